This is an optimization exercise on Yosys and OpenROAD, whose aim is small area, a short achievable clock period and few clock cycles, not a production implementation.
At most, simulation tests tie the RTL to the original design; equivalence was not proved.
Order is by start time. A run may have started before the one above it ended, and the first run may already hold edits.
Not every run is shown, and edits may drop behaviour that the tests do not exercise.
Only the layout flow was run in runs 3 and 4; the RTL was not checked for function there.
Power and IR drop assume default switching activity.

`flow/design.v`:
```
`timescale 1ns / 1ps
module ALU(output_data, zero, sourceA, sourceB, ALUSel);
parameter word_size = 32;
input [word_size-1:0] sourceA, sourceB;
input [2:0] ALUSel; 
output reg [word_size-1:0] output_data;
output zero;
always @(sourceA, sourceB, ALUSel) begin
	case (ALUSel)
		3'b000: output_data = sourceA + sourceB;
		3'b001: output_data = sourceA - sourceB;
		3'b010: output_data = ($signed(sourceA) < $signed(sourceB))? 1 : 0;
		3'b011: output_data = (sourceA >> sourceB);
		3'b100: output_data = (sourceA << sourceB);
		3'b101: output_data = sourceA | sourceB;
		4'b110: output_data = sourceA & sourceB;
		4'b111: output_data = sourceA ^ sourceB;
		default: output_data = 0;
	endcase
end
assign zero = (output_data == 0);
endmodule
`timescale 1ns / 1ps
module RegFile (rna,rnb,d,wn,we,clk,clrn,qa,qb);
	input 	[4:0]	rna,rnb,wn;
	input 	[31:0] 	d;
	input		we,clk,clrn;
	output 	[31:0] 	qa,qb;
	reg 	[31:0] 	register [0:31];  
	assign qa = (rna == 0)? 0 : register[rna];  
	assign qb = (rnb == 0)? 0 : register[rnb];  
	always @(posedge clk) begin
		if ((wn != 0) && (we == 1))  
			register[wn] <= d;
	end
endmodule
`timescale 1ns / 1ps
module holding_reg(output_data, input_data, write, clk, reset, resetData);
parameter word_size = 32;
input [word_size-1:0] input_data;
input [word_size-1:0] resetData;
input	write, clk, reset;
output [word_size-1:0] output_data;
reg [word_size-1:0] content;
assign output_data = content;
always @(posedge clk) begin
	if (reset) begin
		content <= resetData;
	end
	else if (write) begin
		content <= input_data;
	end
end
endmodule
`timescale 1ns / 1ps
module mux_1bit(output_data, input_data0, input_data1, select);
parameter word_size = 32;
input select;
input [word_size-1:0] input_data0, input_data1;
output reg [word_size-1:0] output_data;
always @(select or input_data0 or input_data1) begin
	case (select)
		0: output_data <= input_data0;
		1: output_data <= input_data1;
		default: output_data <= 0;
	endcase
end
endmodule
`timescale 1ns / 1ps
module mux_2bit(output_data, input_data0, input_data1, input_data2, input_data3, select);
parameter word_size = 32;
input [1:0] select;
input [word_size-1:0] input_data0, input_data1, input_data2, input_data3;
output reg [word_size-1:0] output_data;
always @(input_data0 or input_data1 or input_data2 or input_data3 or select) begin
	case (select)
		0: output_data <= input_data0;
		1: output_data <= input_data1;
		2: output_data <= input_data2;
		3: output_data <= input_data3;
		default: output_data <= 0;
	endcase
end
endmodule
`timescale 1ns / 1ps
module read_mux(output_data, input_data0, input_data1, input_data2, select);
parameter word_size = 5;
input [1:0] select;
input [word_size-1:0] input_data0, input_data1, input_data2;
output reg [word_size-1:0] output_data;
always @(select or input_data0 or input_data1 or input_data2) begin
	case (select)
		2'b00: output_data <= input_data0;
		2'b01: output_data <= input_data1;
		2'b10: output_data <= input_data2;
		default: output_data <= 0;
	endcase
end
endmodule
`timescale 1ns / 1ps
module sign_extend(input_data, output_data);
parameter word_size = 32;
parameter imm_size = 16;
input [imm_size-1:0] input_data;
output [word_size-1:0] output_data;
assign output_data = $signed(input_data);
endmodule
`timescale 1ns / 1ps
module zero_extend(input_data, output_data);
parameter word_size = 32;
parameter imm_size = 16;
input [imm_size-1:0] input_data;
output [word_size-1:0] output_data;
assign output_data = $unsigned(input_data);
endmodule
`timescale 1ns / 1ps
module sa_extend(input_data, output_data);
parameter word_size = 32;
parameter sa_size = 5;
input [sa_size-1:0] input_data;
output [word_size-1:0] output_data;
assign output_data = $unsigned(input_data);
endmodule
`timescale 1ns / 1ps
module CU(decode, clk, reset, zero, RegWre, PCWre, IRWre, ALUSrcB, ALUOp, ALUM2Reg, RegOut, DataMemRw,
     PCSrc, ExtSel, InsMemRW, WrRegData, SAExt , state, next_state, halted);
	input clk;
	input reset;
	input [5:0] decode;
	input zero;
	output reg RegWre,PCWre,IRWre,ALUSrcB,ALUM2Reg,DataMemRw,ExtSel, InsMemRW, WrRegData, SAExt;
	output reg [1:0] PCSrc;
	output reg [1:0] RegOut;
	output reg [2:0] ALUOp;
	output reg [2:0] state;
	output reg [2:0] next_state;
	output reg halted;
	parameter [2:0] sif   = 3'b000,
						 sid   = 3'b001,
						 sexe1 = 3'b110,
						 sexe2 = 3'b101,
						 sexe3 = 3'b010,
						 smem  = 3'b011,
						 swb1  = 3'b111,
						 swb2  = 3'b100;
	parameter [5:0] op_add  = 6'b000000,
						 op_sub  = 6'b000001,
						 op_addi = 6'b000010,
						 op_or   = 6'b010000,
						 op_and  = 6'b010001,
						 op_ori  = 6'b010010,
						 op_sll  = 6'b011000,
						 op_move = 6'b100000,
						 op_slt  = 6'b100111,
						 op_sw   = 6'b110000,
						 op_lw   = 6'b110001,
						 op_beq  = 6'b110100,
						 op_j    = 6'b111000,
						 op_jr   = 6'b111001,
						 op_jal  = 6'b111010,
						 op_halt = 6'b111111;
	always @(posedge clk) begin
		if (reset) begin
			state <= sif;
			halted <= 0;
		end else begin
			state <= next_state;
			if (state == sid && decode == op_halt)
				halted <= 1;
		end
	end
	always @(*) begin
		PCWre = 0;       
		IRWre = 0;       
		PCSrc = 2'b00;   
		ExtSel = 0;      
		SAExt = 0;       
		ALUSrcB = 0;     
		ALUOp = 3'b000;  
		DataMemRw = 0;   
		ALUM2Reg = 0;    
		RegOut = 2'b10;  
		RegWre = 0;      
		WrRegData = 0;   
		InsMemRW = 0;    
		next_state = state;
		if (reset) begin
			IRWre = 1;
			next_state = sif;
		end else begin
			case (state)
				sif: begin
					next_state = sid;
					IRWre = 1;
				end
				sid: begin
					case (decode)
						op_add : begin next_state = sexe1; end
						op_sub : begin next_state = sexe1; end
						op_addi: begin next_state = sexe1; ExtSel = 1; end
						op_or  : begin next_state = sexe1; end
						op_and : begin next_state = sexe1; end
						op_ori : begin next_state = sexe1; ExtSel = 1; end
						op_move: begin next_state = sexe1; end
						op_slt : begin next_state = sexe1; end
						op_sll : begin next_state = sexe1; end
						op_beq : begin next_state = sexe2; ExtSel = 1; end
						op_sw  : begin next_state = sexe3; ExtSel = 1; end
						op_lw  : begin next_state = sexe3; ExtSel = 1; end
						op_j   : begin next_state = sif; PCWre = 1; PCSrc = 2'b11; end
						op_jal : begin next_state = sif; PCWre = 1; PCSrc = 2'b11; RegOut = 2'b00; RegWre = 1; end
						op_jr  : begin next_state = sif; PCWre = 1; PCSrc = 2'b10; end
						op_halt: begin next_state = sif; end
						default: ;
					endcase
				end
				sexe1: begin
					next_state = swb1;
					WrRegData = 1;
					case (decode)
						op_add :begin ALUOp = 3'b000; end
						op_sub :begin ALUOp = 3'b001; end
						op_addi:begin ALUOp = 3'b000; ALUSrcB = 1; end
						op_or  :begin ALUOp = 3'b101; end
						op_and :begin ALUOp = 3'b110; end
						op_ori :begin ALUOp = 3'b101; ALUSrcB = 1; end
						op_move:begin ALUOp = 3'b000; end
						op_slt :begin ALUOp = 3'b010; end
						op_sll :begin ALUOp = 3'b100; ALUSrcB = 1; SAExt = 1; end
						default: ;
					endcase
				end
				sexe2: begin
					next_state = sif;
					ALUOp = 3'b001;
					PCWre = 1;
					PCSrc = zero ? 2'b01 : 2'b00;
				end
				sexe3: begin
					case (decode)
						op_sw  : begin next_state = smem; ALUOp = 3'b000; ALUSrcB = 1; end
						op_lw  : begin next_state = smem; ALUOp = 3'b000; ALUSrcB = 1; end
						default: ;
					endcase
				end
				smem: begin
					case (decode)
						op_sw  : begin next_state = sif; DataMemRw = 1; PCWre = 1; end
						op_lw  : begin next_state = swb2; ALUM2Reg = 1; end
						default: ;
					endcase
				end
				swb1: begin
					next_state = sif;
					PCWre = 1;
					WrRegData = 1;
					RegWre = 1;
					case (decode)
						op_add : begin RegOut = 2'b10; end
						op_sub : begin RegOut = 2'b10; end
						op_addi: begin RegOut = 2'b01; end
						op_or  : begin RegOut = 2'b10; end
						op_and : begin RegOut = 2'b10; end
						op_ori : begin RegOut = 2'b01; end
						op_move: begin RegOut = 2'b10; end
						op_slt : begin RegOut = 2'b10; end
						op_sll : begin RegOut = 2'b10; end
						default: ;
					endcase
				end
				swb2: begin
					next_state = sif;
					PCWre = 1;
					WrRegData = 1;
					RegWre = 1;
					RegOut = 2'b01;
				end
			endcase
		end
	end
endmodule
`timescale 1ns / 1ps
module DataPath(decode, clk, reset, zero, RegWre, PCWre, IRWre, ALUSrcB, ALUOp, ALUM2Reg, RegOut, DataMemRw,
     PCSrc, ExtSel, InsMemRW, WrRegData, SAExt, initPC, PCout,
     IMout, DMout, DAddr, DWData, DWe);
	input clk;
	input reset;
	output [5:0] decode;
	output zero;
	input RegWre,PCWre,ALUSrcB,ALUM2Reg,DataMemRw,ExtSel, InsMemRW, IRWre, WrRegData, SAExt;
	input [1:0] PCSrc;
	input [1:0] RegOut;
	input [2:0] ALUOp;
	input [31:0] initPC;
	input [31:0] IMout;       
	input [31:0] DMout;       
	output [31:0] DAddr;
	output [31:0] DWData;
	output DWe;
	parameter word_size = 32;
	parameter zero32 = 32'h0000;
	wire [word_size-1:0] PCin; 
	output [word_size-1:0] PCout;
	wire [word_size-1:0] IRout;
	wire [word_size-1:0] MDRout;
	wire [word_size-1:0] MDRin;
	wire [word_size-1:0] immZE, immSE, saSAE;
	wire [4:0] write_address;
	wire [word_size-1:0] write_data;
	wire [word_size-1:0] read_data_1, read_data_2;
	wire [word_size-1:0] Aout, Bout;
	wire [word_size-1:0] top_extend_wire;
	wire [word_size-1:0] origin_extend_wire;
	wire [word_size-1:0]	sourceB;
	wire [word_size-1:0] ALU_wire;
	wire [word_size-1:0] ALUOut_wire;
	wire [15:0] immediate;
	wire [4:0] rs, rt, rd, sa;
	wire [25:0] j_address;
	assign decode = IRout[31:26];
	assign immediate = IRout[15:0];
	assign rs = IRout[25:21];
	assign rt = IRout[20:16];
	assign rd = IRout[15:11];
	assign sa = IRout[10:6];
	assign j_address[25:0] = IRout[25:0];
	assign DAddr = ALUOut_wire;
	assign DWData = Bout;
	assign DWe = DataMemRw;
	RegFile		RF(rs, rt, write_data, write_address, RegWre,
						clk, 1'b1, read_data_1, read_data_2);
	holding_reg IR(IRout, IMout, IRWre, clk, reset, zero32);
	holding_reg	A(Aout, read_data_1, 1'b1, clk, reset, zero32);
	holding_reg B(Bout, read_data_2, 1'b1, clk, reset, zero32);
	holding_reg	ALUOut(ALUOut_wire, ALU_wire, 1'b1, clk, reset, zero32);
	holding_reg MDR(MDRout, MDRin, 1'b1, clk, reset, zero32);
	zero_extend	ZE(immediate, immZE);
	sign_extend SE(immediate, immSE);
	sa_extend   SAE(sa, saSAE);
	mux_1bit extend_mux(origin_extend_wire, immZE, immSE, ExtSel);
	mux_1bit sa_extend_mux(top_extend_wire, origin_extend_wire, saSAE,  SAExt);
	read_mux	read_sel_mux(write_address, 5'b11111, rt, rd, RegOut); 
	mux_1bit write_data_mux(write_data,PCout+4, MDRout,  WrRegData);
	mux_1bit ALUSrcB_mux(sourceB, Bout, top_extend_wire, ALUSrcB);
	mux_1bit ALUM2Reg_mux(MDRin, ALU_wire, DMout, ALUM2Reg);
	wire [31:0] jump_address;
	assign jump_address[31:28] = PCout[31:28];
	assign jump_address[27:2] = j_address[25:0];
	assign jump_address[1:0] = 2'b00;
	mux_2bit	PC_mux(PCin,
						 PCout+4,        
						 PCout+4+(immSE<<2),  
						 read_data_1,    
						 jump_address,  
						 PCSrc);
	holding_reg	PC(PCout, PCin, PCWre, clk, reset, initPC);
	ALU	mainALU(ALU_wire, zero, Aout, sourceB, ALUOp);
endmodule
`timescale 1ns / 1ps
module CPU(clk, reset, initPC,
			  imem_addr, imem_rdata,
			  dmem_addr, dmem_wdata, dmem_we, dmem_rdata,
			  halted);
	input clk, reset;
	input [31:0] initPC;
	output [31:0] imem_addr;
	input  [31:0] imem_rdata;
	output [31:0] dmem_addr;
	output [31:0] dmem_wdata;
	output dmem_we;
	input  [31:0] dmem_rdata;
	output halted;
	wire [5:0] decode;
	wire zero, RegWre,PCWre,ALUSrcB,ALUM2Reg,DataMemRw,ExtSel, InsMemRW, IRWre, WrRegData, SAExt;
	wire [1:0] PCSrc;
	wire [1:0] RegOut;
	wire [2:0] ALUOp;
	wire [2:0] state, next_state;
	wire [31:0] PCout;
	assign imem_addr = PCout;
	CU _CU(decode, clk, reset, zero, RegWre, PCWre, IRWre, ALUSrcB, ALUOp, ALUM2Reg, RegOut, DataMemRw,
     PCSrc, ExtSel, InsMemRW, WrRegData, SAExt, state, next_state, halted);
	DataPath _DataPath(decode, clk, reset, zero, RegWre, PCWre, IRWre, ALUSrcB, ALUOp, ALUM2Reg, RegOut, DataMemRw,
     PCSrc, ExtSel, InsMemRW, WrRegData, SAExt, initPC, PCout,
     imem_rdata, dmem_rdata, dmem_addr, dmem_wdata, dmem_we);
endmodule
```
`flow/run.sh`:
```
#!/bin/bash
# synth_recipe.tcl (not shown) runs the flow's synth.tcl, then flattens the netlist and writes it again
# the make line also repeats each setting of config.mk as NAME=value (left out here)
make -C /OpenROAD-flow-scripts/flow DESIGN_CONFIG=/design/flow/config.mk WORK_HOME=/design/flow/orfs CLKGATE_MAP_FILE= SYNTH_SCRIPT=/design/flow/synth_recipe.tcl finish
```
`flow/config.mk`:
```
export PLATFORM = sky130hd
export DESIGN_NAME = CPU
export DESIGN_NICKNAME = CPU
export VERILOG_FILES = /design/flow/design.v
export SDC_FILE = /design/flow/constraint.sdc
export NUM_CORES = 4
export LEC_CHECK = 0
export CAP_MARGIN = 20
export CORE_MARGIN = 2
export CORE_UTILIZATION = 40
export SLEW_MARGIN = 20
```
`flow/constraint.sdc`:
```
create_clock -name core_clock -period 10.0 [get_ports {clk}]
set_input_delay 2.0000 -clock core_clock [delete_from_list [all_inputs] [get_ports {clk}]]
set_output_delay 2.0000 -clock core_clock [all_outputs]
set_load 0.01 [all_outputs]
```
==> results.txt, run 1 <==
- The maximum clock rate is ~0.10 GHz.
- After synthesis the cells add up to around 65000 µm².
- The most instantiated library cell after synthesis is edfxtp_1.
- The clock tree from TritonCTS is yes.
- The number of antenna violations at the first check in global routing came to 10.
- The beginning of the worst register-to-register path is _DataPath.IR.content[27].
- The maximum number of buffers from clock root to sink is 3.
- In this run the critical register-to-register path is captured at _DataPath.PC.content[11].
- The number of setup violations in the final report is 0.
- The run finished with no timing, DRC or antenna violations.
- Walking the worst path, the cells encountered are buf_6 -> and4bb_2 -> o211ai_1 -> nand2_1 -> a31o_2 -> ha_1 -> a221oi_1 -> buf_4 -> o311ai_0 -> o211a_1 -> o21ai_0 -> a221o_1 -> a221oi_1 -> o21ai_0 -> buf_4 -> nand3b_1 -> or4_1 -> nor4_2 -> nand4_2 -> nor2_1 -> o21ai_0 -> a32o_1.
- Once the clock tree was built, the resizer swapped 0 gates to a different size.
- The min-delay analysis places its worst path in the category reg2reg.
- The first detailed-routing pass ran for 8 iterations.
- Synthesis produced roughly 4600 cells.
- For this run, the total global-route usage over all layers was measured as 0.300.
- The register bit count reported by yosys is around 1200.
- The detail route stage leaves a number of antenna-violating nets equal to 0.
- In this run the tightest slew margin relative to its limit is 0.281.
- The sequential element share of the synthesized area is 0.541.
- The number of design rule violations left after detail routing is 0.
- Entering global routing, the biggest net connects between 100 and 150 pins.
- The worst hold path stage count is 2.
- Relative to the synthesized area, the layout overhead comes to 15.5%.
- The critical path contains buffers and inverters numbering 3 combined.
- Max-cap violations in this run came to 0.
- In this run the number of H-tree levels came out at 4.
- The endpoint class of the critical path is a register.
- On the critical path, the stage with the largest delay is an instance of o311ai_0.
- Tracing the worst setup path back leads to its startpoint at reset.
- After synthesis, the share of flip-flops with an asynchronous set or reset is 0.
- In this run the mean area of a mapped cell was ~14 µm².
- The site row count is 147.
- The post-CTS setup buffer count is 0.
- Dividing the final minimum period by the clock period gives 0.960.
- The total overflow left after global routing is 0.
- The setup slack on the worst flop-to-flop path is slightly below 0.8 ns.
- The startpoint identified for the worst hold timing path is _DataPath.IR.content[21].
- Of the cells placed in the final design, the portion with a size suffix greater than 1 is 0.238.
- Once layout is done, the placed cells without fillers occupy between 70000 and 80000 µm².
- The core footprint is about 160000 µm².
- Measured on the finished design, the core utilization comes to 0.466.
- The post-layout net count is roughly 5000.
- The half-perimeter wire length after placement is around 170000 µm.
- The die is slightly above 400 µm tall.
- The slew of the pin with the lowest slew margin is approximately 1.1 ns.
- The area enclosed by the die boundary is between 150000 and 200000 µm².
- The global-route wire length before repair is about 350000 µm.
- The nature of the critical path startpoint is an input port.
- In this design, the stage delay of the slowest critical-path cell is roughly 0.86 ns.
- The final number of hold-violating endpoints was 0.
- During synthesis, Yosys emitted a total of 7 warnings.
- The leading area contributor after synthesis is edfxtp_1.
- The sink count of the clock tree is ~1200.
- The overall die width is 407 µm.
- The number of global-route vias before repair is 44000.
- For this design the ratio of total power to cell area is between 200 and 300 nW/µm².
- Sorting the synthesized cells by area gives the leading types as edfxtp_1, mux4_2, dfxtp_1.
- The clock transition at the registers of the reported paths is roughly 0.070 ns.
- The final worst clock skew is just under 0.07 ns.
- At the worst endpoint, the required time is between 10 and 15 ns.
- After layout, the minimum clock period comes to approximately 9.6 ns.
- The worst hold-check slack is 0.518 ns.
- The signal arrival time at the worst endpoint is a little over 10 ns.
- The critical path in this run is classified as in2reg.
- The number of buffers added by the clock tree synthesis step is 135.
- After detailed placement, the total cell area comes to 70300 µm².
- The met3 track utilization from global routing is 0.0633.
- The most crowded layer after global routing is met2.
- In the final routed layout, each cell accounts on average for between 30 and 40 µm.
- The initial detailed-routing violation count is 6122.
- The largest voltage drop on the vdd net is 0.171 mV.
- Setup repair after global routing left no endpoint under its margin.
- The top cell type's share of synthesized area is 0.489.
- The vias after detailed routing is between 40000 and 50000.
- The most frequently used flop master after synthesis is edfxtp_1.
- The number of different library cells used by synthesis comes to 107.
- The number of vias per cell after detailed routing is between 6 and 7.
- The number of synthesized flops with an enable pin is between 1000 and 1500.
- Summed over all failing endpoints, the final setup total negative slack is 0 ns.
- Counting cells, the worst reg-to-reg path comes to 22.
- The cell at the root of the clock tree is clkbuf_16.
- The number of I/O port buffers is 195.
- Buffers inserted to repair hold after CTS numbered 0.
- For this block, the routed nets add up to between 200000 and 250000 µm of wire.
- For this run, global-route usage on met1 was measured as 0.404.
- For this design the static power due to leakage is approximately 24 nW.
- The cell type with the highest occurrence count on the critical path is o21ai_0.
- The total I/O pin count is between 150 and 200.
- The count of pins over their slew limit is 0.
- The commonest cells after synthesis are edfxtp_1, mux4_2, nand2_1.
- Routability-driven placement finished with a final weighted congestion of 1.05.
- Along the worst path, the maximum fanout reaches 23.
- In this design, the largest share of critical-path delay is due to compound AO/OA/AOI/OAI gates.
- The effective utilization at floorplan is 0.403.
- The clock latency on the worst-skew pair is around 0.8 ns.
- In the global route stage, met2 resource usage came out at 0.463.
-- registers in the layout (all words and copies together) (netlist names), 3 cells and up, named ones only --
register                  cells
_DataPath.A.content          32
_DataPath.PC.content         32
_DataPath.B.content          32
_DataPath.MDR.content        32
_DataPath.ALUOut.content     32
_DataPath.IR.content         32
_DataPath.RF.register      1024
_CU.state                     3
-- worst reg2reg max path, cell delays in order (launching register included) --
cell and delay [ns]:
dfxtp_1 0.57, buf_4 0.30, and3b_1 0.23, o211ai_1 0.69
nand2_1 0.51, a31o_2 0.43, ha_1 0.48, a221oi_1 0.10
buf_4 0.18, o311ai_0 0.86, o211a_1 0.28, o21ai_0 0.12
a221o_1 0.38, a221oi_1 0.56, o21ai_0 0.27, buf_4 0.23
nand3b_1 0.14, or4_1 0.64, nor4_2 0.50, nand4_2 0.33
nor2_1 0.64, o21ai_0 0.26, a32o_1 0.31
-- per-stage QoR --
| step | total power, W | instances | worst slack, ns |
|---|---|---|---|
| finish | 0.0210 | 7052 | 0.395 |
| global route | 0.0216 | 7052 | 0.0390 |
| CTS | 0.0208 | 7048 | 0.813 |
| detailed placement | 0.0157 | 6802 | -0.0297 |
| global placement | 0.0157 | 6801 | -0.0208 |
| floorplan | 0.0120 | 4590 | 1.24 |
-- placed cells by master, fill, tap and decap left out, drive strengths merged, types with 151 or more instances in the layout --
cell type         n
a21oi           206
nand2           339
mux4            555
edfxtp         1056
buf             181
inv             151
dfxtp           169
o21ai           156
clkdlybuf4s50   194
clkbuf          170
nor2            322
-- metal layers --
metal,share of wire,vias up
li1,-,18700
met1,0.40,23600
met2,0.45,2607
met3,0.095,539
met4,0.055,4
met5,0.00011,-
-- power by group --
part           switching (W)  leakage [nW]  total, W  internal, W
logic                0.00551          10.9   0.00903      0.00352
registers           0.000728          11.0   0.00680      0.00608
clock network        0.00225          2.21   0.00515      0.00289
total                0.00849          24.1    0.0210       0.0125
-- worst max path at each step --
stage,endpoint,slack (ns),cells past startpoint
3_3_place_gp,_DataPath.PC.content[4],-0.02,24
5_1_grt,_DataPath.PC.content[11],0.04,24
6_report,_DataPath.PC.content[11],0.40,22
3_5_place_dp,_DataPath.PC.content[11],-0.03,24
2_1_floorplan,_DataPath.PC.content[12],1.24,27
4_1_cts,_DataPath.PC.content[11],0.81,24
-- area by class of cell --
| type | instances | area, µm² |
|---|---|---|
| Fill cell | 14000 | 85800 |
| Sequential cell | 1225 | 35100 |
| Multi-Input combinational cell | 2903 | 28600 |
| Clock buffer | 170 | 3630 |
| Timing Repair Buffer | 375 | 3410 |
| Tap cell | 2160 | 2700 |
| Clock inverter | 76 | 942 |
| Inverter | 141 | 532 |
| Antenna cell | 2 | 5.00 |
-- logic make-up (layout without fill, tap and decap cells) --
logic type,after synthesis,count (layout),synth area share
flops,1225,1225,0.541
simple gates,1033,1033,0.0745
compound gates,844,844,0.0899
mux,772,772,0.228
buf+inv,462,762,0.0278
fa+ha+maj,140,140,0.0273
xor+xnor,82,82,0.0111
other cells,1,34,0.0000578
Testbench counts, summed over its fixed seeds: cycles 71,624.
==> run 2: changes to the inputs <==
==> flow/design.v (replaced) <==
`timescale 1ns / 1ps
module ALU (a, b, sa, sub, sel_or, sel_and, sel_slt, sel_sll, y);
	input [31:0] a, b;
	input [4:0] sa;
	input sub, sel_or, sel_and, sel_slt, sel_sll;
	output reg [31:0] y;
	wire [31:0] sum = a + (sub ? ~b : b) + {31'd0, sub};
	wire lt = (a[31] ^ b[31]) ? a[31] : sum[31];
	always @(*) begin
		if (sel_or) y = a | b;
		else if (sel_and) y = a & b;
		else if (sel_slt) y = {31'd0, lt};
		else if (sel_sll) y = a << sa;
		else y = sum;
	end
endmodule
`timescale 1ns / 1ps
module RegFile (clk, we, wa, wd, ra1, ra2, rd1, rd2);
	input clk, we;
	input [4:0] wa, ra1, ra2;
	input [31:0] wd;
	output [31:0] rd1, rd2;
	reg [31:0] register [1:31];
	assign rd1 = (ra1 == 5'd0) ? 32'd0 : register[ra1];
	assign rd2 = (ra2 == 5'd0) ? 32'd0 : register[ra2];
	always @(posedge clk)
		if (we && wa != 5'd0)
			register[wa] <= wd;
endmodule
`timescale 1ns / 1ps
module CPU(clk, reset, initPC,
			  imem_addr, imem_rdata,
			  dmem_addr, dmem_wdata, dmem_we, dmem_rdata,
			  halted);
	input clk, reset;
	input [31:0] initPC;
	output [31:0] imem_addr;
	input  [31:0] imem_rdata;
	output [31:0] dmem_addr;
	output [31:0] dmem_wdata;
	output dmem_we;
	input  [31:0] dmem_rdata;
	output reg halted;
	localparam [5:0] op_add  = 6'b000000, op_sub  = 6'b000001, op_addi = 6'b000010,
	                 op_or   = 6'b010000, op_and  = 6'b010001, op_ori  = 6'b010010,
	                 op_sll  = 6'b011000, op_move = 6'b100000, op_slt  = 6'b100111,
	                 op_sw   = 6'b110000, op_lw   = 6'b110001, op_beq  = 6'b110100,
	                 op_j    = 6'b111000, op_jr   = 6'b111001, op_jal  = 6'b111010,
	                 op_halt = 6'b111111;
	reg [31:0] PC;
	assign imem_addr = PC;
	reg [31:0] e_a, e_b;
	reg [15:0] e_imm;
	reg [4:0]  e_rd;
	reg e_we, e_lw, e_sw, e_beq, e_jr, e_halt;
	reg e_useimm, e_sub, e_or, e_and, e_slt, e_sll;
	wire [31:0] srcb = e_useimm ? {16'd0, e_imm} : e_b;
	wire [31:0] alu_y;
	ALU alu(.a(e_a), .b(srcb), .sa(e_imm[10:6]), .sub(e_sub), .sel_or(e_or),
	        .sel_and(e_and), .sel_slt(e_slt), .sel_sll(e_sll), .y(alu_y));
	wire [31:0] wb = e_lw ? dmem_rdata : alu_y;
	assign dmem_addr  = e_a + {16'd0, e_imm};
	assign dmem_wdata = e_b;
	assign dmem_we    = e_sw & ~reset;
	wire taken = e_beq & (e_a == e_b);
	wire redirect = taken | e_jr;
	wire [31:0] btarget = PC + {{14{e_imm[15]}}, e_imm, 2'b00};
	wire [31:0] ins = imem_rdata;
	wire [5:0] op = ins[31:26];
	wire [4:0] rs = ins[25:21], rt = ins[20:16], rd = ins[15:11];
	wire d_add  = op == op_add,  d_sub  = op == op_sub,  d_addi = op == op_addi;
	wire d_or   = op == op_or,   d_and  = op == op_and,  d_ori  = op == op_ori;
	wire d_sll  = op == op_sll,  d_move = op == op_move, d_slt  = op == op_slt;
	wire d_sw   = op == op_sw,   d_lw   = op == op_lw,   d_beq  = op == op_beq;
	wire d_j    = op == op_j,    d_jr   = op == op_jr,   d_jal  = op == op_jal;
	wire d_halt = op == op_halt;
	wire wr_rd = d_add | d_sub | d_or | d_and | d_sll | d_move | d_slt;
	wire wr_rt = d_addi | d_ori | d_lw;
	wire [4:0] dest = d_jal ? 5'd31 : (wr_rt ? rt : rd);
	wire [31:0] rf_a, rf_b;
	RegFile RF(.clk(clk), .we(e_we), .wa(e_rd), .wd(wb),
	           .ra1(rs), .ra2(rt), .rd1(rf_a), .rd2(rf_b));
	wire [31:0] pc4 = PC + 32'd4;
	wire fwd_a = e_we & (e_rd == rs);
	wire fwd_b = e_we & (e_rd == rt);
	wire [31:0] a_val = d_jal ? pc4 : (fwd_a ? wb : rf_a);
	wire [31:0] b_val = fwd_b ? wb : rf_b;
	wire kill = reset | redirect;
	always @(posedge clk) begin
		e_a <= a_val;
		e_b <= b_val;
		e_imm <= d_jal ? 16'd0 : ins[15:0];
		e_rd <= dest;
		e_useimm <= d_addi | d_ori | d_sw | d_lw | d_jal;
		e_sub <= d_sub | d_slt;
		e_or  <= d_or | d_ori;
		e_and <= d_and;
		e_slt <= d_slt;
		e_sll <= d_sll;
		if (kill) begin
			e_we <= 1'b0; e_lw <= 1'b0; e_sw <= 1'b0;
			e_beq <= 1'b0; e_jr <= 1'b0; e_halt <= 1'b0;
		end else begin
			e_we <= (wr_rd | wr_rt | d_jal) & (dest != 5'd0);
			e_lw <= d_lw; e_sw <= d_sw;
			e_beq <= d_beq; e_jr <= d_jr; e_halt <= d_halt;
		end
	end
	always @(posedge clk) begin
		if (reset) PC <= initPC;
		else if (redirect) PC <= e_jr ? e_a : btarget;
		else if (d_halt) PC <= PC;
		else if (d_j | d_jal) PC <= {PC[31:28], ins[25:0], 2'b00};
		else PC <= pc4;
	end
	always @(posedge clk) begin
		if (reset) halted <= 1'b0;
		else if (e_halt) halted <= 1'b1;
	end
endmodule
==> results.txt, run 2 <==
- The synthesized netlist cell count is 3988.
- The net switching power is about 0.0042 W.
- At the end of routability-driven placement, the weighted congestion stood at approximately 1.0.
- The run finished with no timing, DRC or antenna violations.
- Counting every sink on the clock net gives 1122.
- In this run the remaining antenna-violating nets after routing total 0.
- Clock skew on the completed layout was measured at 0.0605 ns.
- Data on the critical path is required at its endpoint by 8.00 ns.
- Each instance of the synthesized netlist takes up on average 15.1 µm².
- The overall die width is 392 µm.
- Sorting the synthesized cells by area gives the leading types as edfxtp_1, mux4_2, mux2i_1.
- The commonest cells after synthesis are edfxtp_1, mux4_2, nor2_1.
- The number of vias per cell after detailed routing is between 6 and 7.
- The first routing iteration left between 4000 and 5000 violations.
- On the worst path, the slowest cell contributes a delay of between 0.6 and 0.7 ns.
- The overall fraction of global-route tracks in use is 0.287.
- The number of setup violations in the final report is 0.
- Entering global routing, the biggest net connects 143 pins.
- The cell at the root of the clock tree is clkbuf_16.
- The share of the Yosys chip area taken by registers is 0.543.
- The number of design rule violations left after detail routing is 0.
- The iteration count of the initial detailed-routing pass is 6.
- The H-tree generated during clock tree synthesis spans 3 levels.
- The number of antenna violations at the first check in global routing is 12.
- The maximum clock rate is ~0.15 GHz.
- At the worst endpoint, the arrival time is around 4.7 ns.
- The final number of hold-violating endpoints is 0.
- The top register by number of flip-flops is RF.register.
- The share of power burned in the clock network is 0.323.
- The placed cell count is 6038.
- The most instantiated library cell after synthesis is edfxtp_1.
- Max-cap violations in this run came to 0.
- The sequential group share of total power is 0.443.
- Setup repair after global routing left no endpoint under its margin.
- The core footprint is 150000 µm².
- In the finished design, the share of the clock period the worst path needs comes to 0.667.
- The number of global-route vias before repair was around 40000.
- The clock tree from TritonCTS is yes.
- After clock tree synthesis, the clock-pin slew on the worst setup and hold paths is 0.06 ns.
- Yosys printed 3 warnings.
- The synthesized cell area is approximately 60000 µm².
- The global route total overflow is 0.
- In this run the tool buffered the top-level ports with 195 buffer cells.
- The post-layout net count is around 4300.
- The register with the most flip-flops in the layout has 992 of them.
- Measured along the y axis, the die boundary spans 392 µm.
- The worst setup slack after layout is 3.33 ns.
- After routing the design area is roughly 69000 µm².
- The register bit count reported by yosys is ~1100.
- In this run the deepest clock path goes through 3 buffers.
- The critical path goes through ha_1 -> inv_1 -> fa_1 -> nor2b_1 -> o21ai_0 -> a21boi_0 -> o21a_1 -> o211ai_1 -> a31oi_1 -> a21oi_1 -> nor4_1 -> xor2_1 -> clkdlybuf4s50_1.
- The signed area change from the synthesized netlist to the final layout is 14.2%.
- The highest fanout seen on the critical path is 10.
- The final setup TNS is 0 ns.
- The final layout contains routed wiring with a total length of approximately 220000 µm.
- The worst slew slack as a fraction of its limit is 0.199.
- Once the clock tree was built, the setup fixing pass inserted 0 buffers.
- The HPWL after detailed placement is approximately 140000 µm.
- In this run the core area contains approximately 140 standard-cell rows.
- In the final routed layout, each cell accounts on average for about 35 µm.
- The internal portion of the total power is approximately 0.0094 W.
- Once the clock tree was built, the resizer swapped 0 gates to a different size.
- The final critical delay including setup and external delays is between 6 and 7 ns.
- The largest voltage drop on the vdd net is 0.134 mV.
- The fraction of final layout cells sized beyond drive strength 1 is 0.242.
- Pin placement for this block handled slightly below 200 I/O pins.
- The most frequently used flop master after synthesis is edfxtp_1.
- For this design the ratio of total power to cell area is a little under 200 nW/µm².
- The switching power share of the total is 0.310.
- Counting flops with an async set or reset pin after synthesis yields a share of 0.
- The commonest non-fill, non-tap cell in the layout is edfxtp_1.
- In the layout the commonest cells are edfxtp_1, mux4_2, nor2_1.
- For this configuration, the core starts out at a cell density of 0.402.
- The clock latency on the worst-skew pair is roughly 0.78 ns.
- Before CTS, the worst setup slack after placement is between 4 and 5 ns.
- The share of synthesized area in the top cell type comes to 0.510.
- The slew of the pin with the lowest slew margin is 1.19 ns.
- The leading area contributor after synthesis is edfxtp_1.
- Across all layers, the routed design uses ~41000 vias.
- The first global-routing pass estimated ~310000 µm of wire.
- After synthesis, the netlist uses 86 different library cells.
- The kind of critical path is reg2out.
- STA classifies the critical path endpoint as an output port.
- The worst hold-check slack is about 0.46 ns.
- Of the total power, combinational logic draws 0.233.
- Summed over all cells, the static leakage comes to roughly 23 nW.
- The number of buffers added by the clock tree synthesis step is between 100 and 150.
- For this design, the CTS-stage hold fixing added 0 buffers.
- STA classifies the critical path startpoint as a register.
- The min-delay analysis places its worst path in the category reg2reg.
- The total placed instance area is 64900 µm².
- The count of placed standard cells in the final layout, fillers left out is about 6300.
- The master of the slowest instance on the critical path is dfxtp_1.
- The number of synthesized flops with an enable pin is 1024.
- The die covers about 150000 µm².
- The count of pins over their slew limit is 0.
[run 2: changes by cell type after synthesis, sizes merged, moves of 63 or more]
cell	previous run	this run
nand2	339	188
dfxtp	169	98
inv	140	68
mux2i	135	202
nor2	322	255
clkbuf	237	174
[run 2: final timing paths]
check / depth (start not counted) / slack, ns / start / to
worst min-delay path: 2 / 0.46 / e_halt / halted
worst max-delay path: 13 / 3.33 / e_a[0] / dmem_addr[30]
worst min register to register: 2 / 0.46 / e_halt / halted
worst max register to register: 14 / 4.31 / e_useimm / RF.register[21][30]
[run 2: area by class of cell]
| class | instances | area (µm²) |
|---|---|---|
| repair buffers | 328 | 3020 |
| clock buffers | 132 | 2980 |
| diodes | 2 | 5.00 |
| clock inverters | 88 | 877 |
| multi-input cells | 2501 | 26400 |
| fillers | 13000 | 81000 |
| well taps | 2016 | 2520 |
| flip-flops and latches | 1122 | 32700 |
| inverters | 71 | 267 |
[run 2: kinds of logic after synthesis]
kind of cell / count (synthesis) / synth area share
and+or+nand+nor: 733 / 0.0573
muxes: 825 / 0.260
adders and majority gates: 88 / 0.0186
DFF: 1122 / 0.543
AOI/OAI and AO/OA: 686 / 0.0726
xor gates and xnor gates: 169 / 0.0246
buffers and inverters: 365 / 0.0243
[run 2: routing by layer]
metal | global-route usage | share of wire | vias up
met5 | 0 | 0.00033 | -
met4 | 0.135 | 0.053 | 12
met3 | 0.0608 | 0.10 | 489
met2 | 0.459 | 0.47 | 2406
met1 | 0.373 | 0.38 | 21300
li1 | - | - | 16500
[run 2: through the flow]
| step | total power, W | util |
|---|---|---|
| 2_1_floorplan | 0.00782 | - |
| 3_3_place_gp | 0.00927 | 0.433 |
| 3_5_place_dp | 0.00927 | 0.434 |
| 4_1_cts | 0.0137 | 0.459 |
| 5_1_grt | 0.0141 | 0.459 |
| 6_report | 0.0137 | 0.459 |
[run 2: power groups by stage]
| stage | Combinational [W] | Sequential [W] | Clock (W) |
|---|---|---|---|
| final | 0.00319 | 0.00606 | 0.00442 |
| after global routing | 0.00338 | 0.00606 | 0.00465 |
| after CTS | 0.00313 | 0.00605 | 0.00447 |
| after detailed placement | 0.00312 | 0.00615 | 0 |
| after global placement | 0.00312 | 0.00615 | 0 |
| after floorplan | 0.00173 | 0.00609 | 0 |
[run 2: worst max-delay path: cells and delay by family (launching register included)]
kind / cells / cell delay [ns]
AO/OA/AOI/OAI: 6 / 1.37
buffers and inverters: 2 / 0.62
adder cells (fa/ha/maj): 2 / 0.65
flip-flops: 1 / 0.62
XOR/XNOR: 1 / 0.19
AND/OR/NAND/NOR: 2 / 0.43
Testbench counts for the RTL of run 2, summed over its fixed seeds: cycles 18,835.
==> run 3: changes to the inputs <==
--- a/flow/design.v
+++ b/flow/design.v
@@ -19,10 +19,17 @@
 	input clk, we;
 	input [4:0] wa, ra1, ra2;
 	input [31:0] wd;
-	output [31:0] rd1, rd2;
+	output reg [31:0] rd1, rd2;
 	reg [31:0] register [1:31];
-	assign rd1 = (ra1 == 5'd0) ? 32'd0 : register[ra1];
-	assign rd2 = (ra2 == 5'd0) ? 32'd0 : register[ra2];
+	integer i;
+	always @(*) begin
+		rd1 = 32'd0;
+		rd2 = 32'd0;
+		for (i = 1; i < 32; i = i + 1) begin
+			rd1 = rd1 | (register[i] & {32{ra1 == i}});
+			rd2 = rd2 | (register[i] & {32{ra2 == i}});
+		end
+	end
 	always @(posedge clk)
 		if (we && wa != 5'd0)
 			register[wa] <= wd;
@@ -52,14 +59,16 @@
 	reg [31:0] e_a, e_b;
 	reg [15:0] e_imm;
 	reg [4:0]  e_rd;
-	reg e_we, e_lw, e_sw, e_beq, e_jr, e_halt;
+	reg e_we, e_lw, e_sw, e_beq, e_jr;
 	reg e_useimm, e_sub, e_or, e_and, e_slt, e_sll;
 	wire [31:0] srcb = e_useimm ? {16'd0, e_imm} : e_b;
 	wire [31:0] alu_y;
 	ALU alu(.a(e_a), .b(srcb), .sa(e_imm[10:6]), .sub(e_sub), .sel_or(e_or),
 	        .sel_and(e_and), .sel_slt(e_slt), .sel_sll(e_sll), .y(alu_y));
 	wire [31:0] wb = e_lw ? dmem_rdata : alu_y;
-	assign dmem_addr  = e_a + {16'd0, e_imm};
+	wire [16:0] addr_lo = {1'b0, e_a[15:0]} + {1'b0, e_imm};
+	wire [15:0] addr_hi1 = e_a[31:16] + 16'd1;
+	assign dmem_addr  = {addr_lo[16] ? addr_hi1 : e_a[31:16], addr_lo[15:0]};
 	assign dmem_wdata = e_b;
 	assign dmem_we    = e_sw & ~reset;
 	wire taken = e_beq & (e_a == e_b);
@@ -99,11 +108,11 @@
 		e_sll <= d_sll;
 		if (kill) begin
 			e_we <= 1'b0; e_lw <= 1'b0; e_sw <= 1'b0;
-			e_beq <= 1'b0; e_jr <= 1'b0; e_halt <= 1'b0;
+			e_beq <= 1'b0; e_jr <= 1'b0;
 		end else begin
 			e_we <= (wr_rd | wr_rt | d_jal) & (dest != 5'd0);
 			e_lw <= d_lw; e_sw <= d_sw;
-			e_beq <= d_beq; e_jr <= d_jr; e_halt <= d_halt;
+			e_beq <= d_beq; e_jr <= d_jr;
 		end
 	end
 	always @(posedge clk) begin
@@ -115,6 +124,6 @@
 	end
 	always @(posedge clk) begin
 		if (reset) halted <= 1'b0;
-		else if (e_halt) halted <= 1'b1;
+		else if (d_halt & ~redirect) halted <= 1'b1;
 	end
 endmodule
--- a/flow/config.mk
+++ b/flow/config.mk
@@ -7,5 +7,7 @@
 export LEC_CHECK = 0
 export CAP_MARGIN = 20
 export CORE_MARGIN = 2
-export CORE_UTILIZATION = 40
+export CORE_UTILIZATION = 45
+export CTS_BUF_LIST = sky130_fd_sc_hd__clkbuf_4 sky130_fd_sc_hd__clkbuf_8
+export SETUP_SLACK_MARGIN = 5
 export SLEW_MARGIN = 20
==> results.txt, run 3 <==
- At the pin with the least slew margin, the transition time is 1.24 ns.
- The floorplan has roughly 130 rows.
- The total placed instance area is between 60000 and 70000 µm².
- The number of fillers in the final layout is 10500.
- The most frequently used flop master after synthesis is edfxtp_1.
- Input and output buffers added on the ports amount to ~200.
- The share of synthesized area in the top cell type comes to 0.553.
- The area enclosed by the die boundary is approximately 130000 µm².
- The part of the total power dissipated in combinational logic is 0.227.
- The share of total power dissipated in sequential elements is 0.456.
- By count the netlist is led by edfxtp_1, a22oi_1, nand2_1.
- The final standard cell area without fillers is 65000 µm².
- In this run the power density over the cells is 205 nW/µm².
- The sink count of the clock tree is 1121.
- The compound-gate portion of the synthesized area is 0.207.
- The commonest non-fill, non-tap cell in the layout is edfxtp_1.
- The count of nets left with antenna violations after detail routing is 0.
- After clock tree synthesis, the clock-pin slew on the worst setup and hold paths is roughly 0.06 ns.
- The global route total overflow is 0.
- The cell that appears most often on the critical path is buf_4.
- On the critical path, the stage with the largest delay is an instance of dfxtp_4.
- The signal on the critical path passes through ha_4 -> inv_2 -> fa_2 -> nor2b_4 -> o31a_1 -> o22ai_2 -> o211ai_1 -> o311a_1 -> o31ai_1 -> buf_4 -> buf_4 -> nor3b_2 -> xor2_1 -> buf_2.
- The final worst clock skew is between 0.04 and 0.05 ns.
- The final weighted congestion in routability-driven placement is roughly 1.
- edfxtp_1 takes more of the synthesized area than any other cell.
- The worst hold-check slack is 0.563 ns.
- The cell-internal power is between 0.009 and 0.01 W.
- The share of the core filled with cells is 0.528.
- The share of power burned in the clock network is 0.317.
- The share of the Yosys chip area taken by registers is 0.588.
- The register with the most flip-flops in the final layout is RF.register.
- The analysis attributes to net switching a power of ~0.0043 W.
- For this run, the number of Yosys warnings is 3.
- The global-route wire length before repair is roughly 390000 µm.
- The share of synthesized cell area in and, or, nand and nor gates is 0.107.
- Counting flops with a built-in enable in the synthesized netlist gives 1024.
- TritonCTS built the clock tree.
- The xor/xnor share of the synthesized area is 0.0242.
- After layout, the design draws a total of 0.0133 W.
- The number of levels the H-tree was split into is 4.
- The initial detailed-routing violation count is between 9000 and 10000.
- The cell class contributing the biggest share of worst-path delay is compound AO/OA/AOI/OAI gates.
- The adder and majority cell fraction of the synthesized area is 0.0188.
- The clock passes through at most 3 buffers.
- The synthesized cell area is between 50000 and 60000 µm².
- The combinational family with the most area after synthesis is compound AO/OA/AOI/OAI gates.
- The core footprint is 123000 µm².
- The switching power share of the total is 0.320.
- The run finished with no timing, DRC or antenna violations.
- The register bit count reported by yosys is around 1100.
- Together, buffers and inverters on the worst path number 4.
- The largest single stage delay on the critical path is between 0.4 and 0.5 ns.
- The critical path is of the reg2out type.
- Data on the critical path is required at its endpoint by about 8.0 ns.
- Setup repair after global routing could not meet its margin everywhere.
- The routed wire length per instance is about 43 µm.
- The final setup TNS is 0 ns.
- The most instantiated library cell after synthesis is edfxtp_1.
- The cell at the root of the clock tree is clkbuf_8.
- The number of global-route vias before repair is 47300.
- Sorting the synthesized cells by area gives the leading types as edfxtp_1, a22oi_1, dfxtp_1.
- Counting flops with an async set or reset pin after synthesis yields a share of 0.
- Summed over all layers, the routed wires come to approximately 290000 µm.
- After synthesis, the share of cell area in mux cells is 0.0284.
- The worst slew slack as a fraction of its limit is 0.166.
- The endpoint class of the critical path is an output port.
- After the last flow step, the layout net total stands at about 5000.
- The fraction of final layout cells sized beyond drive strength 1 is 0.162.
- During I/O placement, the number of pins put on the boundary was approximately 200.
- The setup slack on the worst flop-to-flop path is between 5 and 6 ns.
- The number of setup violations in the final report is 0.
- The final number of hold-violating endpoints is 0.
- The vias after detailed routing is around 51000.
- In the synthesized netlist, the number of instances is 4627.
- The tightest min-delay check is of the reg2reg type.
- The number of unique standard cell types used by synthesis is between 80 and 90.
- The number of antenna violations at the first check in global routing is 18.
- In this run the vertical extent of the chip is ~360 µm.
- The largest voltage drop on the vdd net is 0.154 mV.
- In the routed layout, each cell is associated on average with a via count of 7.68.
- The highest fanout seen on the critical path is 5.
- The signed area change from the synthesized netlist to the final layout is 16.8%.
- The count of pins over their slew limit was 0.
- The analysis attributes to cell leakage a power of 22.5 nW.
- The initial utilization of the core area, before any placement, comes to 0.452.
- The number of buffers added by the clock tree synthesis step is 177.
- The floorplan step set the die width to around 360 µm.
- The max-cap violation count is 0.
- The clock latency on the worst-skew pair is about 0.91 ns.
- The final critical delay including setup and external delays is between 5 and 6 ns.
- Once detailed placement completed, the half-perimeter wirelength came to 165000 µm.
- The worst setup path is launched from a register.
- The register with the most flip-flops in the layout has 992 of them.
- The number of hold buffers added after cts is 0.
- The overall fraction of global-route tracks in use is 0.443.
- Dividing the final minimum period by the clock period gives 0.578.
- The number of design rule violations left after detail routing is 0.
- The maximum clock rate is around 0.17 GHz.
- The signal arrival time at the worst endpoint is roughly 3.8 ns.
- Leaving out fill and tap cells, the most frequent cells in the layout are edfxtp_1, a22oi_1, nand2_1.
- The first TritonRoute pass finished after 12 iterations.
- The pin count of the biggest net entering global routing is 70.
- The average cell area after synthesis is between 10 and 15 µm².
==> run 3: changes by cell type after synthesis, moves of 36 or more <==
| cell | before | now |
|---|---|---|
| nand2_1 | 188 | 399 |
| a21oi_1 | 213 | 144 |
| a222oi_1 | 2 | 68 |
| clkbuf_1 | 173 | 294 |
| buf_1 | 67 | 31 |
| a22o_1 | 1 | 151 |
| mux2i_1 | 201 | 55 |
| nand4_1 | 20 | 99 |
| a221oi_1 | 10 | 162 |
| nor3_1 | 35 | 85 |
| mux4_2 | 587 | 32 |
| nand3_1 | 45 | 106 |
| a22oi_1 | 11 | 602 |
==> run 3: worst reg2reg max path, cell delays in order (launching register included) <==
cell and delay, ns:
dfxtp_1 0.30, buf_4 0.43, mux2_2 0.47, xor2_1 0.15
ha_1 0.47, o2111a_1 0.33, o211ai_1 0.29, a21boi_0 0.41
a21oi_1 0.17, or4b_2 0.62, nand3_1 0.11, a221o_2 0.73
o21a_1 0.42
==> run 3: power groups by stage <==
stage / Combinational [W] / Sequential, W / Clock [W]
after floorplan: 0.00149 / 0.00608 / 0
after global placement: 0.00278 / 0.00614 / 0
after detailed placement: 0.00280 / 0.00614 / 0
after CTS: 0.00284 / 0.00604 / 0.00421
after global routing: 0.00311 / 0.00605 / 0.00442
final: 0.00302 / 0.00606 / 0.00422
==> run 3: cell families after synthesis <==
logic type                 after synthesis
DFF                                   1121
buffers and inverters                  386
adders and majority gates               82
AOI/OAI and AO/OA                     1541
and+or+nand+nor                       1229
xor gates and xnor gates               154
muxes                                  114
==> run 3: area by class of cell <==
cell class	instances	area (µm²)	area share
tap	1637	2050	0.0315
sequential	1121	32700	0.504
multi-input combinational	3120	22600	0.348
clock inverter	96	841	0.0129
timing repair buffer	419	3620	0.0558
antenna	16	40.0	0.000616
inverter	46	176	0.00271
clock buffer	231	2900	0.0447
==> run 3: what timing repair did <==
item	CTS	global route
buffers inserted	23	14
pin swaps	21	24
endpoints found under the hold margin	0	0
setup endpoints to repair	192	165
resized for setup	174	38
cloned	2	0
==> run 3: per-stage QoR <==
stage / setup WS, ns / instances
6_report: 4.22 / 6686
3_3_place_gp: 4.09 / 6303
4_1_cts: 4.22 / 6655
2_1_floorplan: 5.04 / 4627
3_5_place_dp: 4.08 / 6303
5_1_grt: 4.14 / 6671
==> run 3: metal layers <==
layer	global-route usage	wire, µm
met1	0.526	93400
met2	0.636	117000
met3	0.192	48400
met4	0.329	28700
met5	0.00679	264
==> run 3: worst paths after layout <==
| check | from | cells after the start | to |
|---|---|---|---|
| hold reg to reg | halted | 2 | halted |
| setup / recovery | e_a[0] | 14 | dmem_addr[28] |
| hold / removal | halted | 2 | halted |
| setup reg to reg | e_useimm | 12 | e_b[11] |
==> run 4: changes to the inputs <==
--- a/flow/config.mk
+++ b/flow/config.mk
@@ -8,6 +8,5 @@
 export CAP_MARGIN = 20
 export CORE_MARGIN = 2
 export CORE_UTILIZATION = 45
-export CTS_BUF_LIST = sky130_fd_sc_hd__clkbuf_4 sky130_fd_sc_hd__clkbuf_8
 export SETUP_SLACK_MARGIN = 5
 export SLEW_MARGIN = 20
==> results.txt, run 4 <==
- The flow ran to the end and the layout has no timing, DRC or antenna violations.
- The start point of the critical path is e_a[0].
- For the worst flop-to-flop path, the logic depth is 14.
- The final worst clock skew is between 0.03 and 0.04 ns.
- The die is 356 µm wide.
- The cell class contributing the biggest share of worst-path delay is compound AO/OA/AOI/OAI gates.
- The top register by number of flip-flops is RF.register.
- The number of levels the H-tree was split into is 3.
- Of all nets on the critical path, the largest fanout is 5.
- The final setup TNS is 0 ns.
- By area the synthesized netlist is led by edfxtp_1, a22oi_1, dfxtp_1.
- In this run the power density over the cells is ~210 nW/µm².
- Dividing the detail-routed via count by the number of cells gives 7.77.
- The leading area contributor after synthesis is edfxtp_1.
- The fraction of final layout cells sized beyond drive strength 1 is 0.151.
- Pin placement for this block handled 196 I/O pins.
- After synthesis, the netlist uses slightly below 90 different library cells.
- The worst register-to-register path begins at e_useimm.
- Measured along the y axis, the die boundary spans 356 µm.
- The number of I/O port buffers is between 150 and 200.
- For this run, the number of Yosys warnings is 3.
- The largest voltage drop on the vdd net is approximately 0.17 mV.
- Clock-pin slew was measured on the worst setup and hold paths at ~0.07 ns.
- The area growth from synthesis to layout is 18.0%.
- For this run, asynchronously set or reset flops after synthesis account for 0.
- The slew of the pin with the lowest slew margin is ~1.2 ns.
- Final hold analysis gives a worst-case slack of about 0.55 ns.
- Dividing the synthesized area by the synthesized cell count gives 12.0 µm².
- The synthesized cell area is around 56000 µm².
- The cell at the root of the clock tree is clkbuf_16.
- Across all layers, the routed design uses a little over 50000 vias.
- The initial utilization of the core area, before any placement, comes to 0.452.
- The setup check on the worst reg-to-reg path leaves a slack of a little over 5 ns.
- Max-cap violations in this run came to 0.
- The kind of critical path is reg2out.
- The final critical delay including setup and external delays is roughly 5.6 ns.
- The number of antenna violations at the first check in global routing is 17.
- In this run the standard cell core region covers about 120000 µm².
- In this run the number of cells on the critical path is 14.
- The number of setup violations in the final report is 0.
- The share of synthesized area in the top cell type comes to 0.553.
- Prior to clock tree synthesis, the placed netlist has a worst setup slack of 4.08 ns.
- The signal arrival time at the worst endpoint is about 3.6 ns.
- The final standard cell area without fillers is between 60000 and 70000 µm².
- The total leakage power is between 20 and 25 nW.
- In this run the remaining antenna-violating nets after routing total 0.
- The final number of hold-violating endpoints came to 0.
- The number of design rule violations left after detail routing is 0.
- The multi-input combinational cells in the finished layout cover a total of 22700 µm².
- The endpoint identified for the worst register-to-register timing path is e_a[26].
- The total placed instance area is 60600 µm².
- After synthesis the netlist holds a flip-flop and latch count of ~1100.
- The number of buffers added by the clock tree synthesis step is 112.
- Leaving out fill and tap cells, the most frequent cell in the layout is edfxtp_1.
- The HPWL after detailed placement is approximately 160000 µm.
- The share of the core filled with cells is 0.533.
- The routed design has between 200000 and 300000 µm of wire.
- By count the netlist is led by edfxtp_1, a22oi_1, nand2_1.
- The cell type with the highest occurrence count on the critical path is buf_4.
- The worst setup path is captured at an output port.
- The number of fillers in the final layout is just over 10000.
- The initialized floorplan defines approximately 130 standard-cell rows.
- The routed wire length per instance is approximately 44 µm.
- The number of buffer and inverter instances along the worst setup path is 4.
- The maximum number of buffers from clock root to sink is 3.
- The global route total overflow is 0.
- The worst slew slack as a fraction of its limit is 0.188.
- The number of synthesized flops with an enable pin is 1024.
- The congestion estimate from routability-driven global placement came to 0.977.
- The number of flip-flops in the largest register is approximately 990.
- Setup repair after global routing could not meet its margin everywhere.
- For the worst-skew pair, the clock arrives at the later sink with an insertion delay of ~0.74 ns.
- For this run, the leading register cell type out of synthesis is edfxtp_1.
- The critical path's largest stage delay is ~0.44 ns.
- Summing all flip-flop and latch instances after layout gives around 33000 µm².
- The die covers between 100000 and 150000 µm².
- The post-route clock period utilization is 0.561.
- The first global-routing pass estimated between 300000 and 400000 µm of wire.
- Entering global routing, the biggest net connects 70 pins.
- Leaving out fill and tap cells, the most frequent cells in the layout are edfxtp_1, a22oi_1, nand2_1.
- The net count of the finished layout is about 5000.
- The most instantiated library cell after synthesis is edfxtp_1.
- On the critical path, the stage with the largest delay is an instance of dfxtp_4.
- The capturing instance or port of the critical path is dmem_addr[26].
- STA classifies the critical path startpoint as a register.
- The count of pins over their slew limit is 0.
- Across every metal layer, demand over resource in global routing totals 0.439.
- Counting every instance in the synthesized netlist gives approximately 4600.
- The sink count of the clock tree is roughly 1100.
- The path category of the worst min-delay check is reg2reg.
- For this run, the top clock speed supported by timing is approximately 0.18 GHz.
- The clock tree from TritonCTS is yes.
- The worst hold path begins at halted.
- The number of global-route vias before repair was 46800.
- The endpoint required time on the critical path is approximately 8 ns.
- Traced cell by cell, the critical path runs through ha_4 -> inv_2 -> fa_2 -> nor2b_4 -> o31a_1 -> o22ai_2 -> o211ai_1 -> o311a_1 -> o31ai_2 -> buf_4 -> buf_4 -> nor3b_2 -> xor2_1 -> buf_2.
- Setup slack on the critical path of the routed design comes to 4.39 ns.
- The initial detailed-routing violation count is between 9000 and 10000.
- The iteration count of the initial detailed-routing pass is 14.
- For this run, the register share of the synthesized area comes to 0.588.
run 4: cell counts after synthesis:
Identical to the previous run, type by type.
run 4: metrics by stage:
step | std cells | power [W]
after floorplan | 4627 | 0.00757
after detailed placement | 6303 | 0.00894
after CTS | 6540 | 0.0135
after global placement | 6303 | 0.00892
after global routing | 6582 | 0.0140
final | 6593 | 0.0137
run 4: power breakdown:
group	internal [W]	switching (W)	total [W]
Sequential	0.00587	0.000186	0.00605
Combinational	0.000930	0.00211	0.00304
Clock	0.00273	0.00192	0.00465
Total	0.00953	0.00422	0.0137
run 4: timing repair:
action | 4_1_cts | 5_1_grt
pin swaps | 23 | 32
buffers inserted | 24 | 40
gates cloned | 2 | 1
resized for setup | 161 | 60
endpoints found under the setup margin | 193 | 179
hold buffers | 0 | 0
run 4: worst min path at each step:
stage                         to  slack, ns  cells past startpoint
after global placement    halted       0.53                      2
final                     halted       0.55                      2
after global routing      halted       0.57                      2
after detailed placement  halted       0.54                      2
after floorplan           halted       0.50                      2
after CTS                 halted       0.56                      2
run 4: layout make-up:
cell class,count,share of cell area
flip-flops and latches,1121,0.499
repair buffers,445,0.0595
inverters,46,0.00269
diodes,12,0.000457
clock inverters,70,0.0142
clock buffers,141,0.0474
well taps,1637,0.0312
multi-input cells,3121,0.346
run 4: routing by layer:
| metal | part of all wire | GRT usage | vias to the layer above |
|---|---|---|---|
| li1 | - | - | 19200 |
| met1 | 0.32 | 0.526 | 24600 |
| met2 | 0.41 | 0.637 | 5609 |
| met3 | 0.17 | 0.181 | 1835 |
| met4 | 0.10 | 0.316 | 18 |
| met5 | 0.00067 | 0.00679 | - |
run 4: cell families (layout without fill, tap and decap cells):
kind of cell / count (synthesis) / after routing / share of synthesized area
AND/OR/NAND/NOR: 1229 / 1230 / 0.107
adder cells (fa/ha/maj): 82 / 82 / 0.0188
XOR/XNOR: 154 / 154 / 0.0242
multiplexers: 114 / 114 / 0.0284
flip-flops: 1121 / 1121 / 0.588
buffers and inverters: 386 / 702 / 0.0266
AO/OA/AOI/OAI: 1541 / 1541 / 0.207
other: 0 / 12 / 0
run 4: worst register-to-register path: stages (launching register included):
cell,delay (ns)
dfxtp_1,0.30
buf_4,0.44
mux2i_2,0.66
a21oi_1,0.19
fa_1,0.48
nor2b_1,0.17
o31a_1,0.32
o31ai_2,0.18
a211oi_2,0.41
o31a_1,0.29
mux2i_1,0.24
a21oi_2,0.09
buf_4,0.26
o211ai_1,0.53
o21ai_0,0.18
==> run 5: changes to the inputs <==
--- a/flow/design.v
+++ b/flow/design.v
@@ -15,24 +15,13 @@
 	end
 endmodule
 `timescale 1ns / 1ps
-module RegFile (clk, we, wa, wd, ra1, ra2, rd1, rd2);
-	input clk, we;
-	input [4:0] wa, ra1, ra2;
-	input [31:0] wd;
-	output reg [31:0] rd1, rd2;
-	reg [31:0] register [1:31];
-	integer i;
-	always @(*) begin
-		rd1 = 32'd0;
-		rd2 = 32'd0;
-		for (i = 1; i < 32; i = i + 1) begin
-			rd1 = rd1 | (register[i] & {32{ra1 == i}});
-			rd2 = rd2 | (register[i] & {32{ra2 == i}});
-		end
-	end
-	always @(posedge clk)
-		if (we && wa != 5'd0)
-			register[wa] <= wd;
+module AddrGen (a, imm, y);
+	input [31:0] a;
+	input [15:0] imm;
+	output [31:0] y;
+	wire [16:0] lo = {1'b0, a[15:0]} + {1'b0, imm};
+	wire [15:0] hi1 = a[31:16] + 16'd1;
+	assign y = {lo[16] ? hi1 : a[31:16], lo[15:0]};
 endmodule
 `timescale 1ns / 1ps
 module CPU(clk, reset, initPC,
@@ -60,15 +49,12 @@
 	reg [15:0] e_imm;
 	reg [4:0]  e_rd;
 	reg e_we, e_lw, e_sw, e_beq, e_jr;
-	reg e_useimm, e_sub, e_or, e_and, e_slt, e_sll;
-	wire [31:0] srcb = e_useimm ? {16'd0, e_imm} : e_b;
+	reg e_sub, e_or, e_and, e_slt, e_sll;
 	wire [31:0] alu_y;
-	ALU alu(.a(e_a), .b(srcb), .sa(e_imm[10:6]), .sub(e_sub), .sel_or(e_or),
+	ALU alu(.a(e_a), .b(e_b), .sa(e_imm[10:6]), .sub(e_sub), .sel_or(e_or),
 	        .sel_and(e_and), .sel_slt(e_slt), .sel_sll(e_sll), .y(alu_y));
 	wire [31:0] wb = e_lw ? dmem_rdata : alu_y;
-	wire [16:0] addr_lo = {1'b0, e_a[15:0]} + {1'b0, e_imm};
-	wire [15:0] addr_hi1 = e_a[31:16] + 16'd1;
-	assign dmem_addr  = {addr_lo[16] ? addr_hi1 : e_a[31:16], addr_lo[15:0]};
+	AddrGen ag(.a(e_a), .imm(e_imm), .y(dmem_addr));
 	assign dmem_wdata = e_b;
 	assign dmem_we    = e_sw & ~reset;
 	wire taken = e_beq & (e_a == e_b);
@@ -86,21 +72,32 @@
 	wire wr_rd = d_add | d_sub | d_or | d_and | d_sll | d_move | d_slt;
 	wire wr_rt = d_addi | d_ori | d_lw;
 	wire [4:0] dest = d_jal ? 5'd31 : (wr_rt ? rt : rd);
-	wire [31:0] rf_a, rf_b;
-	RegFile RF(.clk(clk), .we(e_we), .wa(e_rd), .wd(wb),
-	           .ra1(rs), .ra2(rt), .rd1(rf_a), .rd2(rf_b));
+	reg [31:0] register [1:31];
+	reg [31:0] rf_a, rf_b;
+	integer i;
+	always @(*) begin
+		rf_a = 32'd0;
+		rf_b = 32'd0;
+		for (i = 1; i < 32; i = i + 1) begin
+			rf_a = rf_a | (register[i] & {32{rs == i}});
+			rf_b = rf_b | (register[i] & {32{rt == i}});
+		end
+	end
+	always @(posedge clk)
+		if (e_we && e_rd != 5'd0)
+			register[e_rd] <= wb;
 	wire [31:0] pc4 = PC + 32'd4;
 	wire fwd_a = e_we & (e_rd == rs);
 	wire fwd_b = e_we & (e_rd == rt);
 	wire [31:0] a_val = d_jal ? pc4 : (fwd_a ? wb : rf_a);
-	wire [31:0] b_val = fwd_b ? wb : rf_b;
+	wire alu_imm = d_addi | d_ori | d_jal;
+	wire [31:0] b_val = alu_imm ? {16'd0, d_jal ? 16'd0 : ins[15:0]} : (fwd_b ? wb : rf_b);
 	wire kill = reset | redirect;
 	always @(posedge clk) begin
 		e_a <= a_val;
 		e_b <= b_val;
 		e_imm <= d_jal ? 16'd0 : ins[15:0];
 		e_rd <= dest;
-		e_useimm <= d_addi | d_ori | d_sw | d_lw | d_jal;
 		e_sub <= d_sub | d_slt;
 		e_or  <= d_or | d_ori;
 		e_and <= d_and;
--- a/flow/config.mk
+++ b/flow/config.mk
@@ -7,6 +7,7 @@
 export LEC_CHECK = 0
 export CAP_MARGIN = 20
 export CORE_MARGIN = 2
-export CORE_UTILIZATION = 45
+export CORE_UTILIZATION = 40
 export SETUP_SLACK_MARGIN = 5
 export SLEW_MARGIN = 20
+export SYNTH_HIERARCHICAL = 1
==> results.txt, run 5 <==
- At the worst endpoint, the required time is ~8 ns.
- The signed area change from the synthesized netlist to the final layout is 17.4%.
- At the pin with the least slew margin, the transition time is between 1 and 1.5 ns.
- The final worst clock skew is 0.0426 ns.
- STA classifies the critical path endpoint as an output port.
- The initial detailed-routing violation count is 12500.
- Data arrives at the worst endpoint at 3.20 ns.
- The number of antenna violations at the first check in global routing is 24.
- The overall fraction of global-route tracks in use is 0.404.
- The path class of the tightest hold or removal check is reg2reg.
- The final critical delay including setup and external delays is between 5 and 6 ns.
- The signal on the critical path passes through buf_6 -> ha_4 -> o211ai_4 -> a21oi_4 -> nand4bb_4 -> buf_4 -> buf_6 -> buf_6 -> buf_6 -> a211oi_4 -> xnor2_2 -> buf_2.
- The share of total power dissipated in combinational logic is 0.230.
- The analysis attributes to cell leakage a power of around 23 nW.
- The net switching power is roughly 0.0044 W.
- The flow ran to the end and the layout has no timing, DRC or antenna violations.
- The startpoint identified for the worst hold timing path is halted.
- In this run, placement finished with an instance count of 6729.
- The floorplan step defined a core boundary enclosing 139000 µm².
- The worst setup path is of the reg2out kind.
- The number of global-route vias before repair came to ~47000.
- The most instantiated library cell after synthesis is edfxtp_1.
- The critical path starts at e_a[6].
- The fraction of final layout cells sized beyond drive strength 1 is 0.135.
- The clock tree from TritonCTS is yes.
- The total I/O pin count is roughly 200.
- The final weighted congestion in routability-driven placement is around 0.97.
- The iteration count of the initial detailed-routing pass is 11.
- The sink count of the clock tree is roughly 1100.
- Clock latency on the worst-skew pair, taken at its later pin, is 0.78 ns.
- After detailed routing, the number of remaining DRC violations is 0.
- After technology mapping, the gate count stands at just under 5000.
- The clock passes through at most 3 buffers.
- The largest voltage drop on the vdd net is 0.151 mV.
- By count the netlist is led by edfxtp_1, a22oi_1, nand2_1.
- In the routed layout, each cell is associated on average with a via count of roughly 7.4.
- The library cells used most frequently in the layout, excluding fill and tap cells, are edfxtp_1, a22oi_1, nand2_1.
- The number of I/O port buffers is around 200.
- The max-cap violation count is 0.
- The share of async-settable or async-resettable flops after synthesis is 0.
- The cell type with the highest occurrence count on the critical path is buf_6.
- The number of setup violations in the final report is 0.
- The site row count is about 140.
- The sequential group share of total power is 0.450.
- The number of warnings printed during yosys synthesis is 8.
- The mapped netlist covers between 50000 and 60000 µm².
- In this run the number of H-tree levels came out at 3.
- The register with the most flip-flops in the layout has between 900 and 1000 of them.
- STA classifies the critical path startpoint as a register.
- The pin count of the biggest net entering global routing is 80.
- Ranked by total cell area, the synthesized netlist is headed by edfxtp_1, a22oi_1, nand2_1.
- The effective utilization at floorplan is 0.402.
- The overall die width is between 300 and 400 µm.
- Setup repair after global routing could not meet its margin everywhere.
- The number of buffers added by the clock tree synthesis step is around 110.
- The average cell area after synthesis is roughly 12 µm².
- The top register by number of flip-flops is register.
- The master of the slowest instance on the critical path is dfxtp_1.
- The final number of hold-violating endpoints came to 0.
- The half-perimeter wire length after placement is between 150000 and 200000 µm.
- The critical path's largest stage delay is approximately 0.34 ns.
- Leaving out fill and tap cells, the most frequent cell in the layout is edfxtp_1.
- With fillers left out, the area of the finished cells amounts to about 66000 µm².
- For this run, the post-layout net count is 5214.
- Counting flops and latches in the post-synthesis netlist gives 1120.
- The cell at the root of the clock tree is clkbuf_16.
- The total routed wirelength is 300000 µm.
- Along the worst path, the maximum fanout reaches 8.
- The clock transition at the registers of the reported paths is approximately 0.070 ns.
- The vias after detailed routing is roughly 52000.
- The number of fillers in the final layout is about 12000.
- The worst slew slack as a fraction of its limit is 0.0639.
- The count of nets left with antenna violations after detail routing is 0.
- The count of pins over their slew limit was 0.
- The biggest area contributor in the post-synthesis netlist is edfxtp_1.
- The die boundary height is 378 µm.
- The share of synthesized area in the top cell type comes to 0.549.
- The count of cells in the finished layout, fillers not included, comes to 7016.
- Cell internal power was estimated by the tool at 0.00930 W.
- The total placed instance area is around 61000 µm².
- The number of hold buffers added after CTS was 0.
- For this run, the leading register cell type out of synthesis is edfxtp_1.
- The beginning of the worst register-to-register path is e_b[5].
- The total overflow left after global routing is 0.
- Of the synthesized area, sequential elements account for 0.583.
- Of the total power, the clock network draws 0.320.
- Derived from the worst setup path, the maximum achievable clock frequency is 0.192 GHz.
- Dividing the final minimum period by the clock period gives 0.520.
- The number of synthesized flops with an enable pin is 1024.
- After detailed routing, the average wire length per cell comes to 42.7 µm.
- The die covers roughly 140000 µm².
- The global-route wire length before repair is about 390000 µm.
- The synthesized netlist contains 103 unique library cells.
- The power density normalized to cell area is 208 nW/µm².
- The switching power share of the total is 0.322.
- The final setup TNS is 0 ns.
==> run 5: cell types whose count changed in the layout (fill, tap and decap cells not counted), moves of 39 or more <==
cell,delta
nand2_1,+167
a221oi_1,-153
a22oi_1,+258
a22o_1,-142
xor2_1,+39
nand4_1,-48
a21oi_1,+44
nor2_4,-39
==> run 5: per-stage QoR <==
step | total power, W | hold WS [ns] | setup slack, ns | util
floorplan | 0.00769 | 0.489 | 5.35 | -
global placement | 0.00902 | 0.460 | 3.84 | 0.437
detailed placement | 0.00904 | 0.465 | 3.93 | 0.437
CTS | 0.0134 | 0.479 | 4.81 | 0.469
global route | 0.0139 | 0.501 | 4.77 | 0.472
finish | 0.0137 | 0.470 | 4.80 | 0.472
==> run 5: modules after synthesis, one instance, submodules excluded <==
module / cell area [µm²] / times used / cells / flops+latches
CPU: 50200 / 1 / 3999 / 1120
AddrGen: 1240 / 1 / 164 / 0
ALU: 4580 / 1 / 664 / 0
==> run 5: power groups by stage <==
stage                     sequential [W]  combinational (W)  clock (W)
after floorplan                  0.00616            0.00152          0
after detailed placement         0.00626            0.00279          0
after CTS                        0.00615            0.00288    0.00436
final                            0.00617            0.00316    0.00439
after global routing             0.00616            0.00323    0.00454
after global placement           0.00625            0.00276          0
==> run 5: logic make-up (layout without fill, tap and decap cells) <==
kind of cell / Yosys count / after routing / share of synthesized area
xor+xnor: 171 / 171 / 0.0267
compound gates: 1563 / 1563 / 0.203
mux: 102 / 102 / 0.0225
other cells: 0 / 14 / 0
buf+inv: 399 / 696 / 0.0280
simple gates: 1383 / 1385 / 0.117
fa+ha+maj: 89 / 89 / 0.0203
flops: 1120 / 1120 / 0.583
==> run 5: routing by layer <==
metal / track usage / routed length [µm] / vias to the layer above
li1: - / - / 19600
met1: 0.486 / 97500 / 24900
met2: 0.560 / 119000 / 5919
met3: 0.191 / 54000 / 1723
met4: 0.302 / 29100 / 42
met5: 0 / 413 / -
==> run 5: cell type report <==
class | count | area, µm² | area share
antenna | 14 | 35.0 | 0.000532
clock buffer | 145 | 3050 | 0.0464
clock inverter | 68 | 702 | 0.0107
inverter | 63 | 256 | 0.00390
multi-input combinational | 3310 | 22900 | 0.349
sequential | 1120 | 32700 | 0.497
tap | 1876 | 2350 | 0.0357
timing repair buffer | 415 | 3720 | 0.0565
timing repair inverter | 5 | 32.5 | 0.000494
==> run 5: final timing paths <==
path / endpoint / slack, ns / cells after the start
worst max-delay path: dmem_addr[30] / 4.80 / 12
worst min-delay path: halted / 0.47 / 2
worst max register to register: e_a[30] / 5.06 / 15
worst min register to register: halted / 0.47 / 2
==> run 5: what timing repair did <==
action / 4_1_cts / 5_1_grt
gates cloned: 4 / 5
pin swaps: 20 / 16
gates resized for setup: 142 / 70
setup buffers: 29 / 22
endpoints found under the setup margin: 98 / 149
hold endpoints to repair: 0 / 0
==> run 5: worst max-delay path: cells and delay by family, from the launching register on <==
family / cells / cell delay [ns]
XOR/XNOR: 1 / 0.15
buffers and inverters: 6 / 0.87
flip-flops: 1 / 0.34
AO/OA/AOI/OAI: 3 / 0.54
AND/OR/NAND/NOR: 1 / 0.20
adder cells (fa/ha/maj): 1 / 0.31
Testbench counts for the RTL of run 5, summed over its fixed seeds: cycles 18,739.
==> run 6: changes to the inputs <==
==> flow/flow/run.sh (new file) <==
#!/bin/bash
# Own layout flow: the standard flow (standard.sh, every step, its
# synthesis unchanged) with two changes to how the layout is optimised:
#  - the port buffers that global placement inserts are sky130_fd_sc_hd__buf_1
#    rather than the delay buffer buffer_ports picks by default (every input
#    and output port still gets its own buffer, which repair may resize);
#  - repair_timing aims for 5.3 ns of setup slack at the design's 10 ns clock.
# make's full output goes to standard_flow.log in this folder; ORFS's own
# per-step logs stay under orfs/logs.
set -euo pipefail
export BUFFER_PORTS_ARGS="-buffer_cell sky130_fd_sc_hd__buf_1"
export SETUP_SLACK_MARGIN=5.3
bash standard.sh > standard_flow.log 2>&1
==> flow/standard.sh (new file) <==
#!/bin/bash
# synth_recipe.tcl (not shown) runs the flow's synth.tcl, then flattens the netlist and writes it again
# the make line also repeats each setting of config.mk as NAME=value (left out here)
make -C /OpenROAD-flow-scripts/flow DESIGN_CONFIG=/design/flow/config.mk WORK_HOME=/design/flow/orfs CLKGATE_MAP_FILE= SYNTH_SCRIPT=/design/flow/synth_recipe.tcl "${@:-finish}"
--- a/flow/config.mk
+++ b/flow/config.mk
@@ -8,6 +8,7 @@
 export CAP_MARGIN = 20
 export CORE_MARGIN = 2
 export CORE_UTILIZATION = 40
-export SETUP_SLACK_MARGIN = 5
+export CTS_CLUSTER_DIAMETER = 80
+export CTS_CLUSTER_SIZE = 16
 export SLEW_MARGIN = 20
 export SYNTH_HIERARCHICAL = 1
removed: flow/run.sh
==> results.txt, run 6 <==
- For this run, asynchronously set or reset flops after synthesis account for 0.
- The half-perimeter wire length after placement is between 150000 and 200000 µm.
- The die is around 380 µm wide.
- Counting instances in the post-synthesis netlist gives the leading cell types as edfxtp_1, a22oi_1, nand2_1.
- The cell at the root of the clock tree is clkbuf_16.
- The number of flip-flops in the largest register is 992.
- The number of buffers added by the clock tree synthesis step is approximately 80.
- The setup path with the least slack is of type in2reg.
- The final worst clock skew is 0.0341 ns.
- The signed area change from the synthesized netlist to the final layout is 14.1%.
- The number of antenna violations at the first check in global routing is 22.
- The area enclosed by the die boundary is roughly 140000 µm².
- The endpoint required time on the critical path is roughly 11 ns.
- Yosys attributes the largest share of cell area to edfxtp_1, a22oi_1, nand2_1.
- The endpoint identified for the worst register-to-register timing path is e_b[15].
- The number of setup violations in the final report is 0.
- The clock transition at the registers of the reported paths is approximately 0.070 ns.
- Data on the critical path arrives at its endpoint at between 5 and 6 ns.
- Dividing the synthesized area by the synthesized cell count gives 11.6 µm².
- The leading area contributor after synthesis is edfxtp_1.
- Summing over every cut layer, the via total after detailed routing is about 52000.
- IR analysis of the VDD net gives a maximum drop of 0.130 mV.
- In the routed layout, each cell is associated on average with a via count of 7.48.
- After routing, the total negative slack on setup checks comes to 0 ns.
- The post-route clock period utilization is 0.497.
- The power density normalized to cell area is slightly below 200 nW/µm².
- The share of the Yosys chip area taken by registers is 0.583.
- The run finished with no timing, DRC or antenna violations.
- The global-route wire length before repair is 392000 µm.
- Counting flops and latches in the post-synthesis netlist gives about 1100.
- The synthesized design contains 1024 enable-type register cells.
- The synthesized netlist cell count is 4827.
- The clock tree from TritonCTS is yes.
- The maximum number of buffers from clock root to sink is 3.
- The count of buffers added on input and output ports is approximately 200.
- The iteration count of the initial detailed-routing pass is 15.
- The number of global-route vias before repair was roughly 48000.
- Across every metal layer, demand over resource in global routing totals 0.397.
- For this configuration, the core starts out at a cell density of 0.402.
- The total power is ~0.013 W.
- For this block, the initial DRC count from the detailed router was about 13000.
- The detail route stage leaves a number of antenna-violating nets equal to 0.
- The sink count of the clock tree is approximately 1100.
- The count of pins over their slew limit is 0.
- The share of synthesized area in the top cell type comes to 0.549.
- The nature of the critical path startpoint is an input port.
- Measured in cells, the most critical reg-to-reg path has a length of 15.
- The final number of hold-violating endpoints is 0.
- The total routed wirelength is ~300000 µm.
- The global route total overflow is 0.
- In the final routed layout, each cell accounts on average for between 40 and 50 µm.
- Ranked by flip-flop count, first place goes to register.
- The final weighted congestion in routability-driven placement is 1.00.
- The pin count of the biggest net entering global routing is 80.
- The layout has roughly 13000 filler cells.
- Setup repair after global routing could not meet its margin everywhere.
- In this run the count of I/O pins placed on the die edge is a little under 200.
- The total area inside the core boundary comes to approximately 140000 µm².
- Counting instances, the worst hold path has a depth of 2.
- For hold timing, the worst endpoint is halted.
- The launch point of the worst hold path is halted.
- The maximum clock rate is between 0.2 and 0.25 GHz.
- Leaving out fill and tap cells, the most frequent cell in the layout is edfxtp_1.
- In this run the static leakage power is between 20 and 25 nW.
- Yosys mapped the design onto 103 distinct sky130hd cell types.
- Yosys printed 8 warnings.
- The highest fanout seen on the critical path is 29.
- edfxtp_1 is the most common cell in the netlist.
- The post-layout net count is approximately 5200.
- In this run the tightest slew margin relative to its limit is 0.131.
- The most frequently used flop master after synthesis is edfxtp_1.
- The min-delay analysis places its worst path in the category reg2reg.
- The endpoint class of the critical path is a register.
- The beginning of the worst register-to-register path is e_sub.
- The number of levels the H-tree was split into is 3.
- The clock period could shrink to about 5 ns.
- The setup slack on the worst flop-to-flop path is 5.17 ns.
- Max-cap violations in this run came to 0.
- The number of design rule violations left after detail routing is 0.
- The clock latency on the worst-skew pair is between 0.7 and 0.8 ns.
- The fraction of final layout cells sized beyond drive strength 1 is 0.131.
- In the layout the commonest cells are edfxtp_1, a22oi_1, nand2_1.
- The initialized floorplan defines 137 standard-cell rows.
- The slew of the pin with the lowest slew margin is 1.30 ns.
- The synthesized cell area is 56000 µm².
- The die boundary height is between 300 and 400 µm.
## run 6: cell types whose count changed in the layout (fill, tap and decap cells not counted), sizes merged, moves of 5 or more
cell           before  now
clkinvlp           19   14
dlymetal6s2s        6    0
clkdlybuf4s50     164    0
clkbuf            148  136
dlygate4sd2         8    0
bufinv             11    1
clkinv             46    5
buf               232  429
## run 6: cell families after synthesis
| logic type | after synthesis | synth area share |
|---|---|---|
| xor+xnor | 171 | 0.0267 |
| mux | 102 | 0.0225 |
| fa+ha+maj | 89 | 0.0203 |
| compound gates | 1563 | 0.203 |
| simple gates | 1383 | 0.117 |
| buf+inv | 399 | 0.0280 |
| flops | 1120 | 0.583 |
## run 6: stage by stage
| step | hold WS [ns] | cells | setup slack, ns | instance area, µm² | utilization |
|---|---|---|---|---|---|
| after floorplan | 0.489 | 4827 | 5.35 | 56000 | - |
| after detailed placement | 0.470 | 6732 | 4.00 | 59600 | 0.428 |
| after CTS | 0.480 | 6903 | 5.09 | 63200 | 0.453 |
| after global placement | 0.469 | 6732 | 4.00 | 59600 | 0.428 |
| final | 0.472 | 6969 | 5.03 | 63900 | 0.459 |
| after global routing | 0.507 | 6955 | 4.98 | 63900 | 0.458 |
## run 6: worst max path at each step
stage	startpoint	end	slack, ns
after floorplan	reset	dmem_we	5.35
after global placement	imem_rdata[20]	e_b[11]	4.00
after detailed placement	imem_rdata[20]	e_b[11]	4.00
after CTS	e_a[0]	dmem_addr[31]	5.09
after global routing	e_a[0]	dmem_addr[26]	4.98
final	imem_rdata[16]	e_b[15]	5.03
## run 6: final cells by class
type	count	area [µm²]	share of cell area
repair inverters	6	42.5	0.000665
diodes	14	35.0	0.000548
clock inverters	11	194	0.00303
multi-input cells	3312	23100	0.362
well taps	1876	2350	0.0367
flip-flops and latches	1120	32700	0.512
inverters	63	264	0.00413
repair buffers	438	2890	0.0452
clock buffers	129	2300	0.0360
## run 6: per-module statistics from Yosys, one instance, submodules excluded
module,times used,flip-flops and latches,cells inside,cell area [µm²]
ALU,1,0,664,4580
AddrGen,1,0,164,1240
CPU,1,1120,3999,50200
## run 6: layer usage
metal,global-route usage,routed length (µm),vias to the layer above
met5,0.0134,350,-
met4,0.282,29100,20
met3,0.202,55300,1808
met2,0.546,114000,6114
met1,0.476,96000,24700
li1,-,-,19500
## run 6: worst max-delay path, stage by stage
cell and delay (ns):
buf_1 0.07, buf_4 0.23, xnor2_2 0.76, nand3_4 0.60, buf_6 0.43, o211ai_1 0.97, a21oi_2 0.30
## run 6: timing repair
action | in CTS | in global routing
setup endpoints to repair | 438 | 227
setup buffers | 21 | 49
gates resized for setup | 153 | 76
hold buffers | 0 | 0
cloned | 10 | 3
pin swaps | 22 | 33
## run 6: power by group
| part | total, W | internal [W] | switching [W] |
|---|---|---|---|
| logic | 0.00320 | 0.000863 | 0.00234 |
| clock network | 0.00339 | 0.00163 | 0.00175 |
| registers | 0.00613 | 0.00596 | 0.000178 |
==> run 7: changes to the inputs <==
==> flow/run.sh (new file) <==
#!/bin/bash
# synth_recipe.tcl (not shown) runs the flow's synth.tcl, then flattens the netlist and writes it again
# the make line also repeats each setting of config.mk as NAME=value (left out here)
make -C /OpenROAD-flow-scripts/flow DESIGN_CONFIG=/design/flow/config.mk WORK_HOME=/design/flow/orfs CLKGATE_MAP_FILE= SYNTH_SCRIPT=/design/flow/synth_recipe.tcl finish
--- a/flow/config.mk
+++ b/flow/config.mk
@@ -8,7 +8,8 @@
 export CAP_MARGIN = 20
 export CORE_MARGIN = 2
 export CORE_UTILIZATION = 40
-export CTS_CLUSTER_DIAMETER = 80
-export CTS_CLUSTER_SIZE = 16
+export CTS_CLUSTER_DIAMETER = 100
+export CTS_CLUSTER_SIZE = 20
+export SETUP_SLACK_MARGIN = 5
 export SLEW_MARGIN = 20
 export SYNTH_HIERARCHICAL = 1
removed: flow/flow/run.sh
removed: flow/standard.sh
==> results.txt, run 7 <==
- The flow ran to the end and the layout has no timing, DRC or antenna violations.
- The worst slew slack as a fraction of its limit is 0.148.
- For this run, the total global-route usage over all layers was measured as 0.404.
- Once layout is complete, the cells apart from fillers number slightly below 7000.
- The final number of hold-violating endpoints is 0.
- After floorplanning, the core was sized to cover around 140000 µm².
- The final worst clock skew is around 0.044 ns.
- In this run the clock root is driven by a clkbuf_16.
- The clock tree from TritonCTS is yes.
- Setup violations remaining at the end of the flow were counted as 0.
- The filler cells instantiated in the layout total around 13000.
- The number of antenna violations at the first check in global routing is 20.
- The vias after detailed routing is 51500.
- The register with the most flip-flops in the layout has approximately 1000 of them.
- The share of async-settable or async-resettable flops after synthesis is 0.
- The count of pins over their slew limit is 0.
- The number of vias per cell after detailed routing is around 7.4.
- Clock-pin slew was measured on the worst setup and hold paths at approximately 0.090 ns.
- Input and output buffers added on the ports amount to about 200.
- For this run, the detailed router's first-pass iteration total came to 14.
- Counting every sink on the clock net gives 1120.
- Buffers inserted during clock tree synthesis total about 70.
- The maximum number of buffers from clock root to sink is 3.
- Across all hold checks on the routed design, the worst slack comes to around 0.47 ns.
- The total leakage power is 22.4 nW.
- The top cell type's share of synthesized area is 0.549.
- In this run the remaining antenna-violating nets after routing total 0.
- The synthesized cell area is around 56000 µm².
- After the last flow step, the layout net total stands at roughly 5200.
- Global routing finished with a remaining overflow of 0.
- Of the total power, combinational logic draws 0.253.
- The nature of the critical path startpoint is an input port.
- Dividing the final minimum period by the clock period gives 0.514.
- Of all nets on the critical path, the largest fanout is 22.
- Of the total power, the clock network draws 0.247.
- The average cell area after synthesis is ~12 µm².
- The effective utilization at floorplan is 0.402.
- The total routed wirelength is 298000 µm.
- The leading area contributor after synthesis is edfxtp_1.
- The fraction of final layout cells sized beyond drive strength 1 is 0.117.
- Of the total power, the share spent switching nets is 0.335.
- The synthesized design contains between 1000 and 1500 enable-type register cells.
- The die covers 143000 µm².
- After synthesis, the most frequently instantiated cells are edfxtp_1, a22oi_1, nand2_1.
- Detailed placement ended at an HPWL of roughly 170000 µm.
- Compared with the post-synthesis result, the final layout area differs by 14.1%.
- The commonest non-fill, non-tap cell in the layout is edfxtp_1.
- The power density normalized to cell area is just under 200 nW/µm².
- Sorting the synthesized cells by area gives the leading types as edfxtp_1, a22oi_1, nand2_1.
- The synthesized netlist cell count is around 4800.
- The worst-case IR drop observed on VDD is approximately 0.13 mV.
- Summing all placed instances gives a cell area of 60800 µm².
- Data on the critical path is required at its endpoint by between 10 and 15 ns.
- In this run, post-CTS hold repair placed 0 buffers.
- The signal arrival time at the worst endpoint is 5.75 ns.
- Synthesis inferred between 1000 and 1500 register bits.
- Of the total power, registers draw 0.500.
- The worst hold path belongs to the class reg2reg.
- From left edge to right edge, the die measures approximately 380 µm.
- The worst setup path is captured at a register.
- The kind of critical path is in2reg.
- Across the run, the number of max-cap violations was 0.
- The library cells used most frequently in the layout, excluding fill and tap cells, are edfxtp_1, a22oi_1, nand2_1.
- The initialized floorplan defines between 100 and 150 standard-cell rows.
- Entering global routing, the biggest net connects 80 pins.
- The number of design rule violations left after detail routing is 0.
- The number of levels the H-tree was split into is 3.
- After routing, the total negative slack on setup checks comes to 0 ns.
- The number of unique standard cell types used by synthesis is between 100 and 150.
- On the critical path, the stage with the largest delay is an instance of clkdlybuf4s50_1.
- The final weighted congestion in routability-driven placement is between 0.9 and 1.
- Setup repair after global routing could not meet its margin everywhere.
- After the first detailed-routing iteration, the DRC count stood at roughly 12000.
- Yosys printed 8 warnings.
- The die is around 380 µm tall.
- The final critical delay including setup and external delays is ~5.1 ns.
- Summed over all nets, the switching power comes to 0.00413 W.
- edfxtp_1 is the most common cell in the netlist.
- register holds more flip-flops than any other register.
- The total I/O pin count is ~200.
- Summing all non-filler instances in the final layout gives an area of about 64000 µm².
- Counting tap cells, the placed design contains a total of between 6000 and 7000 instances.
- Walking the worst path, the cells encountered are clkdlybuf4s50_1 -> nand3b_1 -> nor2_4 -> buf_4 -> a22oi_1 -> nand2_1 -> nor2_1 -> nand4_1 -> o211ai_1 -> o21ai_0.
- For the pin with the worst max-slew slack, the measured transition is 1.28 ns.
- The maximum clock rate is 0.195 GHz.
- Dividing the detail-routed wire length by the instance count gives between 40 and 50 µm.
- The number of global-route vias before repair is between 40000 and 50000.
- The most frequently used flop master after synthesis is edfxtp_1.
- In this design, the stage delay of the slowest critical-path cell is between 0.7 and 0.8 ns.
- The cell-internal power is ~0.0082 W.
- The global-route wire length before repair is 394000 µm.
- For the worst-skew pair, the clock arrives at the later sink with an insertion delay of around 0.70 ns.
- Of the synthesized area, sequential elements account for 0.583.
==> run 7: cell counts after synthesis <==
Identical to the previous run, type by type.
==> run 7: final timing paths <==
check	startpoint	to	slack, ns	depth (start not counted)
min	halted	halted	0.47	2
max reg2reg	e_b[6]	register[25][25]	5.04	13
max	imem_rdata[22]	e_a[24]	4.86	10
min reg2reg	halted	halted	0.47	2
==> run 7: final cells by class <==
class | instances | area (µm²) | area share
clock inverter | 9 | 120 | 0.00188
inverter | 63 | 256 | 0.00401
antenna | 17 | 42.5 | 0.000665
tap | 1876 | 2350 | 0.0367
clock buffer | 114 | 1950 | 0.0305
sequential | 1120 | 32700 | 0.512
timing repair buffer | 405 | 3610 | 0.0564
multi-input combinational | 3309 | 22900 | 0.358
timing repair inverter | 5 | 32.5 | 0.000509
==> run 7: per-stage QoR <==
stage	power [W]	util	setup slack (ns)
after floorplan	0.00769	-	5.35
final	0.0123	0.459	4.86
after global routing	0.0125	0.459	4.92
after detailed placement	0.00904	0.437	3.93
after CTS	0.0120	0.456	4.82
after global placement	0.00902	0.437	3.84
==> run 7: cell families after synthesis <==
logic type,count (synthesis),synth area share
XOR/XNOR,171,0.0267
AO/OA/AOI/OAI,1563,0.203
buffers and inverters,399,0.0280
AND/OR/NAND/NOR,1383,0.117
flip-flops,1120,0.583
adder cells (fa/ha/maj),89,0.0203
multiplexers,102,0.0225
==> run 7: layer usage <==
metal  global-route usage  vias up  routed length, µm
met5               0.0151        -                391
met1                0.485    24600              97800
li1                     -    19400                  -
met4                0.298       26              28700
met2                0.560     5794             118000
met3                0.188     1631              53300
==> run 7: timing repair <==
item,4_1_cts,5_1_grt
pin swaps,17,15
buffers inserted,33,9
cloned,4,3
resized for setup,122,68
setup endpoints to repair,124,138
==> run 7: worst max-delay path, delay by kind of cell <==
kind | cells | cell delay (ns)
buf+inv | 2 | 1.47
simple gates | 5 | 1.52
compound gates | 3 | 0.71
==> run 7: power groups by stage <==
| stage | registers, W | clock network, W | logic, W |
|---|---|---|---|
| detailed placement | 0.00626 | 0 | 0.00279 |
| floorplan | 0.00616 | 0 | 0.00152 |
| global placement | 0.00625 | 0 | 0.00276 |
| finish | 0.00616 | 0.00304 | 0.00312 |
| global route | 0.00616 | 0.00315 | 0.00320 |
| CTS | 0.00615 | 0.00300 | 0.00287 |
==> run 7: modules after synthesis (local to each module, per instance) <==
module	times used	area [µm²]	flops+latches
AddrGen	1	1240	0
ALU	1	4580	0
CPU	1	50200	1120
==> run 8: changes to the inputs <==
==> flow/flow/run.sh (new file) <==
#!/bin/bash
# Own layout flow: the standard flow (standard.sh, every step, its
# synthesis unchanged) with two changes to how the layout is optimised:
#  - the port buffers that global placement inserts are sky130_fd_sc_hd__buf_1
#    rather than the delay buffer buffer_ports picks by default (every input
#    and output port still gets its own buffer, which repair may resize);
#  - repair_timing aims for 5.6 ns of setup slack at the design's 10 ns clock.
# make's full output goes to standard_flow.log in this folder; ORFS's own
# per-step logs stay under orfs/logs.
set -euo pipefail
export BUFFER_PORTS_ARGS="-buffer_cell sky130_fd_sc_hd__buf_1"
export SETUP_SLACK_MARGIN=5.6
bash standard.sh > standard_flow.log 2>&1
==> flow/standard.sh (new file) <==
#!/bin/bash
# synth_recipe.tcl (not shown) runs the flow's synth.tcl, then flattens the netlist and writes it again
# the make line also repeats each setting of config.mk as NAME=value (left out here)
make -C /OpenROAD-flow-scripts/flow DESIGN_CONFIG=/design/flow/config.mk WORK_HOME=/design/flow/orfs CLKGATE_MAP_FILE= SYNTH_SCRIPT=/design/flow/synth_recipe.tcl "${@:-finish}"
--- a/flow/config.mk
+++ b/flow/config.mk
@@ -10,6 +10,5 @@
 export CORE_UTILIZATION = 40
 export CTS_CLUSTER_DIAMETER = 100
 export CTS_CLUSTER_SIZE = 20
-export SETUP_SLACK_MARGIN = 5
 export SLEW_MARGIN = 20
 export SYNTH_HIERARCHICAL = 1
removed: flow/run.sh
==> results.txt, run 8 <==
- The flow ran to the end and the layout has no timing, DRC or antenna violations.
- The post-layout net count is between 5000 and 6000.
- The multi-input logic area is around 23000 µm².
- The count of pins over their slew limit is 0.
- For this configuration, the core starts out at a cell density of 0.402.
- Leaving out fill and tap cells, the most frequent cells in the layout are edfxtp_1, a22oi_1, nand2_1.
- At the later pin of the worst-skew pair, clock insertion delay measures roughly 0.7 ns.
- Of the cells placed in the final design, the portion with a size suffix greater than 1 is 0.144.
- The cell class contributing the biggest share of worst-path delay is adder cells.
- The top cell type's share of synthesized area is 0.549.
- The critical path contains buffers and inverters numbering 3 combined.
- Sorting the synthesized cells by how often they occur yields edfxtp_1, a22oi_1, nand2_1.
- The number of setup violations in the final report is 0.
- The number of cells on the worst reg-to-reg path is 16.
- The cell at the root of the clock tree is clkbuf_16.
- Clock tree synthesis inserted a total of 68 buffers.
- The tool flagged a number of max-cap violations equal to 0.
- Data on the critical path arrives at its endpoint at 2.85 ns.
- The kind of critical path is reg2out.
- The finished layout holds between 6000 and 7000 standard cells, fillers aside.
- For the pin with the worst max-slew slack, the measured transition is 1.33 ns.
- The sequential cell area is ~33000 µm².
- The overall fraction of global-route tracks in use is 0.410.
- Once detailed placement completed, the half-perimeter wirelength came to 171000 µm.
- Each instance of the synthesized netlist takes up on average roughly 12 µm².
- The final weighted congestion in routability-driven placement is approximately 1.0.
- The clock transition at the registers of the reported paths is ~0.080 ns.
- Summing every instance area after synthesis gives 56000 µm².
- The path with the worst hold slack has its endpoint at halted.
- The analysis attributes to cell leakage a power of about 22 nW.
- The overall die width is 378 µm.
- In the post-synthesis netlist, the biggest area contributors are edfxtp_1, a22oi_1, nand2_1.
- The setup slack on the worst flop-to-flop path is between 5 and 6 ns.
- For this run, the slowest stage of the critical path takes 0.39 ns.
- Across the VDD grid, the largest voltage drop is 0.133 mV.
- The number of global-route vias before repair is approximately 48000.
- The die boundary height is about 380 µm.
- The number of antenna violations at the first check in global routing came to 18.
- The number of levels the H-tree was split into is 3.
- The most frequently used flop master after synthesis is edfxtp_1.
- Final hold analysis gives a worst-case slack of approximately 0.47 ns.
- The synthesized netlist cell count is approximately 4800.
- The worst hold path belongs to the class reg2reg.
- The startpoint identified for the worst hold timing path is halted.
- The die covers 143000 µm².
- The final number of hold-violating endpoints was 0.
- The worst register-to-register path begins at e_sub.
- Walking the worst path, the cells encountered are buf_6 -> ha_4 -> fa_2 -> a211oi_4 -> o21ai_4 -> nand4bb_4 -> buf_4 -> a21oi_1 -> xor2_1 -> buf_2.
- The synthesized design spends more area on one cell type than any other, namely edfxtp_1.
- The number of warnings printed during yosys synthesis is 8.
- The most instantiated library cell after synthesis is edfxtp_1.
- The final worst clock skew is between 0.04 and 0.05 ns.
- The share of async-settable or async-resettable flops after synthesis is 0.
- The worst register-to-register path ends at e_b[15].
- The count of nets left with antenna violations once routing finished came out at 0.
- The commonest non-fill, non-tap cell in the layout is edfxtp_1.
- The pin count of the biggest net entering global routing is between 60 and 70.
- The number of fillers in the final layout is approximately 13000.
- The signed area change from the synthesized netlist to the final layout is 14.8%.
- Dividing the final minimum period by the clock period gives 0.485.
- The worst hold path stage count is 2.
- The first routing iteration left approximately 13000 violations.
- The register bit count reported by yosys is ~1100.
- The first global-routing pass estimated roughly 400000 µm of wire.
- In this run the power density over the cells is between 150 and 200 nW/µm².
- The final setup TNS is 0 ns.
- Timing would allow up to between 0.2 and 0.25 GHz.
- Before antenna repair, the detailed router went through 21 iterations.
- The worst pin sits at a relative slew slack of 0.108.
- The sequential element share of the synthesized area is 0.583.
- The master of the slowest instance on the critical path is fa_2.
- The clock tree from TritonCTS is yes.
- Counting flops with a built-in enable in the synthesized netlist gives a little over 1000.
- Counting flops per register, the top entry is register.
- STA puts the critical path data required time at approximately 8.0 ns.
- During I/O placement, the number of pins put on the boundary was between 150 and 200.
- The total routed wirelength is a little over 300000 µm.
- Setup repair after global routing could not meet its margin everywhere.
- The number of unique standard cell types used by synthesis is 103.
- The share of the core filled with cells is 0.461.
- The vias after detailed routing is 52600.
- The number of I/O port buffers is around 200.
- After detailed routing, the average wire length per cell comes to approximately 43 µm.
- The number of vias per cell after detailed routing is between 7 and 8.
- The maximum number of buffers from clock root to sink is 3.
- In the routed design, unresolved DRC markers number 0.
- The number of flip-flops in the largest register is 992.
- The worst setup path is captured at an output port.
- The worst path in the final design needs a cycle of ~4.9 ns, including I/O delays and setup.
- The nature of the critical path startpoint is a register.
- The sink count of the clock tree is around 1100.
- In this run the worst path has a maximum fanout of 5.
- The total area inside the core boundary comes to between 100000 and 150000 µm².
- The site row count is roughly 140.
- After clock tree synthesis, the flow added hold-fix buffers numbering 0.
- The global route total overflow is 0.
- The placed cell count is roughly 6700.
run 8: cell counts after synthesis:
No cell type changed its count.
run 8: cells by family after synthesis:
logic type               after synthesis  synth area share
buffers and inverters                399            0.0280
AO/OA/AOI/OAI                       1563             0.203
flip-flops                          1120             0.583
multiplexers                         102            0.0225
XOR/XNOR                             171            0.0267
AND/OR/NAND/NOR                     1383             0.117
adder cells (fa/ha/maj)               89            0.0203
run 8: worst reg2reg max path, cell delays in order (launching register included):
cell,delay (ns)
dfxtp_4,0.38
buf_6,0.13
xor2_1,0.15
ha_1,0.38
a21oi_2,0.22
o22ai_4,0.12
a2111oi_4,0.29
buf_4,0.20
o31ai_4,0.08
buf_12,0.16
a21o_1,0.16
a21oi_2,0.16
xor2_2,0.22
o21ai_4,0.09
mux2_4,0.39
o211ai_1,0.98
a21oi_4,0.24
run 8: how the worst max path moves through the flow:
stage                    from            end  slack, ns  depth (start not counted)
2_1_floorplan           reset        dmem_we       5.60                          3
3_3_place_gp   imem_rdata[17]        e_b[11]       3.50                         10
3_5_place_dp   imem_rdata[17]        e_b[11]       3.54                         10
4_1_cts                e_a[0]  dmem_addr[31]       5.16                          9
5_1_grt               e_a[13]  dmem_addr[31]       5.11                         10
6_report               e_a[0]  dmem_addr[18]       5.15                         10
run 8: layout make-up:
| cell class | count | share of cell area |
|---|---|---|
| Sequential cell | 1120 | 0.509 |
| Multi-Input combinational cell | 3316 | 0.365 |
| Timing Repair Buffer | 463 | 0.0514 |
| Tap cell | 1876 | 0.0365 |
| Clock buffer | 107 | 0.0294 |
| Inverter | 63 | 0.00428 |
| Clock inverter | 12 | 0.00198 |
| Timing Repair inverter | 9 | 0.00105 |
| Antenna cell | 21 | 0.000817 |
run 8: per-module statistics from Yosys, one instance, submodules excluded:
module   times used  flip-flops and latches
AddrGen           1                       0
ALU               1                       0
CPU               1                    1120
run 8: metal layers:
layer | GRT usage | up-vias | share of wire
met5 | 0.0151 | - | 0.0018
met3 | 0.212 | 1784 | 0.19
met1 | 0.484 | 25200 | 0.32
met4 | 0.309 | 18 | 0.097
li1 | - | 19600 | -
met2 | 0.562 | 6037 | 0.39
run 8: where the power goes:
group	internal [W]	switching (W)
Sequential	0.00595	0.000164
Clock	0.00133	0.00170
Combinational	0.000984	0.00249
run 8: stage by stage:
stage               area [µm²]  setup slack (ns)  total power [W]
global placement         59600              3.50          0.00891
finish                   64300              5.15           0.0126
detailed placement       59600              3.54          0.00893
global route             64300              5.11           0.0128
CTS                      63400              5.16           0.0121
floorplan                56100              5.60          0.00769
run 8: timing repair:
item	in CTS	in global routing
cloned	16	4
buffers inserted	67	31
setup endpoints to repair	681	392
pin swaps	41	51
resized for setup	268	116
==> run 9: changes to the inputs <==
==> flow/flow/run.sh (replaced) <==
#!/bin/bash
# Own layout flow: the standard flow (standard.sh, every step, its
# synthesis unchanged) with two changes to how the layout is optimised:
#  - the port buffers that global placement inserts are sky130_fd_sc_hd__buf_1
#    rather than the delay buffer buffer_ports picks by default (every input
#    and output port still gets its own buffer, which repair may resize);
#  - repair_timing aims for 5.3 ns of setup slack at the design's 10 ns clock.
# make's full output goes to standard_flow.log in this folder; ORFS's own
# per-step logs stay under orfs/logs.
set -euo pipefail
export BUFFER_PORTS_ARGS="-buffer_cell sky130_fd_sc_hd__buf_1"
export SETUP_SLACK_MARGIN=5.3
bash standard.sh > standard_flow.log 2>&1
--- a/flow/config.mk
+++ b/flow/config.mk
@@ -8,7 +8,8 @@
 export CAP_MARGIN = 20
 export CORE_MARGIN = 2
 export CORE_UTILIZATION = 40
-export CTS_CLUSTER_DIAMETER = 100
-export CTS_CLUSTER_SIZE = 20
+export CTS_BUF_LIST = sky130_fd_sc_hd__clkbuf_8
+export CTS_CLUSTER_DIAMETER = 70
+export CTS_CLUSTER_SIZE = 12
 export SLEW_MARGIN = 20
 export SYNTH_HIERARCHICAL = 1
==> results.txt, run 9 <==
- STA puts the critical path data required time at 8.00 ns.
- In this run the mean area of a mapped cell was about 12 µm².
- The effective utilization at floorplan is 0.402.
- The post-route clock period utilization is 0.514.
- The commonest non-fill, non-tap cell in the layout is edfxtp_1.
- The design draws 0.0121 W.
- The maximum clock rate is 0.195 GHz.
- The path with the worst hold slack has its endpoint at halted.
- The clock latency on the worst-skew pair is 0.94 ns.
- Setup repair after global routing could not meet its margin everywhere.
- In this run, synthesis inferred roughly 1000 flip-flops with an integrated enable.
- IR analysis of the VDD net gives a maximum drop of between 0.1 and 0.15 mV.
- The number of unique standard cell types used by synthesis is between 100 and 150.
- The total overflow left after global routing is 0.
- The flow ran to the end and the layout has no timing, DRC or antenna violations.
- Using the TritonRoute via totals, the vias-per-cell ratio works out to about 7.5.
- The count of pins over their slew limit is 0.
- The filler cells instantiated in the layout total 12700.
- The register bit count reported by yosys is around 1100.
- edfxtp_1 takes more of the synthesized area than any other cell.
- The routed wire length per instance is ~42 µm.
- Of the cells placed in the final design, the portion with a size suffix greater than 1 is 0.133.
- The overall die width is between 300 and 400 µm.
- After layout, the worst setup slack is just under 5 ns.
- The clock transition at the registers of the reported paths is about 0.090 ns.
- In the post-synthesis netlist, the biggest area contributors are edfxtp_1, a22oi_1, nand2_1.
- The worst hold path stage count is 2.
- The critical path is of the reg2out type.
- In this run the most critical hold path is launched from halted.
- The final number of hold-violating endpoints is 0.
- The top register by number of flip-flops is register.
- The max-cap violation count is 0.
- The capture point of the worst reg-to-reg path is e_b[15].
- Clock skew on the completed layout was measured at 0.0780 ns.
- The cell at the root of the clock tree is clkbuf_8.
- The setup slack on the worst flop-to-flop path is about 5.4 ns.
- The number of buffers added by the clock tree synthesis step is approximately 110.
- From synthesis to final layout, the design area changed by 12.9%.
- The number of antenna violations at the first check in global routing came to 29.
- The final weighted congestion in routability-driven placement is approximately 1.0.
- The startpoint identified for the worst register-to-register timing path is e_sub.
- The floorplan step defined a die boundary enclosing around 140000 µm².
- Counting flops with an async set or reset pin after synthesis yields a share of 0.
- The sequential element share of the synthesized area is 0.583.
- The post-layout net count is 5225.
- Traced cell by cell, the critical path runs through buf_6 -> ha_4 -> fa_2 -> a211oi_4 -> o21ai_4 -> nand4bb_4 -> buf_4 -> a21oi_2 -> xor2_2 -> buf_2.
- During synthesis, Yosys emitted a total of 8 warnings.
- The number of hold buffers added after CTS was 0.
- The switching power share of the total is 0.351.
- After routing, the total negative slack on setup checks comes to 0 ns.
- For this block, the via count after detailed routing is 52400.
- The pin count of the biggest net entering global routing is 80.
- The endpoint class of the critical path is an output port.
- The number of I/O port buffers is ~200.
- In the layout the commonest cells are edfxtp_1, a22oi_1, nand2_1.
- The core footprint is 139000 µm².
- The signal arrival time at the worst endpoint is 3.14 ns.
- The min-delay analysis places its worst path in the category reg2reg.
- TritonCTS built the clock tree.
- Synthesis produced just under 5000 cells.
- The number of levels the H-tree was split into is 3.
- The total leakage power is between 20 and 25 nW.
- The most instantiated library cell after synthesis is edfxtp_1.
- The HPWL after detailed placement is 168000 µm.
- At the pin with the least slew margin, the transition time is 1.37 ns.
- Setup violations remaining at the end of the flow were counted as 0.
- Of the post-synthesis cell area, the dominant cell type holds 0.549.
- The sequential group share of total power is 0.505.
- In this design, the stage delay of the slowest critical-path cell is approximately 0.42 ns.
- Ranked by instance count, the synthesized netlist is headed by edfxtp_1, a22oi_1, nand2_1.
- The part of the total power dissipated in combinational logic is 0.263.
- The sink count of the clock tree is around 1100.
- The iteration count of the initial detailed-routing pass is 14.
- The maximum number of buffers from clock root to sink is 3.
- The initial detailed-routing violation count is around 13000.
- The worst setup path is launched from a register.
- The worst slew slack as a fraction of its limit is 0.0804.
- The register with the most flip-flops in the layout has 992 of them.
- The floorplan has roughly 140 rows.
- The detail route stage leaves a number of antenna-violating nets equal to 0.
- Counting cells, the worst reg-to-reg path comes to 14.
- The number of global-route vias before repair is 47700.
- The number of design rule violations left after detail routing is 0.
- Among all stages on the critical path, the largest delay is contributed by fa_2.
- Wires add up to 296000 µm.
- The overall fraction of global-route tracks in use is 0.399.
- The net switching power is roughly 0.0043 W.
- The global-route wire length before repair is roughly 390000 µm.
- The die boundary height is between 300 and 400 µm.
- The most frequently used flop master after synthesis is edfxtp_1.
- Of all nets on the critical path, the largest fanout is 8.
- The mapped netlist covers about 56000 µm².
- During I/O placement, the number of pins put on the boundary was roughly 200.
- The share of total power dissipated in the clock network is 0.232.
- The final critical delay including setup and external delays is about 5.1 ns.
- OpenSTA, run right after detailed placement, puts the worst setup slack at 4.00 ns.
- The cell-internal power is ~0.008 W.
- Dividing total power by cell area gives a power density of between 150 and 200 nW/µm².
==> run 9: cell counts after synthesis <==
No cell type changed its count.
==> run 9: area by class of cell <==
class	count	area, µm²	area share
sequential	1120	32700	0.517
multi-input combinational	3311	23100	0.365
timing repair buffer	424	2790	0.0441
tap	1876	2350	0.0371
clock buffer	113	1560	0.0246
clock inverter	84	417	0.00659
inverter	63	268	0.00423
timing repair inverter	7	50.0	0.000791
antenna	17	42.5	0.000672
==> run 9: how the worst max path moves through the flow <==
stage | start | to | slack, ns | cells past startpoint
after floorplan | reset | dmem_we | 5.35 | 3
after CTS | e_a[0] | dmem_addr[31] | 4.92 | 9
final | e_a[0] | dmem_addr[29] | 4.86 | 10
after global routing | e_a[0] | dmem_addr[18] | 4.83 | 10
after global placement | imem_rdata[20] | e_b[11] | 4.00 | 10
after detailed placement | imem_rdata[20] | e_b[11] | 4.00 | 10
==> run 9: cell families (layout without fill, tap and decap cells) <==
| logic type | Yosys count | after routing | synth area share |
|---|---|---|---|
| XOR/XNOR | 171 | 171 | 0.0267 |
| adder cells (fa/ha/maj) | 89 | 89 | 0.0203 |
| multiplexers | 102 | 102 | 0.0225 |
| AND/OR/NAND/NOR | 1383 | 1386 | 0.117 |
| AO/OA/AOI/OAI | 1563 | 1563 | 0.203 |
| other | 0 | 17 | 0 |
| buffers and inverters | 399 | 691 | 0.0280 |
| flip-flops | 1120 | 1120 | 0.583 |
==> run 9: power by group through the flow <==
stage | Sequential, W | Combinational (W) | Clock [W]
after floorplan | 0.00616 | 0.00152 | 0
after global placement | 0.00623 | 0.00267 | 0
after detailed placement | 0.00623 | 0.00269 | 0
after CTS | 0.00612 | 0.00286 | 0.00279
after global routing | 0.00613 | 0.00327 | 0.00295
final | 0.00613 | 0.00319 | 0.00282
==> run 9: through the flow <==
stage	utilization	hold WS [ns]	instance area [µm²]	instances
CTS	0.449	0.481	62600	6962
global placement	0.428	0.469	59600	6732
floorplan	-	0.489	56000	4827
detailed placement	0.428	0.470	59600	6732
global route	0.454	0.509	63200	6999
finish	0.454	0.473	63300	7015
==> run 9: what timing repair did <==
item / 4_1_cts / 5_1_grt
pin swaps: 21 / 24
gates cloned: 8 / 5
endpoints found under the setup margin: 432 / 209
buffers inserted: 25 / 30
gates resized for setup: 145 / 64
==> run 9: critical path: cells and delay by family, from the launching register on <==
family                   cells  cell delay [ns]
AO/OA/AOI/OAI                3             0.44
AND/OR/NAND/NOR              1             0.25
flip-flops                   1             0.34
buffers and inverters        3             0.46
adder cells (fa/ha/maj)      2             0.58
XOR/XNOR                     1             0.17
==> run 9: per-layer routing <==
layer / track usage / wire (µm) / part of all wire
met5: 0.00240 / 274 / 0.00092
met4: 0.289 / 29200 / 0.099
met3: 0.216 / 55900 / 0.19
met2: 0.542 / 114000 / 0.39
met1: 0.474 / 96800 / 0.33
==> run 9: per-module statistics from Yosys (local to each module, per instance) <==
module	copies in the design	flip-flops and latches
CPU	1	1120
ALU	1	0
AddrGen	1	0
==> run 10: changes to the inputs <==
==> flow/flow/run.sh (replaced) <==
#!/bin/bash
# Own layout flow: the standard flow (standard.sh, every step, its
# synthesis unchanged) with two changes to how the layout is optimised:
#  - the port buffers that global placement inserts are sky130_fd_sc_hd__buf_1
#    rather than the delay buffer buffer_ports picks by default (every input
#    and output port still gets its own buffer, which repair may resize);
#  - repair_timing aims for 6.0 ns of setup slack at the design's 10 ns clock.
# make's full output goes to standard_flow.log in this folder; ORFS's own
# per-step logs stay under orfs/logs.
set -euo pipefail
export BUFFER_PORTS_ARGS="-buffer_cell sky130_fd_sc_hd__buf_1"
export SETUP_SLACK_MARGIN=6.0
bash standard.sh > standard_flow.log 2>&1
--- a/flow/config.mk
+++ b/flow/config.mk
@@ -8,8 +8,7 @@
 export CAP_MARGIN = 20
 export CORE_MARGIN = 2
 export CORE_UTILIZATION = 40
-export CTS_BUF_LIST = sky130_fd_sc_hd__clkbuf_8
-export CTS_CLUSTER_DIAMETER = 70
-export CTS_CLUSTER_SIZE = 12
+export CTS_CLUSTER_DIAMETER = 100
+export CTS_CLUSTER_SIZE = 20
 export SLEW_MARGIN = 20
 export SYNTH_HIERARCHICAL = 1
==> results.txt, run 10 <==
- The run finished with no timing, DRC or antenna violations.
- The initial utilization of the core area, before any placement, comes to 0.402.
- Summing over every cut layer, the via total after detailed routing is around 54000.
- In the layout the commonest cells are edfxtp_1, a22oi_1, nand2_1.
- Input and output buffers added on the ports amount to between 150 and 200.
- The placed instances occupy a cell area of 59700 µm².
- In the final routed layout, each cell accounts on average for ~44 µm.
- The number of levels the H-tree was split into is 3.
- After layout, the worst setup slack is between 5 and 6 ns.
- The average cell area after synthesis is about 12 µm².
- Setup violations remaining at the end of the flow were counted as 0.
- For this run, the leading register cell type out of synthesis is edfxtp_1.
- The number of unique standard cell types used by synthesis is ~100.
- The site row count is between 100 and 150.
- The final worst clock skew is just over 0.04 ns.
- The first detailed-routing pass took 15 iterations.
- The first global-routing pass estimated a little over 400000 µm of wire.
- The total leakage power is ~23 nW.
- For this run, design rule violations remaining after detail routing come to 0.
- STA classifies the critical path endpoint as an output port.
- In this run the worst hold path is classified as reg2reg.
- Yosys mapped a number of flops with a built-in enable equal to 1024.
- The register bit count reported by yosys is ~1100.
- The half-perimeter wire length after placement is 169000 µm.
- At the worst endpoint, the required time is roughly 8.0 ns.
- The clock tree from TritonCTS is yes.
- The total routed wirelength is roughly 310000 µm.
- The finished cells cover 66300 µm².
- After routing, the total negative slack on setup checks comes to 0 ns.
- The count of nets left with antenna violations once routing finished came out at 0.
- The worst pin sits at a relative slew slack of 0.109.
- The area enclosed by the die boundary is between 100000 and 150000 µm².
- The global route total overflow is 0.
- For the pin with the worst max-slew slack, the measured transition is ~1.3 ns.
- During I/O placement, the number of pins put on the boundary was just under 200.
- Summed over all instances, the cell type with the most area after synthesis is edfxtp_1.
- The cell class contributing the biggest share of worst-path delay is compound AO/OA/AOI/OAI gates.
- In the routed layout, each cell is associated on average with a via count of around 7.6.
- The largest voltage drop on the vdd net is approximately 0.14 mV.
- The power density normalized to cell area is around 200 nW/µm².
- The clock transition at the registers of the reported paths is roughly 0.090 ns.
- Setup repair after global routing could not meet its margin everywhere.
- The fraction of final layout cells sized beyond drive strength 1 is 0.176.
- Leaving out fill and tap cells, the most frequent cell in the layout is edfxtp_1.
- The number of hold buffers added after cts is 0.
- Dividing the final minimum period by the clock period gives 0.483.
- The core footprint is roughly 140000 µm².
- The highest fanout seen on the critical path is 3.
- The share of synthesized area in the top cell type comes to 0.549.
- The number of antenna violations at the first check in global routing is 19.
- In the synthesized netlist, the cells that appear most often are edfxtp_1, a22oi_1, nand2_1.
- The pin count of the biggest net entering global routing is 60.
- The synthesized netlist cell count is 4827.
- After synthesis the cells add up to 56000 µm².
- In this run the vertical extent of the chip is approximately 380 µm.
- The filler cells instantiated in the layout total ~12000.
- The signed area change from the synthesized netlist to the final layout is 18.3%.
- Max-cap violations in this run came to 0.
- The maximum clock rate is approximately 0.21 GHz.
- The smallest clock period supported by the final layout is computed as ~4.8 ns.
- The kind of critical path is reg2out.
- Across every metal layer, demand over resource in global routing totals 0.410.
- The share of the Yosys chip area taken by registers is 0.583.
- The Yosys step of the flow raised 8 warnings.
- The count of pins over their slew limit is 0.
- The final number of hold-violating endpoints is 0.
- The initial detailed-routing violation count is ~13000.
- Together, buffers and inverters on the worst path number 1.
- The post-layout net count is about 5300.
- The overall die width is between 300 and 400 µm.
- Sorting the synthesized cells by area gives the leading types as edfxtp_1, a22oi_1, nand2_1.
- The maximum number of buffers from clock root to sink is 3.
- The clock drives 1120 sinks.
- STA classifies the critical path startpoint as a register.
- The clock latency on the worst-skew pair is around 0.71 ns.
- The number of flip-flops in the largest register is approximately 1000.
- The number of buffers added by the clock tree synthesis step is 67.
- In the post-synthesis netlist, the cell with the most instances is edfxtp_1.
- For this design, the slowest cell found on the critical path is dfxtp_4.
- The signal on the critical path passes through ha_4 -> fa_2 -> a211oi_2 -> o21ai_2 -> a31o_1 -> a21oi_2 -> xnor2_2 -> buf_2.
- The root buffer cell chosen for the clock tree is clkbuf_16.
- In this design, the stage delay of the slowest critical-path cell is 0.38 ns.
- The share of async-settable or async-resettable flops after synthesis is 0.
- The top register by number of flip-flops is register.
- The post-placement setup slack is between 4 and 5 ns.
- The number of global-route vias before repair was 48300.
- The signal arrival time at the worst endpoint is 2.83 ns.
- The final weighted congestion in routability-driven placement is between 1 and 1.5.
[run 10: changes by cell type in the layout (fill, tap and decap cells not counted), moves of 24 or more]
cell	change
buf_12	+27
a21oi_1	-24
buf_4	+30
clkbuf_16	+78
clkbuf_8	-115
buf_6	+52
clkbuf_1	+38
inv_1	-66
[run 10: cell type report]
cell class / count / area (µm²) / area share
tap: 1876 / 2350 / 0.0354
inverter: 63 / 275 / 0.00415
sequential: 1120 / 32800 / 0.494
clock inverter: 10 / 110 / 0.00166
timing repair buffer: 558 / 4680 / 0.0706
timing repair inverter: 17 / 128 / 0.00193
clock buffer: 107 / 1870 / 0.0282
antenna: 21 / 52.6 / 0.000793
multi-input combinational: 3321 / 24000 / 0.363
[run 10: path summary, 6_finish.rpt]
check,cells past startpoint,from,slack [ns],endpoint
max,8,e_a[0],5.17,dmem_addr[10]
min,2,halted,0.49,halted
min reg2reg,2,halted,0.49,halted
max reg2reg,19,e_sub,5.60,register[6][25]
[run 10: Yosys stat by module, one instance, submodules excluded]
module / times used / flops+latches
AddrGen: 1 / 0
ALU: 1 / 0
CPU: 1 / 1120
[run 10: tightest hold or removal path: cells and delay by family (launching register included)]
family	cells	cell delay (ns)
flip-flops	1	0.32
AO/OA/AOI/OAI	1	0.07
buffers and inverters	1	0.05
[run 10: kinds of logic after synthesis]
family | count (synthesis) | share of synthesized area
simple gates | 1383 | 0.117
xor+xnor | 171 | 0.0267
buf+inv | 399 | 0.0280
mux | 102 | 0.0225
compound gates | 1563 | 0.203
fa+ha+maj | 89 | 0.0203
flops | 1120 | 0.583
[run 10: repair_timing]
item                                    CTS  global route
cloned                                   20            21
pin swaps                                56            96
buffers inserted                         92            84
resized for setup                       371           267
endpoints found under the setup margin  844           545
[run 10: where the power goes]
group	switching [W]	internal (W)
sequential	0.000200	0.00594
clock	0.00166	0.00131
combinational	0.00266	0.00128
total	0.00452	0.00854
[run 10: layer usage]
metal	global-route usage	part of all wire	vias up
li1	-	-	19800
met1	0.490	0.32	25800
met2	0.560	0.38	6443
met3	0.216	0.20	1957
met4	0.291	0.10	32
met5	0.0199	0.0015	-
[run 10: through the flow]
| step | hold slack, ns | util | power, W | std cells |
|---|---|---|---|---|
| floorplan | 0.489 | - | 0.00769 | 4827 |
| global placement | 0.465 | 0.428 | 0.00890 | 6736 |
| detailed placement | 0.472 | 0.428 | 0.00892 | 6736 |
| CTS | 0.485 | 0.460 | 0.0122 | 6965 |
| global route | 0.528 | 0.475 | 0.0132 | 7075 |
| finish | 0.486 | 0.475 | 0.0131 | 7093 |

## port drivers added, routing unchanged
No port has a modelled driver above. Below, the same layouts with a new extraction and two added sets of constraints. Step 1 assumes that a clkbuf_16 drives the clock port and a buf_2 every other input. Step 2, shift: input delay + t, output delay - t, t = (earliest + latest rising clock arrival at the registers) / 2. This alone moves slack from input paths to output paths. Slacks: no drivers / after step 1 / after step 2; pairs: no drivers / after step 1.
run | t, ns | setup WS [ns] | slew at the worst register clock pin (ns)
run 1 | 0.880 | 0.395 / 0.437 / -0.443 | 0.07 / 0.07
run 2 | 0.831 | 3.332 / 3.247 / 4.027 | 0.07 / 0.07
run 3 | 0.968 | 4.218 / 4.145 / 3.855 | 0.07 / 0.07
run 4 | 0.796 | 4.393 / 4.319 / 4.039 | 0.07 / 0.07
run 5 | 0.845 | 4.805 / 4.719 / 3.997 | 0.07 / 0.07
run 6 | 0.793 | 5.027 / 4.955 / 4.291 | 0.09 / 0.09
run 7 | 0.747 | 4.859 / 4.835 / 4.088 | 0.10 / 0.10
run 8 | 0.761 | 5.148 / 5.074 / 4.618 | 0.11 / 0.11
run 9 | 0.975 | 4.862 / 4.780 / 4.135 | 0.10 / 0.10
run 10 | 0.762 | 5.171 / 5.095 / 5.069 | 0.11 / 0.11
With both steps, setup timing fails in run 1, where it was met with ideal ports. For run 1, which loses most, drivers alone change the setup slack by +0.042 ns; drivers and shift together by -0.838 ns.
